Source: an optimization exercise on an open RTL-to-GDS flow (aim: small area, a short achievable clock period and few clock cycles). Production flows keep margins and buffers that such runs may drop.
The RTL was checked by simulation tests, not by an equivalence proof against the original design.
The runs stand in the order in which they began. Some may have run side by side, so a run need not build on the results above it, and the first need not be the original design.
Not every run is shown, and edits may drop behaviour that the tests do not exercise.

==> design.v <==
`timescale 1ns/1ps
package rv32i_core_pkg;
  localparam int unsigned XLEN = 32;
  typedef enum logic [4:0] {
    ALU_OP_ADD   = 5'd0,
    ALU_OP_SUB   = 5'd1,
    ALU_OP_AND   = 5'd2,
    ALU_OP_OR    = 5'd3,
    ALU_OP_XOR   = 5'd4,
    ALU_OP_SLL   = 5'd5,
    ALU_OP_SRL   = 5'd6,
    ALU_OP_SRA   = 5'd7,
    ALU_OP_SLT   = 5'd8,
    ALU_OP_SLTU  = 5'd9,
    ALU_OP_PASS_B= 5'd10
  } alu_op_e;
  typedef enum logic [2:0] {
    IMM_NONE = 3'd0,
    IMM_I    = 3'd1,
    IMM_S    = 3'd2,
    IMM_B    = 3'd3,
    IMM_U    = 3'd4,
    IMM_J    = 3'd5
  } imm_type_e;
  typedef enum logic [1:0] {
    OP_A_RS1  = 2'b00,
    OP_A_PC   = 2'b01,
    OP_A_ZERO = 2'b10
  } op_a_sel_e;
  typedef enum logic [1:0] {
    OP_B_RS2    = 2'b00,
    OP_B_IMM    = 2'b01,
    OP_B_CONST4 = 2'b10,
    OP_B_ZERO   = 2'b11
  } op_b_sel_e;
  typedef enum logic [2:0] {
    BR_NONE = 3'd0,
    BR_EQ   = 3'd1,
    BR_NE   = 3'd2,
    BR_LT   = 3'd3,
    BR_GE   = 3'd4,
    BR_LTU  = 3'd5,
    BR_GEU  = 3'd6
  } branch_type_e;
  typedef enum logic [1:0] {
    MEM_SIZE_BYTE = 2'b00,
    MEM_SIZE_HALF = 2'b01,
    MEM_SIZE_WORD = 2'b10
  } mem_size_e;
  typedef enum logic [1:0] {
    WB_FROM_ALU = 2'b00,
    WB_FROM_MEM = 2'b01,
    WB_FROM_PC4 = 2'b10,
    WB_FROM_NONE= 2'b11
  } wb_sel_e;
  typedef struct packed {
    logic [31:0] pc;
    logic [31:0] instr;
  } if_id_payload_t;
  typedef struct packed {
    logic [31:0] pc;
    logic [31:0] pc_plus4;
    logic [31:0] instr;
    logic [31:0] imm;
    logic [31:0] rs1_data;
    logic [31:0] rs2_data;
    logic [4:0]  rs1_addr;
    logic [4:0]  rs2_addr;
    logic [4:0]  rd_addr;
    op_a_sel_e   op_a_sel;
    op_b_sel_e   op_b_sel;
    alu_op_e     alu_op;
    wb_sel_e     wb_sel;
    branch_type_e branch_type;
    logic        branch;
    logic        jump;
    logic        jalr;
    logic        mem_read;
    logic        mem_write;
    mem_size_e   mem_size;
    logic        mem_unsigned;
    logic        reg_write;
  } id_ex_payload_t;
  typedef struct packed {
    logic [31:0] pc;
    logic [31:0] pc_plus4;
    logic [31:0] alu_result;
    logic [31:0] rs2_data;
    logic [4:0]  rd_addr;
    wb_sel_e     wb_sel;
    logic        mem_read;
    logic        mem_write;
    mem_size_e   mem_size;
    logic        mem_unsigned;
    logic        reg_write;
    branch_type_e branch_type;
    logic        branch;
    logic        jump;
    logic        jalr;
  } ex_mem_payload_t;
  typedef struct packed {
    logic [31:0] pc;
    logic [31:0] pc_plus4;
    logic [31:0] alu_result;
    logic [31:0] mem_rdata;
    logic [4:0]  rd_addr;
    wb_sel_e     wb_sel;
    logic        reg_write;
  } mem_wb_payload_t;
  typedef struct packed {
    logic        valid;
    logic [4:0]  rd;
    logic [4:0]  rs1;
    logic [4:0]  rs2;
    op_a_sel_e   op_a_sel;
    op_b_sel_e   op_b_sel;
    alu_op_e     alu_op;
    imm_type_e   imm_type;
    wb_sel_e     wb_sel;
    branch_type_e branch_type;
    logic        branch;
    logic        jump;
    logic        jalr;
    logic        mem_read;
    logic        mem_write;
    mem_size_e   mem_size;
    logic        mem_unsigned;
    logic        reg_write;
  } decode_ctrl_t;
  function automatic logic [3:0] mem_size_to_be(input mem_size_e size, input logic [1:0] addr);
    logic [3:0] be;
    case (size)
      rv32i_core_pkg::MEM_SIZE_BYTE: be = 4'b0001 << addr;
      rv32i_core_pkg::MEM_SIZE_HALF: be = addr[1] ? 4'b1100 : 4'b0011;
      default:       be = 4'b1111;
    endcase
    mem_size_to_be = be;
  endfunction
endpackage
`timescale 1ns/1ps
module rv32i_alu #(
  parameter int unsigned XLEN_P = rv32i_core_pkg::XLEN
) (
  input  logic [XLEN_P-1:0] operand_a_i,
  input  logic [XLEN_P-1:0] operand_b_i,
  input  rv32i_core_pkg::alu_op_e           op_i,
  output logic [XLEN_P-1:0] result_o,
  output logic              cmp_eq_o,
  output logic              cmp_lt_o,
  output logic              cmp_ltu_o,
  output logic              result_ready_o,
  output logic              cmp_ready_o
);
  localparam int unsigned SHIFT_WIDTH_P = (XLEN_P > 1) ? $clog2(XLEN_P) : 1;
  logic [SHIFT_WIDTH_P-1:0] shamt;
  logic [XLEN_P-1:0]        add_result;
  logic [XLEN_P-1:0]        sub_result;
  logic [XLEN_P-1:0]        shift_left;
  logic [XLEN_P-1:0]        shift_right_logical;
  logic [XLEN_P-1:0]        shift_right_arith;
  logic [XLEN_P-1:0]        result;
  logic                     cmp_eq;
  logic                     cmp_lt_signed;
  logic                     cmp_lt_unsigned;
  assign shamt               = operand_b_i[SHIFT_WIDTH_P-1:0];
  assign add_result          = operand_a_i + operand_b_i;
  assign sub_result          = operand_a_i - operand_b_i;
  assign shift_left          = operand_a_i << shamt;
  assign shift_right_logical = operand_a_i >> shamt;
  assign shift_right_arith   = $signed(operand_a_i) >>> shamt;
  assign cmp_eq          = (operand_a_i == operand_b_i);
  assign cmp_lt_signed   = ($signed(operand_a_i) < $signed(operand_b_i));
  assign cmp_lt_unsigned = (operand_a_i < operand_b_i);
  always_comb begin
    result = '0;
    unique case (op_i)
      rv32i_core_pkg::ALU_OP_ADD:    result = add_result;
      rv32i_core_pkg::ALU_OP_SUB:    result = sub_result;
      rv32i_core_pkg::ALU_OP_AND:    result = operand_a_i & operand_b_i;
      rv32i_core_pkg::ALU_OP_OR:     result = operand_a_i | operand_b_i;
      rv32i_core_pkg::ALU_OP_XOR:    result = operand_a_i ^ operand_b_i;
      rv32i_core_pkg::ALU_OP_SLL:    result = shift_left;
      rv32i_core_pkg::ALU_OP_SRL:    result = shift_right_logical;
      rv32i_core_pkg::ALU_OP_SRA:    result = shift_right_arith;
      rv32i_core_pkg::ALU_OP_SLT:    result = {{(XLEN_P-1){1'b0}}, cmp_lt_signed};
      rv32i_core_pkg::ALU_OP_SLTU:   result = {{(XLEN_P-1){1'b0}}, cmp_lt_unsigned};
      rv32i_core_pkg::ALU_OP_PASS_B: result = operand_b_i;
      default:       result = '0;
    endcase
  end
  assign result_o     = result;
  assign cmp_eq_o     = cmp_eq;
  assign cmp_lt_o     = cmp_lt_signed;
  assign cmp_ltu_o    = cmp_lt_unsigned;
  assign result_ready_o = 1'b1;
  assign cmp_ready_o    = 1'b1;
endmodule
`timescale 1ns/1ps
module rv32i_imm_gen #(
  parameter int unsigned XLEN_P = rv32i_core_pkg::XLEN
) (
  input  logic [31:0] instr_i,
  input  rv32i_core_pkg::imm_type_e   imm_type_i,
  output logic [XLEN_P-1:0] imm_o
);
  logic [XLEN_P-1:0] imm_value;
  initial begin
    if (XLEN_P != 32) begin
      $fatal(1, "[rv32i_imm_gen] Only rv32i_core_pkg::XLEN=32 is supported in this implementation (got %0d)", XLEN_P);
    end
  end
  always_comb begin
    unique case (imm_type_i)
      rv32i_core_pkg::IMM_I: imm_value = {{20{instr_i[31]}}, instr_i[31:20]};
      rv32i_core_pkg::IMM_S: imm_value = {{20{instr_i[31]}}, instr_i[31:25], instr_i[11:7]};
      rv32i_core_pkg::IMM_B: imm_value = {{19{instr_i[31]}}, instr_i[31], instr_i[7],
                          instr_i[30:25], instr_i[11:8], 1'b0};
      rv32i_core_pkg::IMM_U: imm_value = {instr_i[31:12], 12'b0};
      rv32i_core_pkg::IMM_J: imm_value = {{11{instr_i[31]}}, instr_i[31], instr_i[19:12],
                          instr_i[20], instr_i[30:21], 1'b0};
      default: imm_value = '0;
    endcase
  end
  assign imm_o = imm_value;
endmodule
`timescale 1ns/1ps
module rv32i_decoder (
  input  logic [31:0]  instr_i,
  output rv32i_core_pkg::decode_ctrl_t ctrl_o,
  output logic         illegal_o
);
  logic [6:0] opcode;
  logic [2:0] funct3;
  logic [6:0] funct7;
  logic [4:0] rd;
  logic [4:0] rs1;
  logic [4:0] rs2;
  rv32i_core_pkg::decode_ctrl_t ctrl;
  logic         illegal;
  assign opcode = instr_i[6:0];
  assign funct3 = instr_i[14:12];
  assign funct7 = instr_i[31:25];
  assign rd     = instr_i[11:7];
  assign rs1    = instr_i[19:15];
  assign rs2    = instr_i[24:20];
  always_comb begin
    ctrl = '0;
    ctrl.valid = 1'b0;
    ctrl.rd = 5'd0;
    ctrl.rs1 = 5'd0;
    ctrl.rs2 = 5'd0;
    ctrl.op_a_sel = rv32i_core_pkg::OP_A_ZERO;
    ctrl.op_b_sel = rv32i_core_pkg::OP_B_ZERO;
    ctrl.alu_op = rv32i_core_pkg::ALU_OP_ADD;
    ctrl.imm_type = rv32i_core_pkg::IMM_NONE;
    ctrl.wb_sel = rv32i_core_pkg::WB_FROM_ALU;
    ctrl.branch_type = rv32i_core_pkg::BR_NONE;
    ctrl.branch = 1'b0;
    ctrl.jump = 1'b0;
    ctrl.jalr = 1'b0;
    ctrl.mem_read = 1'b0;
    ctrl.mem_write = 1'b0;
    ctrl.mem_size = rv32i_core_pkg::MEM_SIZE_WORD;
    ctrl.mem_unsigned = 1'b0;
    ctrl.reg_write = 1'b0;
    illegal = 1'b0;
    unique case (opcode)
      7'b0110111: begin  
        ctrl.valid        = 1'b1;
        ctrl.rd           = rd;
        ctrl.alu_op       = rv32i_core_pkg::ALU_OP_PASS_B;
        ctrl.op_a_sel     = rv32i_core_pkg::OP_A_ZERO;
        ctrl.op_b_sel     = rv32i_core_pkg::OP_B_IMM;
        ctrl.imm_type     = rv32i_core_pkg::IMM_U;
        ctrl.wb_sel       = rv32i_core_pkg::WB_FROM_ALU;
        ctrl.reg_write    = 1'b1;
      end
      7'b0010111: begin  
        ctrl.valid        = 1'b1;
        ctrl.rd           = rd;
        ctrl.op_a_sel     = rv32i_core_pkg::OP_A_PC;
        ctrl.op_b_sel     = rv32i_core_pkg::OP_B_IMM;
        ctrl.alu_op       = rv32i_core_pkg::ALU_OP_ADD;
        ctrl.imm_type     = rv32i_core_pkg::IMM_U;
        ctrl.wb_sel       = rv32i_core_pkg::WB_FROM_ALU;
        ctrl.reg_write    = 1'b1;
      end
      7'b1101111: begin  
        ctrl.valid        = 1'b1;
        ctrl.rd           = rd;
        ctrl.op_a_sel     = rv32i_core_pkg::OP_A_PC;
        ctrl.op_b_sel     = rv32i_core_pkg::OP_B_IMM;
        ctrl.alu_op       = rv32i_core_pkg::ALU_OP_ADD;
        ctrl.imm_type     = rv32i_core_pkg::IMM_J;
        ctrl.jump         = 1'b1;
        ctrl.wb_sel       = rv32i_core_pkg::WB_FROM_PC4;
        ctrl.reg_write    = 1'b1;
      end
      7'b1100111: begin  
        ctrl.valid        = 1'b1;
        ctrl.rd           = rd;
        ctrl.rs1          = rs1;
        ctrl.op_a_sel     = rv32i_core_pkg::OP_A_RS1;
        ctrl.op_b_sel     = rv32i_core_pkg::OP_B_IMM;
        ctrl.alu_op       = rv32i_core_pkg::ALU_OP_ADD;
        ctrl.imm_type     = rv32i_core_pkg::IMM_I;
        ctrl.jump         = 1'b1;
        ctrl.jalr         = 1'b1;
        ctrl.wb_sel       = rv32i_core_pkg::WB_FROM_PC4;
        ctrl.reg_write    = 1'b1;
      end
      7'b1100011: begin  
        ctrl.valid     = 1'b1;
        ctrl.rs1       = rs1;
        ctrl.rs2       = rs2;
        ctrl.op_a_sel  = rv32i_core_pkg::OP_A_PC;
        ctrl.op_b_sel  = rv32i_core_pkg::OP_B_IMM;
        ctrl.alu_op    = rv32i_core_pkg::ALU_OP_ADD;
        ctrl.imm_type  = rv32i_core_pkg::IMM_B;
        ctrl.branch    = 1'b1;
        unique case (funct3)
          3'b000: ctrl.branch_type = rv32i_core_pkg::BR_EQ;
          3'b001: ctrl.branch_type = rv32i_core_pkg::BR_NE;
          3'b100: ctrl.branch_type = rv32i_core_pkg::BR_LT;
          3'b101: ctrl.branch_type = rv32i_core_pkg::BR_GE;
          3'b110: ctrl.branch_type = rv32i_core_pkg::BR_LTU;
          3'b111: ctrl.branch_type = rv32i_core_pkg::BR_GEU;
          default: begin
            ctrl.valid  = 1'b0;
            illegal     = 1'b1;
          end
        endcase
      end
      7'b0000011: begin  
        ctrl.valid        = 1'b1;
        ctrl.rd           = rd;
        ctrl.rs1          = rs1;
        ctrl.op_a_sel     = rv32i_core_pkg::OP_A_RS1;
        ctrl.op_b_sel     = rv32i_core_pkg::OP_B_IMM;
        ctrl.alu_op       = rv32i_core_pkg::ALU_OP_ADD;
        ctrl.imm_type     = rv32i_core_pkg::IMM_I;
        ctrl.mem_read     = 1'b1;
        ctrl.wb_sel       = rv32i_core_pkg::WB_FROM_MEM;
        ctrl.reg_write    = 1'b1;
        unique case (funct3)
          3'b000: begin ctrl.mem_size = rv32i_core_pkg::MEM_SIZE_BYTE; ctrl.mem_unsigned = 1'b0; end  
          3'b001: begin ctrl.mem_size = rv32i_core_pkg::MEM_SIZE_HALF; ctrl.mem_unsigned = 1'b0; end  
          3'b010: begin ctrl.mem_size = rv32i_core_pkg::MEM_SIZE_WORD; ctrl.mem_unsigned = 1'b0; end  
          3'b100: begin ctrl.mem_size = rv32i_core_pkg::MEM_SIZE_BYTE; ctrl.mem_unsigned = 1'b1; end  
          3'b101: begin ctrl.mem_size = rv32i_core_pkg::MEM_SIZE_HALF; ctrl.mem_unsigned = 1'b1; end  
          default: begin
            ctrl.valid  = 1'b0;
            illegal     = 1'b1;
          end
        endcase
      end
      7'b0100011: begin  
        ctrl.valid        = 1'b1;
        ctrl.rs1          = rs1;
        ctrl.rs2          = rs2;
        ctrl.op_a_sel     = rv32i_core_pkg::OP_A_RS1;
        ctrl.op_b_sel     = rv32i_core_pkg::OP_B_IMM;
        ctrl.alu_op       = rv32i_core_pkg::ALU_OP_ADD;
        ctrl.imm_type     = rv32i_core_pkg::IMM_S;
        ctrl.mem_write    = 1'b1;
        ctrl.wb_sel       = rv32i_core_pkg::WB_FROM_NONE;
        unique case (funct3)
          3'b000: ctrl.mem_size = rv32i_core_pkg::MEM_SIZE_BYTE;  
          3'b001: ctrl.mem_size = rv32i_core_pkg::MEM_SIZE_HALF;  
          3'b010: ctrl.mem_size = rv32i_core_pkg::MEM_SIZE_WORD;  
          default: begin
            ctrl.valid  = 1'b0;
            illegal     = 1'b1;
          end
        endcase
      end
      7'b0010011: begin  
        ctrl.valid        = 1'b1;
        ctrl.rd           = rd;
        ctrl.rs1          = rs1;
        ctrl.op_a_sel     = rv32i_core_pkg::OP_A_RS1;
        ctrl.op_b_sel     = rv32i_core_pkg::OP_B_IMM;
        ctrl.imm_type     = rv32i_core_pkg::IMM_I;
        ctrl.wb_sel       = rv32i_core_pkg::WB_FROM_ALU;
        ctrl.reg_write    = 1'b1;
        unique case (funct3)
          3'b000: ctrl.alu_op = rv32i_core_pkg::ALU_OP_ADD;   
          3'b010: ctrl.alu_op = rv32i_core_pkg::ALU_OP_SLT;   
          3'b011: ctrl.alu_op = rv32i_core_pkg::ALU_OP_SLTU;  
          3'b100: ctrl.alu_op = rv32i_core_pkg::ALU_OP_XOR;   
          3'b110: ctrl.alu_op = rv32i_core_pkg::ALU_OP_OR;    
          3'b111: ctrl.alu_op = rv32i_core_pkg::ALU_OP_AND;   
          3'b001: begin  
            if (funct7 == 7'b0000000) begin
              ctrl.alu_op = rv32i_core_pkg::ALU_OP_SLL;
            end else begin
              ctrl.valid  = 1'b0;
              illegal     = 1'b1;
            end
          end
          3'b101: begin
            if (funct7 == 7'b0000000) begin
              ctrl.alu_op = rv32i_core_pkg::ALU_OP_SRL;  
            end else if (funct7 == 7'b0100000) begin
              ctrl.alu_op = rv32i_core_pkg::ALU_OP_SRA;  
            end else begin
              ctrl.valid  = 1'b0;
              illegal     = 1'b1;
            end
          end
          default: begin
            ctrl.valid  = 1'b0;
            illegal     = 1'b1;
          end
        endcase
      end
      7'b0110011: begin  
        ctrl.valid        = 1'b1;
        ctrl.rd           = rd;
        ctrl.rs1          = rs1;
        ctrl.rs2          = rs2;
        ctrl.op_a_sel     = rv32i_core_pkg::OP_A_RS1;
        ctrl.op_b_sel     = rv32i_core_pkg::OP_B_RS2;
        ctrl.imm_type     = rv32i_core_pkg::IMM_NONE;
        ctrl.wb_sel       = rv32i_core_pkg::WB_FROM_ALU;
        ctrl.reg_write    = 1'b1;
        unique case ({funct7, funct3})
          {7'b0000000,3'b000}: ctrl.alu_op = rv32i_core_pkg::ALU_OP_ADD;
          {7'b0100000,3'b000}: ctrl.alu_op = rv32i_core_pkg::ALU_OP_SUB;
          {7'b0000000,3'b001}: ctrl.alu_op = rv32i_core_pkg::ALU_OP_SLL;
          {7'b0000000,3'b010}: ctrl.alu_op = rv32i_core_pkg::ALU_OP_SLT;
          {7'b0000000,3'b011}: ctrl.alu_op = rv32i_core_pkg::ALU_OP_SLTU;
          {7'b0000000,3'b100}: ctrl.alu_op = rv32i_core_pkg::ALU_OP_XOR;
          {7'b0000000,3'b101}: ctrl.alu_op = rv32i_core_pkg::ALU_OP_SRL;
          {7'b0100000,3'b101}: ctrl.alu_op = rv32i_core_pkg::ALU_OP_SRA;
          {7'b0000000,3'b110}: ctrl.alu_op = rv32i_core_pkg::ALU_OP_OR;
          {7'b0000000,3'b111}: ctrl.alu_op = rv32i_core_pkg::ALU_OP_AND;
          default: begin
            ctrl.valid  = 1'b0;
            illegal     = 1'b1;
          end
        endcase
      end
      7'b0001111: begin  
        ctrl.valid        = 1'b1;
        ctrl.rd           = rd;
        ctrl.rs1          = rs1;
        ctrl.reg_write    = 1'b0;
      end
      default: begin
        ctrl.valid  = 1'b0;
        illegal     = 1'b1;
      end
    endcase
  end
  assign ctrl_o    = ctrl;
  assign illegal_o = illegal;
endmodule
`timescale 1ns/1ps
module rv32i_register_file #(
  parameter int unsigned XLEN_P       = rv32i_core_pkg::XLEN,
  parameter int unsigned DEPTH_P      = 32,
  parameter int unsigned ADDR_WIDTH_P = (DEPTH_P > 1) ? $clog2(DEPTH_P) : 1
) (
  input  logic                     clk_i,
  input  logic                     rst_ni,
  input  logic [ADDR_WIDTH_P-1:0]  rs1_addr_i,
  input  logic [ADDR_WIDTH_P-1:0]  rs2_addr_i,
  output logic [XLEN_P-1:0]        rs1_data_o,
  output logic [XLEN_P-1:0]        rs2_data_o,
  input  logic                     rd_we_i,
  input  logic [ADDR_WIDTH_P-1:0]  rd_addr_i,
  input  logic [XLEN_P-1:0]        rd_wdata_i
);
  localparam int unsigned ZERO_REG_INDEX = 0;
  logic [XLEN_P-1:0] regs_q [0:DEPTH_P-1];
  logic [XLEN_P-1:0] rs1_raw;
  logic [XLEN_P-1:0] rs2_raw;
  logic              rs1_addr_in_range;
  logic              rs2_addr_in_range;
  logic              rd_addr_in_range;
  integer idx;
  initial begin
    if (DEPTH_P < 1) begin
      $fatal(1, "[rv32i_register_file] DEPTH_P must be at least 1 (got %0d)", DEPTH_P);
    end
    if (ZERO_REG_INDEX >= DEPTH_P) begin
      $fatal(1, "[rv32i_register_file] ZERO register index %0d outside DEPTH %0d",
             ZERO_REG_INDEX, DEPTH_P);
    end
    if (ADDR_WIDTH_P < $clog2(DEPTH_P)) begin
      $fatal(1, "[rv32i_register_file] ADDR_WIDTH_P (%0d) insufficient for DEPTH_P (%0d)",
             ADDR_WIDTH_P, DEPTH_P);
    end
  end
  assign rs1_addr_in_range = (rs1_addr_i < DEPTH_P);
  assign rs2_addr_in_range = (rs2_addr_i < DEPTH_P);
  assign rd_addr_in_range  = (rd_addr_i  < DEPTH_P);
  always_ff @(posedge clk_i or negedge rst_ni) begin
    if (!rst_ni) begin
      for (idx = 0; idx < DEPTH_P; idx++) begin
        regs_q[idx] <= '0;
      end
    end else begin
      if (rd_we_i && (rd_addr_i != ZERO_REG_INDEX) && rd_addr_in_range) begin
        regs_q[rd_addr_i] <= rd_wdata_i;
      end
      regs_q[ZERO_REG_INDEX] <= '0;
    end
  end
  assign rs1_raw = (rs1_addr_i == ZERO_REG_INDEX) ? '0 :
                   (rs1_addr_in_range ? regs_q[rs1_addr_i] : '0);
  assign rs2_raw = (rs2_addr_i == ZERO_REG_INDEX) ? '0 :
                   (rs2_addr_in_range ? regs_q[rs2_addr_i] : '0);
  assign rs1_data_o = (rd_we_i && (rd_addr_i == rs1_addr_i) &&
                       (rd_addr_i != ZERO_REG_INDEX) && rd_addr_in_range)
                      ? rd_wdata_i : rs1_raw;
  assign rs2_data_o = (rd_we_i && (rd_addr_i == rs2_addr_i) &&
                       (rd_addr_i != ZERO_REG_INDEX) && rd_addr_in_range)
                      ? rd_wdata_i : rs2_raw;
endmodule
`timescale 1ns/1ps
module rv32i_pipeline_reg #(
  parameter int unsigned W = 1
) (
  input  logic         clk_i,
  input  logic         rst_ni,
  input  logic         hold_i,
  input  logic         flush_i,
  input  logic         valid_i,
  input  logic [W-1:0] data_i,
  output logic         valid_o,
  output logic [W-1:0] data_o
);
  always_ff @(posedge clk_i or negedge rst_ni) begin
    if (!rst_ni) begin
      valid_o <= 1'b0;
      data_o  <= '0;
    end else begin
      if (flush_i) begin
        valid_o <= 1'b0;
      end else if (!hold_i) begin
        valid_o <= valid_i;
        data_o  <= data_i;
      end
    end
  end
endmodule
`timescale 1ns/1ps
module rv32i_if_stage #(
  parameter logic [31:0] RESET_PC = 32'h0000_0000
) (
  input  logic        clk_i,
  input  logic        rst_ni,
  input  logic        stall_i,
  input  logic        flush_i,
  input  logic        redirect_i,
  input  logic [31:0] redirect_pc_i,
  output logic        instr_req_o,
  output logic [31:0] instr_addr_o,
  input  logic        instr_gnt_i,
  input  logic        instr_rvalid_i,
  input  logic [31:0] instr_rdata_i,
  output logic        fetch_valid_o,
  output logic [31:0] fetch_pc_o,
  output logic [31:0] fetch_instr_o,
  input  logic        fetch_ready_i
);
  logic [31:0] pc_q;
  logic [31:0] issue_pc_q;
  logic        outstanding_q;
  logic        buffer_valid_q;
  logic [31:0] buffer_pc_q;
  logic [31:0] buffer_instr_q;
  logic        drop_response_q;
  logic        request_ok;
  logic        advance_pc;
  assign instr_addr_o = pc_q;
  assign request_ok = !stall_i && !redirect_i && !buffer_valid_q && !outstanding_q;
  assign instr_req_o = request_ok;
  assign fetch_valid_o = buffer_valid_q;
  assign fetch_pc_o    = buffer_pc_q;
  assign fetch_instr_o = buffer_instr_q;
  assign advance_pc = (buffer_valid_q && fetch_ready_i && !stall_i && !redirect_i);
  always_ff @(posedge clk_i or negedge rst_ni) begin
    if (!rst_ni) begin
      pc_q           <= RESET_PC;
      outstanding_q  <= 1'b0;
      issue_pc_q     <= RESET_PC;
      buffer_valid_q <= 1'b0;
      buffer_pc_q    <= RESET_PC;
      buffer_instr_q <= 32'h00000013;  
      drop_response_q<= 1'b0;
    end else begin
      if (redirect_i) begin
        pc_q <= redirect_pc_i;
      end else if (advance_pc) begin
        pc_q <= pc_q + 32'd4;
      end
      if (request_ok && instr_gnt_i) begin
        outstanding_q <= 1'b1;
        issue_pc_q    <= pc_q;
      end
      if (instr_rvalid_i) begin
        outstanding_q <= 1'b0;
        if (drop_response_q) begin
          drop_response_q <= 1'b0;
        end else begin
          buffer_valid_q <= 1'b1;
          buffer_pc_q    <= issue_pc_q;
          buffer_instr_q <= instr_rdata_i;
        end
      end
      if (flush_i) begin
        buffer_valid_q <= 1'b0;
        if (outstanding_q) begin
          drop_response_q <= 1'b1;
        end
      end
      if (redirect_i) begin
        buffer_valid_q <= 1'b0;
        if (outstanding_q) begin
          drop_response_q <= 1'b1;
        end
      end
      if (buffer_valid_q && fetch_ready_i) begin
        buffer_valid_q <= 1'b0;
      end
      if (!outstanding_q && !drop_response_q && !buffer_valid_q && redirect_i) begin
        drop_response_q <= 1'b0;
      end
    end
  end
endmodule
`timescale 1ns/1ps
module rv32i_id_stage (
  input  logic            if_valid_i,
  input  rv32i_core_pkg::if_id_payload_t  if_payload_i,
  output logic            id_valid_o,
  output rv32i_core_pkg::id_ex_payload_t  id_payload_o,
  output logic [4:0]      rf_rs1_addr_o,
  output logic [4:0]      rf_rs2_addr_o,
  input  logic [31:0]     rf_rs1_data_i,
  input  logic [31:0]     rf_rs2_data_i
);
  rv32i_core_pkg::decode_ctrl_t decode_ctrl;
  logic         illegal_instr;
  logic [31:0]  imm_value;
  rv32i_decoder decoder_i (
    .instr_i   (if_payload_i.instr),
    .ctrl_o    (decode_ctrl),
    .illegal_o (illegal_instr)
  );
  rv32i_imm_gen imm_gen_i (
    .instr_i    (if_payload_i.instr),
    .imm_type_i (decode_ctrl.imm_type),
    .imm_o      (imm_value)
  );
  assign rf_rs1_addr_o = decode_ctrl.rs1;
  assign rf_rs2_addr_o = decode_ctrl.rs2;
  always_comb begin
    id_payload_o = '0;
    id_valid_o   = if_valid_i && decode_ctrl.valid && !illegal_instr;
    if (id_valid_o) begin
      id_payload_o.pc          = if_payload_i.pc;
      id_payload_o.pc_plus4    = if_payload_i.pc + 32'd4;
      id_payload_o.instr       = if_payload_i.instr;
      id_payload_o.imm         = imm_value;
      id_payload_o.rs1_data    = rf_rs1_data_i;
      id_payload_o.rs2_data    = rf_rs2_data_i;
      id_payload_o.rs1_addr    = decode_ctrl.rs1;
      id_payload_o.rs2_addr    = decode_ctrl.rs2;
      id_payload_o.rd_addr     = decode_ctrl.rd;
      id_payload_o.op_a_sel    = decode_ctrl.op_a_sel;
      id_payload_o.op_b_sel    = decode_ctrl.op_b_sel;
      id_payload_o.alu_op      = decode_ctrl.alu_op;
      id_payload_o.wb_sel      = decode_ctrl.wb_sel;
      id_payload_o.branch_type = decode_ctrl.branch_type;
      id_payload_o.branch      = decode_ctrl.branch;
      id_payload_o.jump        = decode_ctrl.jump;
      id_payload_o.jalr        = decode_ctrl.jalr;
      id_payload_o.mem_read    = decode_ctrl.mem_read;
      id_payload_o.mem_write   = decode_ctrl.mem_write;
      id_payload_o.mem_size    = decode_ctrl.mem_size;
      id_payload_o.mem_unsigned= decode_ctrl.mem_unsigned;
      id_payload_o.reg_write   = decode_ctrl.reg_write;
    end
  end
endmodule
`timescale 1ns/1ps
module rv32i_ex_stage (
  input  logic            id_valid_i,
  input  rv32i_core_pkg::id_ex_payload_t  id_payload_i,
  output logic            ex_valid_o,
  output rv32i_core_pkg::ex_mem_payload_t ex_payload_o,
  output logic            branch_taken_o,
  output logic [31:0]     branch_target_o
);
  logic [31:0] operand_a;
  logic [31:0] operand_b;
  logic [31:0] alu_result;
  logic        cmp_eq;
  logic        cmp_lt;
  logic        cmp_ltu;
  logic        alu_result_ready;
  logic        alu_cmp_ready;
  logic [31:0] pc_plus_imm;
  logic [31:0] jalr_target;
  logic        branch_condition_met;
  logic        branch_taken;
  logic        br_eq;
  logic        br_lt;
  logic        br_ltu;
  always_comb begin
    unique case (id_payload_i.op_a_sel)
      rv32i_core_pkg::OP_A_RS1:  operand_a = id_payload_i.rs1_data;
      rv32i_core_pkg::OP_A_PC:   operand_a = id_payload_i.pc;
      default:   operand_a = 32'd0;
    endcase
    unique case (id_payload_i.op_b_sel)
      rv32i_core_pkg::OP_B_RS2:    operand_b = id_payload_i.rs2_data;
      rv32i_core_pkg::OP_B_IMM:    operand_b = id_payload_i.imm;
      rv32i_core_pkg::OP_B_CONST4: operand_b = 32'd4;
      default:     operand_b = 32'd0;
    endcase
  end
  rv32i_alu alu_i (
    .operand_a_i     (operand_a),
    .operand_b_i     (operand_b),
    .op_i            (id_payload_i.alu_op),
    .result_o        (alu_result),
    .cmp_eq_o        (cmp_eq),
    .cmp_lt_o        (cmp_lt),
    .cmp_ltu_o       (cmp_ltu),
    .result_ready_o  (alu_result_ready),
    .cmp_ready_o     (alu_cmp_ready)
  );
  assign pc_plus_imm = id_payload_i.pc + id_payload_i.imm;
  assign br_eq  = (id_payload_i.rs1_data == id_payload_i.rs2_data);
  assign br_lt  = ($signed(id_payload_i.rs1_data) < $signed(id_payload_i.rs2_data));
  assign br_ltu = (id_payload_i.rs1_data < id_payload_i.rs2_data);
  assign jalr_target = {alu_result[31:1], 1'b0};
  always_comb begin
    branch_condition_met = 1'b0;
    if (alu_cmp_ready) begin
      unique case (id_payload_i.branch_type)
        rv32i_core_pkg::BR_EQ:  branch_condition_met = br_eq;
        rv32i_core_pkg::BR_NE:  branch_condition_met = !br_eq;
        rv32i_core_pkg::BR_LT:  branch_condition_met = br_lt;
        rv32i_core_pkg::BR_GE:  branch_condition_met = !br_lt;
        rv32i_core_pkg::BR_LTU: branch_condition_met = br_ltu;
        rv32i_core_pkg::BR_GEU: branch_condition_met = !br_ltu;
        default: branch_condition_met = 1'b0;
      endcase
    end
  end
  assign branch_taken   = id_valid_i && ((id_payload_i.branch && branch_condition_met) || id_payload_i.jump);
  assign branch_target_o= id_payload_i.jalr ? jalr_target : pc_plus_imm;
  assign branch_taken_o = branch_taken;
  always_comb begin
    ex_payload_o = '0;
    ex_payload_o.pc           = id_payload_i.pc;
    ex_payload_o.pc_plus4     = id_payload_i.pc_plus4;
    ex_payload_o.alu_result   = alu_result;
    ex_payload_o.rs2_data     = id_payload_i.rs2_data;
    ex_payload_o.rd_addr      = id_payload_i.rd_addr;
    ex_payload_o.wb_sel       = id_payload_i.wb_sel;
    ex_payload_o.mem_read     = id_payload_i.mem_read;
    ex_payload_o.mem_write    = id_payload_i.mem_write;
    ex_payload_o.mem_size     = id_payload_i.mem_size;
    ex_payload_o.mem_unsigned = id_payload_i.mem_unsigned;
    ex_payload_o.reg_write    = id_payload_i.reg_write;
    ex_payload_o.branch_type  = id_payload_i.branch_type;
    ex_payload_o.branch       = id_payload_i.branch;
    ex_payload_o.jump         = id_payload_i.jump;
    ex_payload_o.jalr         = id_payload_i.jalr;
  end
  assign ex_valid_o = id_valid_i && alu_result_ready;
endmodule
`timescale 1ns/1ps
module rv32i_mem_stage (
  input  logic            clk_i,
  input  logic            rst_ni,
  input  logic            ex_valid_i,
  input  rv32i_core_pkg::ex_mem_payload_t ex_payload_i,
  output logic            ex_hold_o,
  output logic            data_req_o,
  output logic            data_we_o,
  output logic [3:0]      data_be_o,
  output logic [31:0]     data_addr_o,
  output logic [31:0]     data_wdata_o,
  input  logic            data_rvalid_i,
  input  logic [31:0]     data_rdata_i,
  output logic            mem_valid_o,
  output rv32i_core_pkg::mem_wb_payload_t mem_payload_o
);
  logic                    load_pending_q;
  rv32i_core_pkg::ex_mem_payload_t          pending_payload_q;
  logic [1:0]               pending_addr_offset_q;
  rv32i_core_pkg::mem_wb_payload_t          mem_payload_q;
  logic                     mem_valid_q;
  logic                     start_load;
  logic                     start_store;
  logic [1:0]               curr_addr_offset;
  logic [3:0]               curr_store_be;
  logic [31:0]              curr_store_data;
  assign start_load  = ex_valid_i && ex_payload_i.mem_read  && !load_pending_q;
  assign start_store = ex_valid_i && ex_payload_i.mem_write && !load_pending_q;
  assign curr_addr_offset = ex_payload_i.alu_result[1:0];
  always_comb begin
    curr_store_data = 32'h0000_0000;
    if (ex_payload_i.mem_write) begin
      unique case (ex_payload_i.mem_size)
        rv32i_core_pkg::MEM_SIZE_BYTE: curr_store_data = {{24{1'b0}}, ex_payload_i.rs2_data[7:0]} << {curr_addr_offset, 3'b000};
        rv32i_core_pkg::MEM_SIZE_HALF: curr_store_data = {{16{1'b0}}, ex_payload_i.rs2_data[15:0]} << {curr_addr_offset, 3'b000};
        default:       curr_store_data = ex_payload_i.rs2_data;
      endcase
    end
  end
  assign curr_store_be = start_store
      ? rv32i_core_pkg::mem_size_to_be(ex_payload_i.mem_size, curr_addr_offset)
      : 4'b0000;
  function automatic logic [31:0] extend_load_data(
    input rv32i_core_pkg::mem_size_e size,
    input logic      is_unsigned,
    input logic [31:0] data,
    input logic [1:0] offset
  );
    logic [31:0] shifted;
    logic [7:0]  byte_val;
    logic [15:0] half_val;
    logic [31:0] result;
    shifted  = data >> {offset, 3'b000};
    byte_val = shifted[7:0];
    half_val = shifted[15:0];
    unique case (size)
      rv32i_core_pkg::MEM_SIZE_BYTE: result = is_unsigned ? {24'h0, byte_val} : {{24{byte_val[7]}}, byte_val};
      rv32i_core_pkg::MEM_SIZE_HALF: result = is_unsigned ? {16'h0, half_val} : {{16{half_val[15]}}, half_val};
      default:       result = shifted;
    endcase
    extend_load_data = result;
  endfunction
  assign data_req_o   = start_load || start_store;
  assign data_we_o    = start_store;
  assign data_addr_o  = ex_payload_i.alu_result;
  assign data_be_o    = curr_store_be;
  assign data_wdata_o = curr_store_data;
  always_ff @(posedge clk_i or negedge rst_ni) begin
    if (!rst_ni) begin
      load_pending_q          <= 1'b0;
      pending_payload_q       <= '0;
      pending_addr_offset_q   <= 2'b00;
      mem_payload_q           <= '0;
      mem_valid_q             <= 1'b0;
    end else begin
      mem_valid_q <= 1'b0;
      if (load_pending_q) begin
        if (data_rvalid_i) begin
          load_pending_q        <= 1'b0;
          mem_valid_q           <= 1'b1;
          mem_payload_q.pc          <= pending_payload_q.pc;
          mem_payload_q.pc_plus4    <= pending_payload_q.pc_plus4;
          mem_payload_q.alu_result  <= pending_payload_q.alu_result;
          mem_payload_q.mem_rdata   <= extend_load_data(
                                         pending_payload_q.mem_size,
                                         pending_payload_q.mem_unsigned,
                                         data_rdata_i,
                                         pending_addr_offset_q
                                       );
          mem_payload_q.rd_addr     <= pending_payload_q.rd_addr;
          mem_payload_q.wb_sel      <= pending_payload_q.wb_sel;
          mem_payload_q.reg_write   <= pending_payload_q.reg_write;
        end
      end else if (ex_valid_i) begin
        if (ex_payload_i.mem_read) begin
          load_pending_q        <= 1'b1;
          pending_payload_q     <= ex_payload_i;
          pending_addr_offset_q <= curr_addr_offset;
        end else begin
          mem_valid_q           <= 1'b1;
          mem_payload_q.pc         <= ex_payload_i.pc;
          mem_payload_q.pc_plus4   <= ex_payload_i.pc_plus4;
          mem_payload_q.alu_result <= ex_payload_i.alu_result;
          mem_payload_q.mem_rdata  <= '0;
          mem_payload_q.rd_addr    <= ex_payload_i.rd_addr;
          mem_payload_q.wb_sel     <= ex_payload_i.wb_sel;
          mem_payload_q.reg_write  <= ex_payload_i.reg_write;
        end
      end
    end
  end
  assign ex_hold_o    = start_load || (load_pending_q && !data_rvalid_i);
  assign mem_valid_o  = mem_valid_q;
  assign mem_payload_o= mem_payload_q;
endmodule
`timescale 1ns/1ps
module rv32i_wb_stage (
  input  logic            mem_valid_i,
  input  rv32i_core_pkg::mem_wb_payload_t mem_payload_i,
  output logic            rd_we_o,
  output logic [4:0]      rd_addr_o,
  output logic [31:0]     rd_wdata_o
);
  logic [31:0] wb_data;
  always_comb begin
    unique case (mem_payload_i.wb_sel)
      rv32i_core_pkg::WB_FROM_MEM: wb_data = mem_payload_i.mem_rdata;
      rv32i_core_pkg::WB_FROM_PC4: wb_data = mem_payload_i.pc_plus4;
      default:     wb_data = mem_payload_i.alu_result;
    endcase
  end
  assign rd_we_o    = mem_valid_i && mem_payload_i.reg_write && (mem_payload_i.rd_addr != 5'd0);
  assign rd_addr_o  = mem_payload_i.rd_addr;
  assign rd_wdata_o = wb_data;
endmodule
`timescale 1ns/1ps
module rv32i_core #(
  parameter logic [31:0] RESET_VECTOR = 32'h0000_0000
) (
  input  logic        clk_i,
  input  logic        rst_ni,
  output logic        instr_req_o,
  input  logic        instr_gnt_i,
  input  logic        instr_rvalid_i,
  output logic [31:0] instr_addr_o,
  input  logic [31:0] instr_rdata_i,
  output logic        data_req_o,
  output logic        data_we_o,
  output logic [3:0]  data_be_o,
  output logic [31:0] data_addr_o,
  output logic [31:0] data_wdata_o,
  input  logic        data_rvalid_i,
  input  logic [31:0] data_rdata_i,
  input  logic        irq_timer_i,
  input  logic        irq_external_i,
  input  logic        irq_soft_i,
  input  logic        dbg_req_i,
  output logic        dbg_halted_o
);
  logic             if_fetch_valid;
  logic [31:0]      if_fetch_pc;
  logic [31:0]      if_fetch_instr;
  logic             instr_req;
  logic [31:0]      instr_addr;
  logic             if_id_valid;
  rv32i_core_pkg::if_id_payload_t   if_id_payload;
  logic             id_stage_valid;
  rv32i_core_pkg::id_ex_payload_t   id_stage_payload;
  logic [4:0]       id_rs1_addr;
  logic [4:0]       id_rs2_addr;
  logic [31:0]      rf_rs1_data;
  logic [31:0]      rf_rs2_data;
  logic             id_ex_valid;
  rv32i_core_pkg::id_ex_payload_t   id_ex_payload;
  logic             ex_stage_valid;
  rv32i_core_pkg::ex_mem_payload_t  ex_stage_payload;
  logic             branch_taken;
  logic [31:0]      branch_target;
  logic             ex_mem_valid;
  rv32i_core_pkg::ex_mem_payload_t  ex_mem_payload;
  logic             mem_stage_valid;
  rv32i_core_pkg::mem_wb_payload_t  mem_stage_payload;
  logic             ex_stage_hold;
  logic             data_req;
  logic             data_we;
  logic [3:0]       data_be;
  logic [31:0]      data_addr;
  logic [31:0]      data_wdata;
  logic             mem_wb_valid;
  rv32i_core_pkg::mem_wb_payload_t  mem_wb_payload;
  logic             wb_rd_we;
  logic [4:0]       wb_rd_addr;
  logic [31:0]      wb_rd_wdata;
  logic             pipeline_hold;
  logic             pipeline_flush_if;
  logic             pipeline_flush_id;
  logic             redirect;
  logic             id_hazard;
  logic             front_hold;
  rv32i_if_stage #(
    .RESET_PC (RESET_VECTOR)
  ) if_stage_i (
    .clk_i          (clk_i),
    .rst_ni         (rst_ni),
    .stall_i        (front_hold),
    .flush_i        (pipeline_flush_if),
    .redirect_i     (redirect),
    .redirect_pc_i  (branch_target),
    .instr_req_o    (instr_req),
    .instr_addr_o   (instr_addr),
    .instr_gnt_i    (instr_gnt_i),
    .instr_rvalid_i (instr_rvalid_i),
    .instr_rdata_i  (instr_rdata_i),
    .fetch_valid_o  (if_fetch_valid),
    .fetch_pc_o     (if_fetch_pc),
    .fetch_instr_o  (if_fetch_instr),
    .fetch_ready_i  (!front_hold)
  );
  rv32i_pipeline_reg #(
    .W(64)
  ) if_id_reg_i (
    .clk_i    (clk_i),
    .rst_ni   (rst_ni),
    .hold_i   (front_hold),
    .flush_i  (pipeline_flush_if),
    .valid_i  (if_fetch_valid),
    .data_i   ({if_fetch_pc, if_fetch_instr}),
    .valid_o  (if_id_valid),
    .data_o   (if_id_payload)
  );
  rv32i_id_stage id_stage_i (
    .if_valid_i    (if_id_valid),
    .if_payload_i  (if_id_payload),
    .id_valid_o    (id_stage_valid),
    .id_payload_o  (id_stage_payload),
    .rf_rs1_addr_o (id_rs1_addr),
    .rf_rs2_addr_o (id_rs2_addr),
    .rf_rs1_data_i (rf_rs1_data),
    .rf_rs2_data_i (rf_rs2_data)
  );
  rv32i_pipeline_reg #(
    .W(230)
  ) id_ex_reg_i (
    .clk_i    (clk_i),
    .rst_ni   (rst_ni),
    .hold_i   (pipeline_hold),
    .flush_i  (pipeline_flush_id),
    .valid_i  (id_stage_valid && !id_hazard),
    .data_i   (id_stage_payload),
    .valid_o  (id_ex_valid),
    .data_o   (id_ex_payload)
  );
  rv32i_ex_stage ex_stage_i (
    .id_valid_i      (id_ex_valid),
    .id_payload_i    (id_ex_payload),
    .ex_valid_o      (ex_stage_valid),
    .ex_payload_o    (ex_stage_payload),
    .branch_taken_o  (branch_taken),
    .branch_target_o (branch_target)
  );
  rv32i_pipeline_reg #(
    .W(147)
  ) ex_mem_reg_i (
    .clk_i    (clk_i),
    .rst_ni   (rst_ni),
    .hold_i   (ex_stage_hold),
    .flush_i  (1'b0),
    .valid_i  (ex_stage_valid),
    .data_i   (ex_stage_payload),
    .valid_o  (ex_mem_valid),
    .data_o   (ex_mem_payload)
  );
  rv32i_mem_stage mem_stage_i (
    .clk_i         (clk_i),
    .rst_ni        (rst_ni),
    .ex_valid_i    (ex_mem_valid),
    .ex_payload_i  (ex_mem_payload),
    .ex_hold_o     (ex_stage_hold),
    .data_req_o    (data_req),
    .data_we_o     (data_we),
    .data_be_o     (data_be),
    .data_addr_o   (data_addr),
    .data_wdata_o  (data_wdata),
    .data_rvalid_i (data_rvalid_i),
    .data_rdata_i  (data_rdata_i),
    .mem_valid_o   (mem_stage_valid),
    .mem_payload_o (mem_stage_payload)
  );
  rv32i_pipeline_reg #(
    .W(136)
  ) mem_wb_reg_i (
    .clk_i    (clk_i),
    .rst_ni   (rst_ni),
    .hold_i   (1'b0),
    .flush_i  (1'b0),
    .valid_i  (mem_stage_valid),
    .data_i   (mem_stage_payload),
    .valid_o  (mem_wb_valid),
    .data_o   (mem_wb_payload)
  );
  rv32i_wb_stage wb_stage_i (
    .mem_valid_i  (mem_wb_valid),
    .mem_payload_i(mem_wb_payload),
    .rd_we_o      (wb_rd_we),
    .rd_addr_o    (wb_rd_addr),
    .rd_wdata_o   (wb_rd_wdata)
  );
  rv32i_register_file rf_i (
    .clk_i       (clk_i),
    .rst_ni      (rst_ni),
    .rs1_addr_i  (id_rs1_addr),
    .rs2_addr_i  (id_rs2_addr),
    .rs1_data_o  (rf_rs1_data),
    .rs2_data_o  (rf_rs2_data),
    .rd_we_i     (wb_rd_we),
    .rd_addr_i   (wb_rd_addr),
    .rd_wdata_i  (wb_rd_wdata)
  );
  assign pipeline_hold     = ex_stage_hold;
  assign redirect          = branch_taken && !pipeline_hold;
  assign pipeline_flush_if = redirect;
  assign pipeline_flush_id = redirect;
  function automatic logic rd_match(input logic v, input logic we, input logic [4:0] rd,
                                    input logic [4:0] rs);
    rd_match = v && we && (rd != 5'd0) && (rd == rs);
  endfunction
  assign id_hazard = if_id_valid && (
      rd_match(id_ex_valid, id_ex_payload.reg_write, id_ex_payload.rd_addr, id_rs1_addr) ||
      rd_match(id_ex_valid, id_ex_payload.reg_write, id_ex_payload.rd_addr, id_rs2_addr) ||
      rd_match(ex_mem_valid, ex_mem_payload.reg_write, ex_mem_payload.rd_addr, id_rs1_addr) ||
      rd_match(ex_mem_valid, ex_mem_payload.reg_write, ex_mem_payload.rd_addr, id_rs2_addr) ||
      rd_match(mem_stage_valid, mem_stage_payload.reg_write, mem_stage_payload.rd_addr, id_rs1_addr) ||
      rd_match(mem_stage_valid, mem_stage_payload.reg_write, mem_stage_payload.rd_addr, id_rs2_addr));
  assign front_hold = pipeline_hold || id_hazard;
  assign instr_req_o   = instr_req;
  assign instr_addr_o  = instr_addr;
  assign data_req_o    = data_req;
  assign data_we_o     = data_we;
  assign data_be_o     = data_be;
  assign data_addr_o   = data_addr;
  assign data_wdata_o  = data_wdata;
  assign dbg_halted_o  = 1'b0;
endmodule
==> run.sh <==
#!/bin/bash
# synth_recipe.tcl (not shown) runs the flow's synth.tcl, then flattens the netlist and writes it again
# the make line also repeats each setting of config.mk as NAME=value (left out here)
make -C /OpenROAD-flow-scripts/flow DESIGN_CONFIG=/design/flow/config.mk WORK_HOME=/design/flow/orfs CLKGATE_MAP_FILE= SYNTH_SCRIPT=/design/flow/synth_recipe.tcl finish
==> config.mk <==
export PLATFORM = sky130hd
export DESIGN_NAME = rv32i_core
export DESIGN_NICKNAME = rv32i_core
export VERILOG_FILES = /design/flow/design.v
export SDC_FILE = /design/flow/constraint.sdc
export NUM_CORES = 4
export LEC_CHECK = 0
export CAP_MARGIN = 20
export CORE_MARGIN = 2
export CORE_UTILIZATION = 45
export PLACE_DENSITY = 0.6
export SLEW_MARGIN = 20
==> constraint.sdc <==
create_clock -name core_clock -period 8.0 [get_ports {clk_i}]
set_input_delay 1.6000 -clock core_clock [delete_from_list [all_inputs] [get_ports {clk_i}]]
set_output_delay 1.6000 -clock core_clock [all_outputs]
set_load 0.01 [all_outputs]
==> results.txt, run 1 <==
EDFF count, synth=0; number of CTS-inserted buffers=191; area share of the largest cell type after synthesis=0.472; Worst EP arrival=5.42 ns; post-CTS resize count=0; worst-path fanout max=15; Clock Skew=0.0523 ns; Root Driver=clkbuf_16; Chip Width=460 um; DR vias/cell=6.88; Synth area leader=dfrtp_1; Clock Latency Late Sink=0.89 ns; fin crit share=0.877; Slew Viols, Final=0; class of the worst hold path=reg2reg; Nets=10318; Worst setup SP type=flip-flop; drt pass-1 iters=11; Mapped Cells=10276; first-pass GRT wire length=660000 um; Worst-path clk slew=0.06 ns; top_reg_cell synth=dfrtp_1; Final HPWL DP=317000 um; residual DRC count=0; vias in the first global route=84856; wirelength, routed=475000 um; CP required=6.40 ns; post-synthesis cell area=0.0937 mm^2; max_cap viols=0; Worst Tran Pin Value=1.32 ns; Core ar.=0.207 mm^2; CP Capture Type=output pin; Num Clock Sinks=1770; initial DRC count=14499; CTS H-tree depth=4; post-cts hold buffer count=0; outcome=no timing/DRC/antenna violations; starting density of the core=0.453; Hold Violations, Final=0; Final ANT Viol Nets=0; top sig layer=met5; Routed met1 length=171000 um; P&R area growth vs syn=12.4%; Slew HR=0.117; path type of the worst setup path=reg2out; Synth area leaders=dfrtp_1 47%, nand2_1 7.6%, o21ai_0 7.6%, a22oi_1 4.9%, mux2i_1 2.8%; antenna violations before repair=25; ys async rst share=1.00; RePlAce Congestion=1.03; Setup TNS=0 ns; min cycle time layout=7.02 ns; YS warnings=15; achievable frequency=0.142 GHz; vias=89772; post-synthesis sequential area ratio=0.473; num rows=167; final setup fails=0; Filler cells=19351; port bufs=171; number of synthesized register bits=1770; Routed WL per cell=36.4 um; # Post-CTS Setup Buffers=0; clock buffer depth=3; total grt overflow=0; die area=0.212 mm^2; met3 wire length=56900 um; I/O pin count=177; Syn Area/Cell=9.12 um^2; metal2 WL=199000 um; CTS tree=yes; Synth cell types=109; largest net degree at the start of global routing=212; unrepaired setup endpoints after global routing=false; most common cell after layout, fill and taps aside=nand2_1; share of layout cells above drive strength 1=0.109; gr usage total=0.440; chip height=460 um; highest-count cells in the layout ignoring fill and taps=1872 x nand2_1, 1761 x dfrtp_1, 1421 x o21ai_0
[metrics by stage]
stage | worst slack (ns) | cells | instance area [um^2] | utilization | hold WS, ns
6_report | 0.981 | 13049 | 105000 | 0.509 | 0.363
2_1_floorplan | 3.51 | 10276 | 93700 | - | 0.352
3_5_place_dp | 1.95 | 12669 | 98700 | 0.477 | 0.359
3_3_place_gp | 1.98 | 12669 | 98700 | 0.477 | 0.357
5_1_grt | 0.794 | 13026 | 105000 | 0.509 | 0.364
4_1_cts | 1.02 | 13015 | 105000 | 0.508 | 0.351
[kinds of logic (layout without fill, tap and decap cells)]
family	count (synthesis)	in the layout	share of synthesized area
AOI/OAI and AO/OA	3487	3487	0.240
xor gates and xnor gates	100	100	0.00934
adders and majority gates	167	167	0.0225
buffers and inverters	1086	1041	0.0484
DFF	1770	1770	0.473
muxes	525	525	0.0611
other	1	31	0.0000400
and+or+nand+nor	3140	3140	0.146
[per-layer routing]
layer  GRT usage  vias up
met2       0.641     6718
li1            -    37008
met3       0.151     2260
met5     0.00344        -
met4       0.350       16
met1       0.530    43770
[cell type report]
class	instances	area, um^2	area share
multi-input combinational	7420	45800	0.434
sequential	1770	44300	0.420
clock buffer	285	5670	0.0538
timing repair buffer	522	4610	0.0437
tap	2788	3490	0.0331
clock inverter	61	836	0.00793
inverter	173	652	0.00619
antenna	30	75.1	0.000712
[cells in the mapped netlist, types with 107 or more instances]
library cell and count:
nand3_1 169, a221oi_1 159, clkbuf_1 665, o31ai_1 107, a21oi_1 388, mux2i_1 258
nand4_1 124, nor3_1 164, a22oi_1 611, nor2_1 437, nand2_1 1898, o21ai_0 1422
mux2_2 223, a22o_1 125, ha_1 164, inv_1 165, dfrtp_1 1767
[registers in the layout, indices dropped and copies added, names as in the netlist, 32 cells and up]
register	count
if_id_reg_i.data_o	64
mem_stage_i.mem_payload_q	104
if_stage_i.buffer_pc_q	32
if_stage_i.issue_pc_q	32
if_stage_i.pc_q	32
id_ex_reg_i.data_o	185
mem_stage_i.pending_payload_q	74
if_stage_i.buffer_instr_q	32
rf_i.regs_q	992
mem_wb_reg_i.data_o	104
ex_mem_reg_i.data_o	109
[critical path, cell delays in order (launching register included)]
cell and delay [ns]:
dfrtp_1 0.54, nand4bb_1 0.62, nor2_1 0.90, buf_4 0.36
nand2_1 0.27, xor2_1 0.25, a41o_1 0.26, nor2_1 0.24
a31oi_4 0.26, nor4_4 0.26, clkdlybuf4s50_1 0.59
[final timing paths]
kind,from,slack [ns],cells past startpoint,endpoint
min,mem_stage_i.mem_payload_q[96],0.36,0,mem_wb_reg_i.data_o[96]
min reg2reg,mem_stage_i.mem_payload_q[96],0.36,0,mem_wb_reg_i.data_o[96]
max reg2reg,if_id_reg_i.data_o[5],1.57,11,id_ex_reg_i.data_o[72]
max in group asynchronous,rst_ni,5.37,3,rf_i.regs_q[27][0]
min in group asynchronous,rst_ni,0.66,1,mem_stage_i.pending_addr_offset_q[0]
max,if_id_reg_i.data_o[3],0.98,10,instr_req_o
Testbench counts, summed over its fixed seeds: cycles 57,901.
Power of run 1 is not shown: the default activity estimate is doubtful for this run.
==> run 2, diff against run 1 <==
==> design.v (replaced) <==
module rv32i_ks_add #(
  parameter int W = 32
) (
  input  logic [W-1:0] a,
  input  logic [W-1:0] b,
  input  logic         cin,
  output logic [W-1:0] sum,
  output logic         cout
);
  localparam int L = $clog2(W);
  logic [W-1:0] g [0:L];
  logic [W-1:0] p [0:L];
  logic [W-1:0] p0;
  logic [W:0]   c;
  assign p0 = a ^ b;
  always_comb begin
    g[0] = a & b;
    p[0] = p0;
    g[0][0] = (a[0] & b[0]) | (p0[0] & cin);
    for (int l = 1; l <= L; l++) begin
      for (int i = 0; i < W; i++) begin
        if (i >= (1 << (l - 1))) begin
          g[l][i] = g[l-1][i] | (p[l-1][i] & g[l-1][i - (1 << (l - 1))]);
          p[l][i] = p[l-1][i] & p[l-1][i - (1 << (l - 1))];
        end else begin
          g[l][i] = g[l-1][i];
          p[l][i] = p[l-1][i];
        end
      end
    end
  end
  assign c   = {g[L], cin};
  assign sum = p0 ^ c[W-1:0];
  assign cout = c[W];
endmodule
`timescale 1ns/1ps
module rv32i_core #(
  parameter logic [31:0] RESET_VECTOR = 32'h0000_0000
) (
  input  logic        clk_i,
  input  logic        rst_ni,
  output logic        instr_req_o,
  input  logic        instr_gnt_i,
  input  logic        instr_rvalid_i,
  output logic [31:0] instr_addr_o,
  input  logic [31:0] instr_rdata_i,
  output logic        data_req_o,
  output logic        data_we_o,
  output logic [3:0]  data_be_o,
  output logic [31:0] data_addr_o,
  output logic [31:0] data_wdata_o,
  input  logic        data_rvalid_i,
  input  logic [31:0] data_rdata_i,
  input  logic        irq_timer_i,
  input  logic        irq_external_i,
  input  logic        irq_soft_i,
  input  logic        dbg_req_i,
  output logic        dbg_halted_o
);
  logic [31:2] pc_q;         
  logic [1:0]  ocnt_q;       
  logic [1:0]  dcnt_q;       
  logic [1:0]  qcnt_q;       
  logic [31:0] buf0_q, buf1_q;
  logic [31:2] dpc_q;        
  logic        x_redirect_q;  
  logic        xd_redirect_q;  
  logic        e_valid_q;
  logic [31:0] e_a_q, e_b_q;
  logic [11:0] e_simm_q;
  logic [31:2] e_alt_q;
  logic [31:2] e_tgt_q;      
  logic [2:0]  e_asel_q;     
  logic [3:0]  e_bsel_q;     
  logic [2:0]  e_dsel_q;     
  logic        e_sub_q;
  logic        e_r_add_q, e_r_slt_q, e_r_sltu_q, e_r_xor_q, e_r_or_q, e_r_and_q,
               e_r_sh_q, e_r_link_q;
  logic        e_sh_left_q, e_sh_arith_q;
  logic        e_branch_q, e_jalr_q, e_pred_q;
  logic [2:0]  e_f3_q;
  logic        e_load_q, e_store_q, e_we_q;
  logic [4:0]  e_rd_q;
  logic        m_valid_q;
  logic [31:0] m_res_q;
  logic [31:0] m_wdata_q;
  logic        m_load_q, m_store_q, m_we_q, m_issued_q;
  logic [2:0]  m_f3_q;
  logic [4:0]  m_rd_q;
  logic        w_valid_q;
  logic [31:0] w_res_q;
  logic        w_load_q, w_we_q;
  logic [2:0]  w_f3_q;
  logic [4:0]  w_rd_q;
  logic [31:0] rf_q [1:31];
  logic w_wait;
  logic hold;
  assign w_wait = w_valid_q && w_load_q && !data_rvalid_i;
  assign hold   = w_wait;
  logic [31:0] ld_shift;
  logic [31:0] ld_data;
  logic [31:0] w_data;
  logic        w_write;
  always_comb begin
    ld_shift = data_rdata_i >> {w_res_q[1:0], 3'b000};
    case (w_f3_q[1:0])
      2'b00:   ld_data = {{24{ld_shift[7]  & ~w_f3_q[2]}}, ld_shift[7:0]};
      2'b01:   ld_data = {{16{ld_shift[15] & ~w_f3_q[2]}}, ld_shift[15:0]};
      default: ld_data = data_rdata_i;
    endcase
  end
  assign w_data  = w_load_q ? ld_data : w_res_q;
  assign w_write = w_valid_q && w_we_q && !w_wait;
  always_ff @(posedge clk_i) begin
    if (w_write) rf_q[w_rd_q] <= w_data;
  end
  logic        resp;          
  logic        d_valid;
  logic [31:0] d_ins;
  logic        d_adv;         
  logic        d_stall;
  logic        fetch;         
  logic        e_redirect;
  logic [31:2] e_target;
  logic        d_redirect;
  logic [31:2] d_target;
  assign instr_req_o  = ({1'b0, ocnt_q} + {1'b0, qcnt_q}) < 3'd2;
  logic [31:2] fa;
  assign fa           = x_redirect_q ? e_tgt_q : pc_q;
  assign instr_addr_o = {fa, 2'b00};
  assign fetch        = instr_req_o && instr_gnt_i;
  assign resp    = instr_rvalid_i && (dcnt_q == 2'd0);
  assign d_valid = (qcnt_q != 2'd0) || resp;
  assign d_ins   = (qcnt_q != 2'd0) ? buf0_q : instr_rdata_i;
  logic [4:0] opc;
  logic [2:0] f3;
  logic [4:0] rs1, rs2, rd;
  logic op_load, op_imm, op_auipc, op_store, op_op, op_lui, op_branch, op_jalr, op_jal;
  logic use_rs1, use_rs2, writes_rd;
  assign opc = d_ins[6:2];
  assign f3  = d_ins[14:12];
  assign rs1 = d_ins[19:15];
  assign rs2 = d_ins[24:20];
  assign rd  = d_ins[11:7];
  assign op_load   = (opc == 5'b00000);
  assign op_imm    = (opc == 5'b00100);
  assign op_auipc  = (opc == 5'b00101);
  assign op_store  = (opc == 5'b01000);
  assign op_op     = (opc == 5'b01100);
  assign op_lui    = (opc == 5'b01101);
  assign op_branch = (opc == 5'b11000);
  assign op_jalr   = (opc == 5'b11001);
  assign op_jal    = (opc == 5'b11011);
  assign use_rs1   = op_load | op_imm | op_store | op_op | op_branch | op_jalr;
  assign use_rs2   = op_store | op_op | op_branch;
  assign writes_rd = (op_load | op_imm | op_auipc | op_op | op_lui | op_jalr | op_jal)
                     && (rd != 5'd0);
  logic [31:0] imm_i, imm_u, imm_b, imm_j;
  assign imm_i = {{20{d_ins[31]}}, d_ins[31:20]};
  assign imm_u = {d_ins[31:12], 12'd0};
  assign imm_b = {{20{d_ins[31]}}, d_ins[7], d_ins[30:25], d_ins[11:8], 1'b0};
  assign imm_j = {{12{d_ins[31]}}, d_ins[19:12], d_ins[20], d_ins[30:21], 1'b0};
  logic [31:0] rf_rs1, rf_rs2, rd1, rd2;
  always_comb begin
    rf_rs1 = 32'd0;
    rf_rs2 = 32'd0;
    for (int i = 1; i < 32; i++) begin
      rf_rs1 = rf_rs1 | ({32{rs1 == 5'(i)}} & rf_q[i]);
      rf_rs2 = rf_rs2 | ({32{rs2 == 5'(i)}} & rf_q[i]);
    end
  end
  assign rd1 = (w_valid_q && w_we_q && (w_rd_q == rs1)) ? w_data : rf_rs1;
  assign rd2 = (w_valid_q && w_we_q && (w_rd_q == rs2)) ? w_data : rf_rs2;
  logic e_hit1, e_hit2, m_hit1, m_hit2;
  assign e_hit1 = e_valid_q && e_we_q && (e_rd_q == rs1);
  assign e_hit2 = e_valid_q && e_we_q && (e_rd_q == rs2);
  assign m_hit1 = m_valid_q && m_we_q && (m_rd_q == rs1);
  assign m_hit2 = m_valid_q && m_we_q && (m_rd_q == rs2);
  assign d_stall = (use_rs1 && ((e_hit1 && e_load_q) || (m_hit1 && m_load_q))) ||
                   (use_rs2 && ((e_hit2 && e_load_q) || (m_hit2 && m_load_q)));
  assign d_adv = d_valid && !d_stall && !hold && !x_redirect_q && !xd_redirect_q;
  logic        pred_taken;
  logic [31:2] d_pc4, d_tgt;
  assign pred_taken = d_ins[6] && (d_ins[3] || (!d_ins[2] && d_ins[31]));
  assign d_pc4      = dpc_q + 30'd1;
  logic d_tgt_co;
  rv32i_ks_add #(.W(30)) tgt_add_i (
    .a(dpc_q), .b(d_ins[3] ? imm_j[31:2] : imm_b[31:2]), .cin(1'b0),
    .sum(d_tgt), .cout(d_tgt_co)
  );
  assign d_redirect = d_adv && pred_taken;
  assign d_target   = d_tgt;
  logic [31:0] alu_a, alu_b, st_data;
  logic [31:0] b_x, sum;
  logic        cout;
  logic        lt_u, lt_s, eq;
  logic [31:0] sh_in, sh_out;
  logic [32:0] sh_r;
  logic [31:0] e_res;
  logic        br_cond;
  assign alu_a = ({32{e_asel_q[0]}} & e_a_q) |
                 ({32{e_asel_q[1]}} & m_res_q) |
                 ({32{e_asel_q[2]}} & w_res_q);
  assign alu_b = ({32{e_bsel_q[0]}} & e_b_q) |
                 ({32{e_bsel_q[1]}} & m_res_q) |
                 ({32{e_bsel_q[2]}} & w_res_q) |
                 ({32{e_bsel_q[3]}} & {{20{e_simm_q[11]}}, e_simm_q});
  assign st_data = ({32{e_dsel_q[0]}} & e_b_q) |
                   ({32{e_dsel_q[1]}} & m_res_q) |
                   ({32{e_dsel_q[2]}} & w_res_q);
  assign b_x = alu_b ^ {32{e_sub_q}};
  rv32i_ks_add #(.W(32)) alu_add_i (
    .a(alu_a), .b(b_x), .cin(e_sub_q), .sum(sum), .cout(cout)
  );
  assign lt_u = !cout;
  assign lt_s = (alu_a[31] ^ alu_b[31]) ? alu_a[31] : sum[31];
  assign eq   = (alu_a == alu_b);
  function automatic logic [31:0] rev32(input logic [31:0] x);
    for (int i = 0; i < 32; i++) rev32[i] = x[31-i];
  endfunction
  assign sh_in  = e_sh_left_q ? rev32(alu_a) : alu_a;
  assign sh_r   = $signed({e_sh_arith_q & alu_a[31], sh_in}) >>> alu_b[4:0];
  assign sh_out = e_sh_left_q ? rev32(sh_r[31:0]) : sh_r[31:0];
  assign e_res = ({32{e_r_add_q}}  & sum) |
                 ({32{e_r_slt_q}}  & {31'd0, lt_s}) |
                 ({32{e_r_sltu_q}} & {31'd0, lt_u}) |
                 ({32{e_r_xor_q}}  & (alu_a ^ alu_b)) |
                 ({32{e_r_or_q}}   & (alu_a | alu_b)) |
                 ({32{e_r_and_q}}  & (alu_a & alu_b)) |
                 ({32{e_r_sh_q}}   & sh_out) |
                 ({32{e_r_link_q}} & {e_alt_q, 2'b00});
  always_comb begin
    case (e_f3_q)
      3'b000:  br_cond = eq;
      3'b001:  br_cond = !eq;
      3'b100:  br_cond = lt_s;
      3'b101:  br_cond = !lt_s;
      3'b110:  br_cond = lt_u;
      default: br_cond = !lt_u;
    endcase
  end
  logic e_live;
  assign e_live     = e_valid_q && !x_redirect_q;
  assign e_redirect = e_live && !hold &&
                      ((e_branch_q && (br_cond != e_pred_q)) || e_jalr_q);
  assign e_target   = e_jalr_q ? sum[31:2] : e_alt_q;
  assign data_req_o   = m_valid_q && (m_load_q || m_store_q) && !m_issued_q;
  assign data_we_o    = m_store_q;
  assign data_addr_o  = m_res_q;
  assign data_wdata_o = m_wdata_q;
  always_comb begin
    case (m_f3_q[1:0])
      2'b00:   data_be_o = 4'b0001 << m_res_q[1:0];
      2'b01:   data_be_o = m_res_q[1] ? 4'b1100 : 4'b0011;
      default: data_be_o = 4'b1111;
    endcase
  end
  assign dbg_halted_o = 1'b0;
  logic [1:0] ocnt_n;
  assign ocnt_n = ocnt_q + {1'b0, fetch} - {1'b0, instr_rvalid_i};
  always_ff @(posedge clk_i or negedge rst_ni) begin
    if (!rst_ni) begin
      pc_q   <= RESET_VECTOR[31:2];
      dpc_q  <= RESET_VECTOR[31:2];
      ocnt_q <= 2'd0;
      dcnt_q <= 2'd0;
      qcnt_q <= 2'd0;
      x_redirect_q <= 1'b0;
      xd_redirect_q <= 1'b0;
    end else begin
      ocnt_q       <= ocnt_n;
      x_redirect_q  <= e_redirect;
      xd_redirect_q <= d_redirect;
      if (d_redirect)      pc_q <= d_target;
      else if (fetch)      pc_q <= fa + 30'd1;
      else                 pc_q <= fa;
      if (x_redirect_q || xd_redirect_q) begin
        dpc_q  <= fa;
        dcnt_q <= ocnt_q - {1'b0, instr_rvalid_i};
        qcnt_q <= 2'd0;
      end else begin
        if (d_adv) dpc_q <= d_pc4;
        if (instr_rvalid_i && dcnt_q != 2'd0) dcnt_q <= dcnt_q - 2'd1;
        qcnt_q <= qcnt_q + {1'b0, resp} - {1'b0, d_adv};
      end
    end
  end
  always_ff @(posedge clk_i) begin
    e_tgt_q <= e_target;
  end
  always_ff @(posedge clk_i) begin
    case (qcnt_q)
      2'd0: if (resp && !d_adv) buf0_q <= instr_rdata_i;
      2'd1: begin
        if (d_adv) buf0_q <= instr_rdata_i;
        else       buf1_q <= instr_rdata_i;
      end
      default: if (d_adv) buf0_q <= buf1_q;
    endcase
  end
  always_ff @(posedge clk_i or negedge rst_ni) begin
    if (!rst_ni) begin
      e_valid_q <= 1'b0;
    end else if (!hold) begin
      e_valid_q <= d_adv;
    end else if (x_redirect_q) begin
      e_valid_q <= 1'b0;
    end
  end
  always_ff @(posedge clk_i) begin
    if (!hold) begin
      e_a_q    <= op_lui ? 32'd0 : (op_auipc ? {dpc_q, 2'b00} : rd1);
      e_b_q    <= (op_op | op_branch | op_store) ? rd2 :
                  ((op_lui | op_auipc) ? imm_u : imm_i);
      e_simm_q <= {d_ins[31:25], d_ins[11:7]};
      e_alt_q  <= (op_branch && !d_ins[31]) ? d_tgt : d_pc4;
      e_asel_q[1] <= use_rs1 && e_hit1 && !op_auipc && !op_lui;
      e_asel_q[2] <= use_rs1 && !e_hit1 && m_hit1;
      e_asel_q[0] <= !(use_rs1 && (e_hit1 || m_hit1));
      e_bsel_q[3] <= op_store;
      e_bsel_q[1] <= (op_op | op_branch) && e_hit2;
      e_bsel_q[2] <= (op_op | op_branch) && !e_hit2 && m_hit2;
      e_bsel_q[0] <= !op_store && !((op_op | op_branch) && (e_hit2 || m_hit2));
      e_dsel_q[1] <= e_hit2;
      e_dsel_q[2] <= !e_hit2 && m_hit2;
      e_dsel_q[0] <= !(e_hit2 || m_hit2);
      e_sub_q      <= op_branch || (op_op && d_ins[30] && f3 == 3'b000) ||
                      ((op_op || op_imm) && (f3 == 3'b010 || f3 == 3'b011));
      e_r_add_q    <= op_load || op_store || op_lui || op_auipc ||
                      ((op_op || op_imm) && f3 == 3'b000);
      e_r_slt_q    <= (op_op || op_imm) && f3 == 3'b010;
      e_r_sltu_q   <= (op_op || op_imm) && f3 == 3'b011;
      e_r_xor_q    <= (op_op || op_imm) && f3 == 3'b100;
      e_r_or_q     <= (op_op || op_imm) && f3 == 3'b110;
      e_r_and_q    <= (op_op || op_imm) && f3 == 3'b111;
      e_r_sh_q     <= (op_op || op_imm) && f3[1:0] == 2'b01;
      e_r_link_q   <= op_jal || op_jalr;
      e_sh_left_q  <= !f3[2];
      e_sh_arith_q <= d_ins[30];
      e_branch_q   <= op_branch;
      e_jalr_q     <= op_jalr;
      e_pred_q     <= d_ins[31];
      e_f3_q       <= f3;
      e_load_q     <= op_load;
      e_store_q    <= op_store;
      e_we_q       <= writes_rd;
      e_rd_q       <= rd;
    end
  end
  always_ff @(posedge clk_i or negedge rst_ni) begin
    if (!rst_ni) begin
      m_valid_q  <= 1'b0;
      m_issued_q <= 1'b0;
      w_valid_q  <= 1'b0;
    end else begin
      if (!hold) begin
        m_valid_q  <= e_live;
        m_issued_q <= 1'b0;
        w_valid_q  <= m_valid_q;
      end else if (data_req_o) begin
        m_issued_q <= 1'b1;
      end
    end
  end
  always_ff @(posedge clk_i) begin
    if (!hold) begin
      m_res_q   <= e_res;
      case (e_f3_q[1:0])
        2'b00:   m_wdata_q <= {4{st_data[7:0]}};
        2'b01:   m_wdata_q <= {2{st_data[15:0]}};
        default: m_wdata_q <= st_data;
      endcase
      m_load_q  <= e_load_q;
      m_store_q <= e_store_q;
      m_we_q    <= e_we_q;
      m_f3_q    <= e_f3_q;
      m_rd_q    <= e_rd_q;
      w_res_q   <= m_res_q;
      w_load_q  <= m_load_q;
      w_we_q    <= m_we_q;
      w_f3_q    <= m_f3_q;
      w_rd_q    <= m_rd_q;
    end
  end
endmodule
--- a/config.mk
+++ b/config.mk
@@ -8,5 +8,7 @@
 export CAP_MARGIN = 20
 export CORE_MARGIN = 2
-export CORE_UTILIZATION = 45
+export CORE_UTILIZATION = 40
 export PLACE_DENSITY = 0.6
+export SETUP_SLACK_MARGIN = 4.0
 export SLEW_MARGIN = 20
+export TNS_END_PERCENT = 100
==> run 2 against run 1 <==
  * Global-route usage decreased by 5.8 points
  * Area after synthesis down 26%
  * Maximum frequency rose by 62%
  * First-iteration DRC count up 1.3%
  * Setup slack improved by 2.7 ns
  * Cell count fell by 33%
  * Synthesized cell count down 45%
  * Sequential cell count shrank 366
  * Utilization shrank 0.10 points
  * Die area decreased by 16%
  * Clock skew grew 0.045 ns
  * Sequential share of layout area rose by 5.1 points
==> results.txt, run 2 <==
fin crit share=0.543 (-0.335); Nets=6448 (-38%); CTS tree=yes; gr usage total=0.382 (-0.0584); Clock Skew=0.0970 ns (+0.0447 ns); Mapped Cells=5613 (-45%); Slew Viols, Final=0 (unchanged); initial DRC count=14687 (+1.3%); starting density of the core=0.402 (-0.0510); vias=64239 (-28%); vias in the first global route=58166 (-31%); YS warnings=7 (-8); post-synthesis cell area=0.0697 mm^2 (-26%); share of layout cells above drive strength 1=0.249 (+0.140); Clock Latency Late Sink=0.87 ns (-0.02 ns); CP Cell Sequence=buf_6 -> buf_12 -> a22oi_2 -> nand2_2 -> xor2_4 -> fa_2 -> a21o_1 -> a221o_1 -> o211ai_1 -> o211ai_1 -> a211o_1 -> a211oi_4 -> mux2i_1 -> a21oi_2 -> o311ai_4 -> mux2i_1 -> nand3_1; number of CTS-inserted buffers=151 (-21%); Worst Tran Pin Value=1.18 ns (-0.145 ns); DP Area=0.0757 mm^2 (-23%); Root Driver=clkbuf_16; drt pass-1 iters=17 (+6); top_reg_cell synth=edfxtp_1; Synth area leader=edfxtp_1; Setup crit start=e_bsel_q[0]; Top Family by Delay on Critical Path=compound AO/OA/AOI/OAI gates; first-pass GRT wire length=474000 um (-28%); CTS H-tree depth=4 (unchanged); ys async rst share=0.0513 (-0.949); Final HPWL DP=209000 um (-34%); outcome=no timing/DRC/antenna violations; Routed WL per cell=41.1 um (+13%); antenna violations before repair=25 (unchanged); Slowest-stage cell, CP=edfxtp_1; residual DRC count=0 (unchanged); worst r2r src=e_bsel_q[0]; class of the worst hold path=reg2reg; EDFF count, synth=1302 (+1302); largest net degree at the start of global routing=160 (-25%); number of flip-flops in the largest register=992 (unchanged); CP Capture Type=flip-flop; count leader, synth=edfxtp_1; reg-to-reg endpoint=x_redirect_q; stages on the worst setup path=17 (+7); min cycle time layout=4.34 ns (-2.68 ns); Chip Width=421 um (-8.5%); highest-count cells in the layout ignoring fill and taps=1302 x edfxtp_1, 546 x a22oi_1, 493 x buf_4; Final ANT Viol Nets=0 (unchanged); Slew HR=0.213 (+0.0959); Fin Hold WS=0.454 ns (+0.0909 ns); number of synthesized register bits=1404 (-21%); CP required=8.70 ns (+2.30 ns); post-synthesis sequential area ratio=0.596 (+0.123); R2R Setup Slk=3.66 ns (+2.09 ns); Syn Area/Cell=12.4 um^2 (+36%); clock buffer depth=3 (unchanged); total grt overflow=0 (unchanged); Synth area leaders=edfxtp_1 56%, a22oi_1 6.0%, a221oi_1 2.6%, dfrtp_1 2.6%, a22o_1 2.5%; worst-path fanout max=6 (-9); final setup fails=0 (unchanged); die area=0.178 mm^2 (-16%); Worst-path clk slew=0.06 ns (about the same); most instantiated cells after synthesis=1302 x edfxtp_1, 554 x a22oi_1, 335 x nand2_1, 335 x nor2_1, 245 x o21ai_0; Core ar.=0.173 mm^2 (-16%); Largest Register=rf_q; R2R depth=17 (+6); num rows=153 (-8.4%); wirelength, routed=358000 um (-25%); path type of the worst setup path=reg2reg; RePlAce Congestion=1.02 (-0.43%); Worst setup endpoint=x_redirect_q; area share of the largest cell type after synthesis=0.561 (+0.0895); I/O pin count=177 (unchanged); DR vias/cell=7.37 (+7.2%); unrepaired setup endpoints after global routing=true; Worst EP arrival=5.04 ns (-0.38 ns); most common cell after layout, fill and taps aside=edfxtp_1; max_cap viols=0 (unchanged); Num Clock Sinks=1404 (-21%); CP Buf/Inv Count=2 (unchanged); Worst setup SP type=flip-flop; Synth cell types=92 (-16%); port bufs=167 (-2.3%); worst stage delay on the critical path=0.45 ns (-0.45 ns); achievable frequency=0.230 GHz (+62%); Hold Violations, Final=0 (unchanged); chip height=421 um (-8.5%); Setup TNS=0 ns (unchanged); P&R area growth vs syn=26.5%; design area=0.0881 mm^2 (-16%)
## run 2: final cells by class
class                           instances  area (um^2)
Inverter                              146          594
Antenna cell                           23         57.6
Timing Repair Buffer                  857         8480
Timing Repair inverter                  3         18.8
Fill cell                           14795        85300
Clock inverter                         99         1110
Sequential cell                      1404        41500
Multi-Input combinational cell       3676        29500
Tap cell                             2325         2910
Clock buffer                          178         3920
## run 2: metal layers
layer | up-vias | global-route usage | share of wire
li1 | 24025 | - | -
met1 | 30866 | 0.460 | 0.32
met2 | 7147 | 0.538 | 0.40
met3 | 2178 | 0.174 | 0.18
met4 | 23 | 0.273 | 0.10
met5 | - | 0.00860 | 0.00086
## run 2: metrics by stage
step / util / cells / worst slack, ns
after global routing: 0.508 / 8691 / 3.54
after CTS: 0.492 / 8553 / 3.57
after detailed placement: 0.437 / 7988 / 1.36
after global placement: 0.436 / 7985 / 1.42
final: 0.508 / 8711 / 3.66
after floorplan: - / 5615 / 1.60
## run 2: repair_timing
action	4_1_cts	5_1_grt
setup endpoints to repair	1322	725
buffers inserted	275	124
pin swaps	164	147
cloned	13	11
hold buffers	0	0
resized for setup	520	355
## run 2: kinds of logic after synthesis
family | Yosys count | share of synthesized area
DFF | 1404 | 0.596
muxes | 251 | 0.0412
xor gates and xnor gates | 177 | 0.0223
adders and majority gates | 136 | 0.0248
AOI/OAI and AO/OA | 1829 | 0.196
and+or+nand+nor | 1275 | 0.0874
other | 1 | 0.0000538
buffers and inverters | 540 | 0.0321
## run 2: worst min-delay path by stage
| stage | startpoint | end | slack, ns | cells after the start |
|---|---|---|---|---|
| after floorplan | m_f3_q[2] | w_f3_q[2] | 0.40 | 0 |
| after global placement | m_f3_q[2] | w_f3_q[2] | 0.42 | 0 |
| after detailed placement | m_f3_q[2] | w_f3_q[2] | 0.43 | 0 |
| after CTS | e_load_q | m_load_q | 0.45 | 0 |
| after global routing | e_load_q | m_load_q | 0.47 | 0 |
| final | e_load_q | m_load_q | 0.45 | 0 |
Testbench counts for the RTL of run 2, summed over its fixed seeds: cycles 18,927.
Power of run 2 is not shown: the default activity estimate is doubtful for this run.
==> run 3, diff against run 2 <==
--- a/design.v
+++ b/design.v
@@ -61,6 +61,6 @@
   logic [1:0]  ocnt_q;       
   logic [1:0]  dcnt_q;       
-  logic [1:0]  qcnt_q;       
-  logic [31:0] buf0_q, buf1_q;
+  logic        bvalid_q;     
+  logic [31:0] buf_q;
   logic [31:2] dpc_q;        
   logic        x_redirect_q;  
@@ -125,5 +125,5 @@
   logic        d_redirect;
   logic [31:2] d_target;
-  assign instr_req_o  = ({1'b0, ocnt_q} + {1'b0, qcnt_q}) < 3'd2;
+  assign instr_req_o  = ({1'b0, ocnt_q} + {2'b00, bvalid_q}) < 3'd2;
   logic [31:2] fa;
   assign fa           = x_redirect_q ? e_tgt_q : pc_q;
@@ -131,6 +131,6 @@
   assign fetch        = instr_req_o && instr_gnt_i;
   assign resp    = instr_rvalid_i && (dcnt_q == 2'd0);
-  assign d_valid = (qcnt_q != 2'd0) || resp;
-  assign d_ins   = (qcnt_q != 2'd0) ? buf0_q : instr_rdata_i;
+  assign d_valid = bvalid_q || resp;
+  assign d_ins   = bvalid_q ? buf_q : instr_rdata_i;
   logic [4:0] opc;
   logic [2:0] f3;
@@ -259,43 +259,43 @@
   logic [1:0] ocnt_n;
   assign ocnt_n = ocnt_q + {1'b0, fetch} - {1'b0, instr_rvalid_i};
+  logic cleanup, overflow;
+  assign cleanup  = x_redirect_q || xd_redirect_q;
+  assign overflow = bvalid_q && resp && !d_adv && !cleanup;
   always_ff @(posedge clk_i or negedge rst_ni) begin
     if (!rst_ni) begin
-      pc_q   <= RESET_VECTOR[31:2];
-      dpc_q  <= RESET_VECTOR[31:2];
-      ocnt_q <= 2'd0;
-      dcnt_q <= 2'd0;
-      qcnt_q <= 2'd0;
-      x_redirect_q <= 1'b0;
-      xd_redirect_q <= 1'b0;
+      pc_q          <= RESET_VECTOR[31:2];
+      ocnt_q        <= 2'd0;
+      dcnt_q        <= 2'd0;
+      bvalid_q      <= 1'b0;
+      x_redirect_q  <= 1'b0;
+      xd_redirect_q <= 1'b1;
     end else begin
-      ocnt_q       <= ocnt_n;
+      ocnt_q        <= ocnt_n;
       x_redirect_q  <= e_redirect;
       xd_redirect_q <= d_redirect;
       if (d_redirect)      pc_q <= d_target;
+      else if (overflow)   pc_q <= d_pc4;
       else if (fetch)      pc_q <= fa + 30'd1;
       else                 pc_q <= fa;
-      if (x_redirect_q || xd_redirect_q) begin
-        dpc_q  <= fa;
-        dcnt_q <= ocnt_q - {1'b0, instr_rvalid_i};
-        qcnt_q <= 2'd0;
+      if (cleanup) begin
+        dcnt_q   <= ocnt_q - {1'b0, instr_rvalid_i};
+        bvalid_q <= 1'b0;
+      end else if (overflow) begin
+        dcnt_q   <= ocnt_n;
       end else begin
-        if (d_adv) dpc_q <= d_pc4;
         if (instr_rvalid_i && dcnt_q != 2'd0) dcnt_q <= dcnt_q - 2'd1;
-        qcnt_q <= qcnt_q + {1'b0, resp} - {1'b0, d_adv};
+        bvalid_q <= bvalid_q ? (!d_adv || resp) : (resp && !d_adv);
       end
     end
   end
   always_ff @(posedge clk_i) begin
+    if (cleanup)    dpc_q <= fa;
+    else if (d_adv) dpc_q <= d_pc4;
+  end
+  always_ff @(posedge clk_i) begin
     e_tgt_q <= e_target;
   end
   always_ff @(posedge clk_i) begin
-    case (qcnt_q)
-      2'd0: if (resp && !d_adv) buf0_q <= instr_rdata_i;
-      2'd1: begin
-        if (d_adv) buf0_q <= instr_rdata_i;
-        else       buf1_q <= instr_rdata_i;
-      end
-      default: if (d_adv) buf0_q <= buf1_q;
-    endcase
+    if (resp && (bvalid_q ? d_adv : !d_adv)) buf_q <= instr_rdata_i;
   end
   always_ff @(posedge clk_i or negedge rst_ni) begin
@@ -314,5 +314,5 @@
                   ((op_lui | op_auipc) ? imm_u : imm_i);
       e_simm_q <= {d_ins[31:25], d_ins[11:7]};
-      e_alt_q  <= (op_branch && !d_ins[31]) ? d_tgt : d_pc4;
+      e_alt_q  <= (!d_ins[31] && !d_ins[2]) ? d_tgt : d_pc4;
       e_asel_q[1] <= use_rs1 && e_hit1 && !op_auipc && !op_lui;
       e_asel_q[2] <= use_rs1 && !e_hit1 && m_hit1;
==> run 3 against run 2 <==
  * Still clean on timing, DRC and antenna
  * Critical path depth shrank 1
  * Setup slack gained 0.039 ns
  * Maximum frequency grew 0.90%
  * Synthesized cell count shrank 2.9%
  * Via count shrank 2.0%
  * Clock skew shrank 0.036 ns
  * Register-to-register slack gained 0.04 ns
  * Critical path type unchanged
  * Critical endpoint is now m_res_q[19]
  * Highest routed layer unchanged
==> results.txt, run 3 <==
number of CTS-inserted buffers=148 (-2.0%); class of the worst hold path=reg2reg; design area=0.0859 mm^2 (-2.5%); Worst setup SP type=flip-flop; Slowest-stage cell, CP=edfxtp_1; num rows=151 (-1.3%); CP Capture Type=flip-flop; starting density of the core=0.403 (+0.00100); Worst-path clk slew=0.06 ns (about the same); placed insts=7745 (-3.0%); stages on the worst setup path=16 (-1); share of layout cells above drive strength 1=0.242 (-0.00739); R2R Setup Slk=3.70 ns (+0.04 ns); achievable frequency=0.232 GHz (+0.90%); Clock Latency Late Sink=0.83 ns (-0.04 ns); Synth area leader=edfxtp_1; Final ANT Viol Nets=0 (unchanged); CTS tree=yes; Chip Width=417 um (-1.0%); top_reg_cell synth=edfxtp_1; highest-count cells in the layout ignoring fill and taps=1302 x edfxtp_1, 512 x a22oi_1, 478 x buf_4; area share of the largest cell type after synthesis=0.573 (+0.0117); Setup TNS=0 ns (unchanged); worst-path fanout max=32 (+26); post-synthesis sequential area ratio=0.597 (+0.00108); Mapped Cells=5451 (-2.9%); Worst setup endpoint=m_res_q[19]; clock buffer depth=3 (unchanged); Num Clock Sinks=1373 (-2.2%); EDFF count, synth=1302 (unchanged); CP Buf/Inv Count=4 (+2); Syn Area/Cell=12.5 um^2 (+0.87%); number of flip-flops in the largest register=992 (unchanged); Worst Tran Pin Value=1.31 ns (+0.130 ns); number of synthesized register bits=1373 (-2.2%); fin crit share=0.538 (-0.00482); P&R area growth vs syn=25.9%; wirelength, routed=367000 um (+2.6%); DP Area=0.0743 mm^2 (-1.9%); Place WS=1.68 ns (+0.315 ns); Slew HR=0.129 (-0.0838); Synth cell types=95 (+3.3%); Final HPWL DP=223000 um (+6.6%); Nets=6239 (-3.2%); DR vias/cell=7.50 (+1.6%); gr usage total=0.407 (+0.0253); Root Driver=clkbuf_16; I/O pin count=177 (unchanged); largest net degree at the start of global routing=76 (-53%); final std cells w/o fill=8396 (-3.6%); RePlAce Congestion=1.05 (+3.0%); post-synthesis cell area=0.0682 mm^2 (-2.0%); drt pass-1 iters=16 (-1); vias in the first global route=57927 (-0.41%); total grt overflow=0 (unchanged); most common cell after layout, fill and taps aside=edfxtp_1; CP required=8.42 ns (-0.28 ns); vias=62934 (-2.0%); R2R depth=16 (-1); count leader, synth=edfxtp_1; Worst EP arrival=4.72 ns (-0.32 ns); Core ar.=0.169 mm^2 (-2.3%); unrepaired setup endpoints after global routing=true; Setup crit start=e_asel_q[2]; chip height=417 um (-1.0%); final worst slack=3.70 ns (+0.0385 ns); Largest Register=rf_q; worst r2r src=e_asel_q[2]; Routed WL per cell=43.8 um (+6.5%); most instantiated cells after synthesis=1302 x edfxtp_1, 529 x a22oi_1, 297 x nor2_1; YS warnings=7 (unchanged); initial DRC count=15085 (+2.7%); first-pass GRT wire length=486000 um (+2.5%); port bufs=167 (unchanged); outcome=no timing/DRC/antenna violations; reg-to-reg endpoint=m_res_q[19]; Hold Violations, Final=0 (unchanged); Clock Skew=0.0612 ns (-0.0359 ns); Slew Viols, Final=0 (unchanged); CP Cell Sequence=buf_12 -> a222oi_1 -> buf_4 -> clkinvlp_4 -> ha_4 -> or3_4 -> nand4_1 -> buf_4 -> a21oi_4 -> nor4_4 -> a211oi_2 -> o31ai_2 -> nand2_1 -> xor2_2 -> nand2_1 -> nand4_1; min cycle time layout=4.30 ns (-0.0385 ns); Synth area leaders=edfxtp_1 57%, a22oi_1 5.8%, a221oi_1 2.9%, a22o_1 2.8%, ha_1 2.4%; final setup fails=0 (unchanged); post-cts hold buffer count=0 (unchanged); worst stage delay on the critical path=0.43 ns (-0.02 ns); Top Family by Delay on Critical Path=simple AND/OR/NAND/NOR gates; ys async rst share=0.0299 (-0.0214); residual DRC count=0 (unchanged); antenna violations before repair=28 (+12%); CTS H-tree depth=4 (unchanged); max_cap viols=0 (unchanged); path type of the worst setup path=reg2reg; die area=0.174 mm^2 (-2.0%)
## run 3: metrics by stage
step	hold slack [ns]	util
2_1_floorplan	0.400	-
3_3_place_gp	0.410	0.438
3_5_place_dp	0.416	0.438
4_1_cts	0.423	0.495
5_1_grt	0.445	0.507
6_report	0.420	0.507
## run 3: area by class of cell
cell class	instances	area (um^2)
diodes	26	65.1
repair buffers	813	7910
clock buffers	185	3890
fillers	14383	83600
clock inverters	83	1050
well taps	2218	2780
inverters	128	528
multi-input cells	3570	29000
flip-flops and latches	1373	40700
## run 3: what timing repair did
| action | in CTS | in global routing |
|---|---|---|
| hold endpoints to repair | 0 | 0 |
| setup endpoints to repair | 1031 | 279 |
| setup buffers | 250 | 93 |
| gates cloned | 9 | 4 |
| pin swaps | 136 | 138 |
| resized for setup | 492 | 267 |
## run 3: cells by family after synthesis
group                      Yosys count  synth area share
DFF                               1373             0.597
muxes                              265            0.0439
and+or+nand+nor                   1142            0.0803
adders and majority gates          133            0.0246
buffers and inverters              514            0.0303
AOI/OAI and AO/OA                 1845             0.201
xor gates and xnor gates           178            0.0228
other                                1         0.0000550
## run 3: how the worst min path moves through the flow
stage          startpoint        end  slack, ns  depth (start not counted)
2_1_floorplan   m_f3_q[2]  w_f3_q[2]       0.40                          0
3_5_place_dp    m_f3_q[2]  w_f3_q[2]       0.42                          0
6_report        m_f3_q[2]  w_f3_q[2]       0.42                          0
4_1_cts         m_f3_q[2]  w_f3_q[2]       0.42                          0
3_3_place_gp    m_f3_q[2]  w_f3_q[2]       0.41                          0
5_1_grt         m_f3_q[2]  w_f3_q[2]       0.45                          0
## run 3: metal layers
metal / vias to the layer above / wire (um) / GRT usage
li1: 23437 / - / -
met1: 30330 / 115000 / 0.459
met2: 6923 / 150000 / 0.579
met3: 2226 / 60900 / 0.189
met4: 18 / 41800 / 0.351
met5: - / 292 / 0.0183
Testbench counts for the RTL of run 3, summed over its fixed seeds: cycles 18,927.
Power of run 3 is not shown: the default activity estimate is doubtful for this run.
==> run 4, diff against run 3 <==
--- a/design.v
+++ b/design.v
@@ -71,4 +71,5 @@
   logic [31:2] e_alt_q;
   logic [31:2] e_tgt_q;      
+  logic [4:0]  e_sh_q;       
   logic [2:0]  e_asel_q;     
   logic [3:0]  e_bsel_q;     
@@ -78,5 +79,6 @@
                e_r_sh_q, e_r_link_q;
   logic        e_sh_left_q, e_sh_arith_q;
-  logic        e_branch_q, e_jalr_q, e_pred_q;
+  logic        e_jalr_q;
+  logic        e_br_eq_q, e_br_lts_q, e_br_ltu_q, e_br_inv_q;
   logic [2:0]  e_f3_q;
   logic        e_load_q, e_store_q, e_we_q;
@@ -220,5 +222,9 @@
   endfunction
   assign sh_in  = e_sh_left_q ? rev32(alu_a) : alu_a;
-  assign sh_r   = $signed({e_sh_arith_q & alu_a[31], sh_in}) >>> alu_b[4:0];
+  logic [4:0] shamt;
+  assign shamt  = ({5{e_bsel_q[0]}} & e_sh_q) |
+                  ({5{e_bsel_q[1]}} & m_res_q[4:0]) |
+                  ({5{e_bsel_q[2]}} & w_res_q[4:0]);
+  assign sh_r   = $signed({e_sh_arith_q & alu_a[31], sh_in}) >>> shamt;
   assign sh_out = e_sh_left_q ? rev32(sh_r[31:0]) : sh_r[31:0];
   assign e_res = ({32{e_r_add_q}}  & sum) |
@@ -230,18 +236,9 @@
                  ({32{e_r_sh_q}}   & sh_out) |
                  ({32{e_r_link_q}} & {e_alt_q, 2'b00});
-  always_comb begin
-    case (e_f3_q)
-      3'b000:  br_cond = eq;
-      3'b001:  br_cond = !eq;
-      3'b100:  br_cond = lt_s;
-      3'b101:  br_cond = !lt_s;
-      3'b110:  br_cond = lt_u;
-      default: br_cond = !lt_u;
-    endcase
-  end
+  assign br_cond = ((e_br_eq_q & eq) | (e_br_lts_q & lt_s) | (e_br_ltu_q & lt_u)) ^ e_br_inv_q;
   logic e_live;
   assign e_live     = e_valid_q && !x_redirect_q;
   assign e_redirect = e_live && !hold &&
-                      ((e_branch_q && (br_cond != e_pred_q)) || e_jalr_q);
+                      (br_cond || e_jalr_q);
   assign e_target   = e_jalr_q ? sum[31:2] : e_alt_q;
   assign data_req_o   = m_valid_q && (m_load_q || m_store_q) && !m_issued_q;
@@ -311,4 +308,5 @@
     if (!hold) begin
       e_a_q    <= op_lui ? 32'd0 : (op_auipc ? {dpc_q, 2'b00} : rd1);
+      e_sh_q   <= op_op ? rd2[4:0] : d_ins[24:20];
       e_b_q    <= (op_op | op_branch | op_store) ? rd2 :
                   ((op_lui | op_auipc) ? imm_u : imm_i);
@@ -338,7 +336,9 @@
       e_sh_left_q  <= !f3[2];
       e_sh_arith_q <= d_ins[30];
-      e_branch_q   <= op_branch;
+      e_br_eq_q    <= op_branch && !f3[2];
+      e_br_lts_q   <= op_branch && f3[2:1] == 2'b10;
+      e_br_ltu_q   <= op_branch && f3[2:1] == 2'b11;
+      e_br_inv_q   <= op_branch && (f3[0] ^ d_ins[31]);
       e_jalr_q     <= op_jalr;
-      e_pred_q     <= d_ins[31];
       e_f3_q       <= f3;
       e_load_q     <= op_load;
==> run 4 against run 3 <==
  * Clock skew up 0.012 ns
  * Wire length down 3.2%
  * Area after synthesis is 0.27% higher
  * Highest routed layer unchanged
  * Critical endpoint is now m_res_q[0]
  * Global-route usage down 1.8 points
  * Sequential share of layout area rose by 0.87 points
  * Clock-buffer cell count is 13 lower
  * First-iteration DRC count shrank 8.8%
==> results.txt, run 4 <==
outcome=no timing/DRC/antenna violations; Final ANT Viol Nets=0 (unchanged); met2 usage=0.560 (-0.0191); initial DRC count=13751 (-8.8%); Hold Violations, Final=0 (unchanged); I/O pin count=177 (unchanged); Clock Skew=0.0728 ns (+0.0116 ns); Chip Width=418 um (+0.13%); wirelength, routed=356000 um (-3.2%); final std cells w/o fill=8322 (-0.88%); Synth area leaders=edfxtp_1 57%, a22oi_1 4.7%, a22o_1 3.4%, a221oi_1 3.4%, ha_1 2.4%; post-synthesis sequential area ratio=0.599 (+0.00190); max_cap viols=0 (unchanged); Routed WL per cell=42.7 um (-2.3%); RePlAce Congestion=1.01 (-3.8%); unrepaired setup endpoints after global routing=true; Syn Area/Cell=12.6 um^2 (+0.64%); worst-path fanout max=17 (-47%); antenna violations before repair=33 (+18%); Finished Core Util=0.500 (-0.00679); Nets=6180 (-0.95%); num rows=151 (unchanged); DR vias/cell=7.48 (-0.22%); total grt overflow=0 (unchanged); EDFF count, synth=1310 (+0.61%); Worst Tran Pin Value=1.19 ns (-0.119 ns); number of CTS-inserted buffers=148 (unchanged); number of synthesized register bits=1381 (+0.58%); CP Capture Type=flip-flop; CP required=8.55 ns (+0.13 ns); CTS tree=yes; Synth area leader=edfxtp_1; GR Layer Usage met3=0.169 (-0.0204); YS warnings=7 (unchanged); placed insts=7689 (-0.72%); final setup fails=0 (unchanged); achievable frequency=0.234 GHz (+0.73%); Num Clock Sinks=1381 (+0.58%); Synth cell types=94 (-1.1%); clock buffer depth=3 (unchanged); Slowest-stage cell, CP=a221o_1; P&R area growth vs syn=24.0%; Core ar.=0.170 mm^2 (+0.11%); fin crit share=0.534 (-0.00392); min cycle time layout=4.27 ns (-0.0313 ns); most common cell after layout, fill and taps aside=edfxtp_1; chip height=418 um (+0.13%); Clock Latency Late Sink=0.86 ns (+0.03 ns); gr usage total=0.389 (-0.0184); Slew HR=0.208 (+0.0791); Worst-path clk slew=0.06 ns (about the same); first-pass GRT wire length=469000 um (-3.5%); top_reg_cell synth=edfxtp_1; post-synthesis cell area=0.0684 mm^2 (+0.27%); count leader, synth=edfxtp_1; share of layout cells above drive strength 1=0.229 (-0.0126); Root Driver=clkbuf_16; CTS H-tree depth=4 (unchanged); largest net degree at the start of global routing=139 (+83%); Worst setup SP type=flip-flop; worst stage delay on the critical path=0.45 ns (+0.02 ns); Final HPWL DP=211000 um (-5.6%); path type of the worst setup path=reg2reg; ys async rst share=0.0297 (-0.000173); Mapped Cells=5431 (-0.37%); starting density of the core=0.403 (+0.000643); Worst EP arrival=4.82 ns (+0.10 ns); GR Layer Usage met1=0.448 (-0.0104); die area=0.174 mm^2 (+0.27%); drt pass-1 iters=15 (-1); area share of the largest cell type after synthesis=0.575 (+0.00196); Slew Viols, Final=0 (unchanged); vias in the first global route=57281 (-1.1%); number of flip-flops in the largest register=992 (unchanged); most instantiated cells after synthesis=1310 x edfxtp_1, 427 x a22oi_1, 358 x nor2_1; residual DRC count=0 (unchanged); Fin Hold WS=0.421 ns (+0.000724 ns); class of the worst hold path=reg2reg; GRT Max-Usage Layer=met2; CP Cell Sequence=buf_4 -> bufbuf_16 -> a22oi_1 -> nand3_2 -> xnor2_1 -> ha_1 -> a211o_1 -> a221o_1 -> or3_1 -> mux2i_4 -> buf_6 -> nor2_4 -> a311o_1; port bufs=167 (unchanged); Largest Register=rf_q; highest-count cells in the layout ignoring fill and taps=1310 x edfxtp_1, 477 x buf_4, 423 x a22oi_1; vias=62244 (-1.1%)
run 4: cell types whose count changed in the layout (fill, tap and decap cells not counted), moves of 37 or more:
cell	before	now
a21oi_1	168	217
a221oi_1	224	261
a22o_1	215	265
a22oi_1	512	423
mux2i_1	125	75
nor2_1	222	262
o21ai_0	184	129
run 4: worst paths after layout:
path	startpoint	endpoint	slack (ns)	cells after the start
max	e_bsel_q[2]	m_res_q[0]	3.73	13
min	e_f3_q[2]	m_f3_q[2]	0.42	0
max reg2reg	e_bsel_q[2]	m_res_q[0]	3.73	13
min reg2reg	e_f3_q[2]	m_f3_q[2]	0.42	0
max in group asynchronous	rst_ni	bvalid_q	6.56	2
min in group asynchronous	rst_ni	pc_q[18]	0.89	2
run 4: metal layers:
layer	share of wire	wire length, um
met5	0.0013	448
met4	0.11	39100
met3	0.16	57800
met1	0.32	113000
met2	0.41	145000
run 4: logic make-up after synthesis:
kind of cell / count (synthesis) / share of synthesized area
other cells: 1 / 0.0000548
simple gates: 1162 / 0.0808
fa+ha+maj: 132 / 0.0244
compound gates: 1857 / 0.204
xor+xnor: 176 / 0.0225
mux: 213 / 0.0390
flops: 1381 / 0.599
buf+inv: 509 / 0.0305
run 4: worst max-delay path, delay by kind of cell (launching register included):
family                     cells  cell delay (ns)
and+or+nand+nor                3             0.72
DFF                            1             0.43
muxes                          1             0.22
xor gates and xnor gates       1             0.22
buffers and inverters          3             0.66
adders and majority gates      1             0.40
AOI/OAI and AO/OA              4             1.33
run 4: metrics by stage:
| stage | setup WS, ns | TNS [ns] | area [um^2] |
|---|---|---|---|
| after floorplan | -2.46 | -3020.33 | 68700 |
| after global placement | 2.00 | 0 | 74200 |
| after detailed placement | 2.01 | 0 | 74300 |
| after CTS | 3.74 | 0 | 82700 |
| after global routing | 3.67 | 0 | 84800 |
| final | 3.73 | 0 | 84800 |
run 4: repair_timing:
action,in CTS,in global routing
setup endpoints to repair,834,385
cloned,13,10
hold buffers,0,0
pin swaps,131,145
gates resized for setup,368,262
buffers inserted,213,116
run 4: layout make-up:
cell class	instances	area, um^2
flip-flops and latches	1381	41000
clock buffers	172	3820
well taps	2218	2780
diodes	10	25.0
repair inverters	1	5.00
clock inverters	97	1010
multi-input cells	3552	28500
inverters	122	472
fillers	14543	84800
repair buffers	769	7280
Testbench counts for the RTL of run 4, summed over its fixed seeds: cycles 18,927.
Power of run 4 is not shown: the default activity estimate is doubtful for this run.
==> run 5, diff against run 4 <==
--- a/config.mk
+++ b/config.mk
@@ -9,4 +9,5 @@
 export CORE_MARGIN = 2
 export CORE_UTILIZATION = 40
+export CTS_BUF_LIST = sky130_fd_sc_hd__clkbuf_8
 export PLACE_DENSITY = 0.6
 export SETUP_SLACK_MARGIN = 4.0
==> run 5 against run 4 <==
  * Highest routed layer unchanged
  * First-iteration DRC count decreased by 1.5%
  * Global-route usage increased by 0.15 points
  * Sequential share of layout area increased by 0.66 points
  * Hold slack got worse by 0.0010 ns
  * Wire length decreased by 0.75%
  * Critical endpoint is now x_redirect_q
  * Die area unchanged
  * Non-clock buffer count decreased by 46
  * Clock-buffer cell count increased by 61
  * Setup slack got worse by 0.012 ns
  * Sequential cell count unchanged
  * Register-to-register slack about the same
==> results.txt, run 5 <==
outcome=no timing/DRC/antenna violations; chip height=418 um (unchanged); starting density of the core=0.403 (unchanged); path type of the worst setup path=reg2reg; initial DRC count=13547 (-1.5%); final setup fails=0 (unchanged); vias in the first global route=57657 (+0.66%); Clock Skew=0.108 ns (+0.0356 ns); Top Family by Delay on Critical Path=simple AND/OR/NAND/NOR gates; share of layout cells above drive strength 1=0.228 (-0.000541); mux contribution to synthesized area=0.0390 (unchanged); Core ar.=0.170 mm^2 (unchanged); largest family of logic cells by synthesized area=compound AO/OA/AOI/OAI gates; achievable frequency=0.233 GHz (-0.28%); drt pass-1 iters=13 (-2); post-synthesis cell area=0.0684 mm^2 (unchanged); Num Clock Sinks=1381 (unchanged); most used cell, CP=nand3_2; Finished Core Util=0.493 (-0.00674); post-synthesis sequential area ratio=0.599 (unchanged); Compound-Gate Fraction of Synth Area=0.204 (unchanged); CP Buf/Inv Count=2 (-1); num rows=151 (unchanged); Slowest-stage cell, CP=a2111o_1; Worst EP arrival=5.15 ns (+0.33 ns); P&R area growth vs syn=22.3%; CP required=8.87 ns (+0.32 ns); highest-count cells in the layout ignoring fill and taps=1310 x edfxtp_1, 446 x buf_4, 424 x a22oi_1; Filler cells=14801 (+1.8%); most instantiated cells after synthesis=1310 x edfxtp_1, 427 x a22oi_1, 358 x nor2_1; Worst Tran Pin Value=1.27 ns (+0.0861 ns); largest net degree at the start of global routing=139 (unchanged); die area=0.174 mm^2 (unchanged); CTS H-tree depth=4 (unchanged); post-synthesis simple-gate area fraction=0.0808 (unchanged); Synth area leaders=edfxtp_1 57%, a22oi_1 4.7%, a22o_1 3.4%, a221oi_1 3.4%, ha_1 2.4%; total grt overflow=0 (unchanged); Root Driver=clkbuf_8; Synth area leader=edfxtp_1; Chip Width=418 um (unchanged); clock buffer depth=3 (unchanged); max_cap viols=0 (unchanged); min cycle time layout=4.28 ns (+0.0121 ns); adder-cell area share of the yosys netlist=0.0244 (unchanged); Nets=6208 (+0.45%); ys async rst share=0.0297 (unchanged); EDFF count, synth=1310 (unchanged); most common cell after layout, fill and taps aside=edfxtp_1; RePlAce Congestion=1.01 (unchanged); DR vias/cell=7.35 (-1.7%); placed insts=7689 (unchanged); Syn Area/Cell=12.6 um^2 (unchanged); CP Cell Sequence=buf_12 -> buf_4 -> a22oi_1 -> nand3_2 -> xnor2_1 -> ha_1 -> and4_1 -> and4_4 -> nand2_2 -> o211ai_1 -> o2111ai_4 -> nand3_2 -> a41oi_4 -> a2111o_1 -> nor4_4 -> nor3b_2; Hold Violations, Final=0 (unchanged); vias=61990 (-0.41%); worst-path fanout max=8 (-9); CTS tree=yes; area share of the largest cell type after synthesis=0.575 (unchanged); worst stage delay on the critical path=0.56 ns (+0.11 ns); Clock Latency Late Sink=1.05 ns (+0.19 ns); Slew HR=0.149 (-0.0594); Largest Register=rf_q; YS warnings=7 (unchanged); port bufs=167 (unchanged); first-pass GRT wire length=471000 um (+0.34%); final std cells w/o fill=8431 (+1.3%); CP Capture Type=flip-flop; residual DRC count=0 (unchanged); Worst-path clk slew=0.06 ns (about the same); Slew Viols, Final=0 (unchanged); count leader, synth=edfxtp_1; Final HPWL DP=211000 um (unchanged); Routed WL per cell=41.9 um (-2.0%); class of the worst hold path=reg2reg; Final ANT Viol Nets=0 (unchanged); number of CTS-inserted buffers=224 (+51%); post-cts hold buffer count=0 (unchanged); antenna violations before repair=22 (-33%); I/O pin count=177 (unchanged); unrepaired setup endpoints after global routing=true; Synth cell types=94 (unchanged); number of flip-flops in the largest register=992 (unchanged); number of synthesized register bits=1381 (unchanged); fin crit share=0.535 (+0.00151); top_reg_cell synth=edfxtp_1; wirelength, routed=353000 um (-0.75%); Worst setup SP type=flip-flop; gr usage total=0.390 (+0.00145); Synth Area in XOR/XNOR=0.0225 (unchanged); Mapped Cells=5431 (unchanged)
-- run 5: changes by cell type in the layout (fill, tap and decap cells not counted), sizes merged, moves of 4 or more --
cell,delta
dlymetal6s2s,+5
clkinv,+20
diode,+7
inv,+70
clkinvlp,-4
buf,-35
clkbuf,+68
dlygate4sd2,-27
-- run 5: cell families (layout without fill, tap and decap cells) --
family,after synthesis,count (layout)
AO/OA/AOI/OAI,1857,1857
XOR/XNOR,176,176
adder cells (fa/ha/maj),132,132
buffers and inverters,509,1265
flip-flops,1381,1381
multiplexers,213,215
other,1,20
AND/OR/NAND/NOR,1162,1167
-- run 5: final cells by class --
type / count / area, um^2 / share of cell area
sequential: 1381 / 41000 / 0.489
clock inverter: 186 / 1250 / 0.0150
tap: 2218 / 2780 / 0.0332
inverter: 122 / 469 / 0.00561
antenna: 17 / 42.5 / 0.000508
timing repair buffer: 723 / 6770 / 0.0808
timing repair inverter: 1 / 5.00 / 0.0000598
clock buffer: 233 / 3210 / 0.0383
multi-input combinational: 3550 / 28200 / 0.337
-- run 5: worst paths after layout --
path	from	to	slack, ns	depth (start not counted)
min reg2reg	e_f3_q[2]	m_f3_q[2]	0.42	0
min in group asynchronous	rst_ni	pc_q[20]	0.75	2
max reg2reg	e_bsel_q[2]	x_redirect_q	3.72	16
max	e_bsel_q[2]	x_redirect_q	3.72	16
max in group asynchronous	rst_ni	bvalid_q	6.69	2
min	e_f3_q[2]	m_f3_q[2]	0.42	0
-- run 5: repair_timing --
item | in CTS | in global routing
setup endpoints to repair | 488 | 255
resized for setup | 356 | 276
gates cloned | 13 | 4
pin swaps | 116 | 119
setup buffers | 189 | 97
-- run 5: stage by stage --
step	worst slack [ns]	area (um^2)	setup TNS, ns	hold WS [ns]
global placement	2.00	74200	0	0.403
finish	3.72	83700	0	0.420
CTS	3.71	81900	0	0.420
global route	3.61	83700	0	0.426
detailed placement	2.01	74300	0	0.406
floorplan	-2.46	68700	-3020.33	0.400
-- run 5: routing by layer --
layer / vias up / track usage / part of all wire
met2: 6529 / 0.562 / 0.41
li1: 23453 / - / -
met5: - / 0.00861 / 0.0012
met1: 29932 / 0.452 / 0.32
met3: 2060 / 0.169 / 0.16
met4: 16 / 0.313 / 0.11
Power of run 5 is not shown: the default activity estimate is doubtful for this run.
==> run 6, diff against run 5 <==
==> design.v: back to that of run 3 <==
==> run 6 against run 5 <==
  * Global-route usage rose by 1.2 points
  * Clock skew fell by 0.032 ns
  * Design area rose by 1.1%
  * Via count rose by 1.1%
  * Synthesized cell count rose by 0.37%
  * Maximum frequency fell by 0.13%
  * First-iteration DRC count rose by 6.1%
  * Clock-buffer cell count fell by 1
  * Setup slack got worse by 0.0054 ns
  * Sequential cell count fell by 8
  * Cell count rose by 0.53%
  * Sequential share of layout area fell by 0.83 points
  * Critical path type unchanged
  * Highest routed layer unchanged
==> results.txt, run 6 <==
outcome=no timing/DRC/antenna violations; die area=0.174 mm^2 (-0.27%); R2R depth=17 (+1); initial DRC count=14369 (+6.1%); number of flip-flops in the largest register=992 (unchanged); clock buffer depth=3 (unchanged); Worst setup SP type=flip-flop; Synth cell types=95 (+1.1%); antenna violations before repair=32 (+45%); vias=62700 (+1.1%); class of the worst hold path=reg2reg; R2R Setup Slk=3.71 ns (about the same); most common cell after layout, fill and taps aside=edfxtp_1; top_reg_cell synth=edfxtp_1; Nets=6263 (+0.89%); Synth area leaders=edfxtp_1 57%, a22oi_1 5.8%, a221oi_1 2.9%, a22o_1 2.8%, ha_1 2.4%; Setup crit start=e_asel_q[0]; Root Driver=clkbuf_8; CTS H-tree depth=4 (unchanged); worst r2r src=e_asel_q[0]; Largest Register=rf_q; drt pass-1 iters=15 (+2); unrepaired setup endpoints after global routing=true; first-pass GRT wire length=481000 um (+2.3%); CP Capture Type=flip-flop; Final HPWL DP=223000 um (+6.0%); gr usage total=0.403 (+0.0121); I/O pin count=177 (unchanged); Clock Latency Late Sink=1.03 ns (-0.02 ns); post-synthesis sequential area ratio=0.597 (-0.00190); Filler cells=14690 (-0.75%); Setup TNS=0 ns (unchanged); number of synthesized register bits=1373 (-0.58%); min cycle time layout=4.29 ns (+0.00540 ns); wirelength, routed=364000 um (+3.0%); ys async rst share=0.0299 (+0.000173); Slew Viols, Final=0 (unchanged); starting density of the core=0.403 (-0.000643); CTS tree=yes; Hold Violations, Final=0 (unchanged); achievable frequency=0.233 GHz (-0.13%); Mapped Cells=5451 (+0.37%); YS warnings=7 (unchanged); share of layout cells above drive strength 1=0.241 (+0.0123); Final ANT Viol Nets=0 (unchanged); EDFF count, synth=1302 (-0.61%); most instantiated cells after synthesis=1302 x edfxtp_1, 529 x a22oi_1, 297 x nor2_1; Slew HR=0.141 (-0.00805); worst-path fanout max=5 (-3); Chip Width=417 um (-0.13%); Worst-path clk slew=0.07 ns (about the same); Worst EP arrival=4.85 ns (-0.30 ns); Routed WL per cell=42.9 um (+2.5%); total grt overflow=0 (unchanged); final setup fails=0 (unchanged); path type of the worst setup path=reg2reg; DR vias/cell=7.40 (+0.61%); vias in the first global route=57795 (+0.24%); number of CTS-inserted buffers=225 (+0.45%); Clock Skew=0.0765 ns (-0.0318 ns); largest net degree at the start of global routing=76 (-45%); count leader, synth=edfxtp_1; port bufs=167 (unchanged); post-synthesis cell area=0.0682 mm^2 (-0.27%); P&R area growth vs syn=24.0%; Worst setup endpoint=m_res_q[19]; CP required=8.57 ns (-0.30 ns); highest-count cells in the layout ignoring fill and taps=1302 x edfxtp_1, 517 x a22oi_1, 460 x buf_4; Num Clock Sinks=1373 (-0.58%); fin crit share=0.536 (+0.000675); area share of the largest cell type after synthesis=0.573 (-0.00196); reg-to-reg endpoint=m_res_q[19]; Syn Area/Cell=12.5 um^2 (-0.64%); Worst Tran Pin Value=1.29 ns (+0.0151 ns); chip height=417 um (-0.13%); Synth area leader=edfxtp_1; num rows=151 (unchanged); max_cap viols=0 (unchanged); RePlAce Congestion=1.05 (+3.9%); Core ar.=0.169 mm^2 (-0.11%); residual DRC count=0 (unchanged)
-- run 6: cell types whose count changed after synthesis, moves of 15 or more --
cell / change
mux2_2: +21
a22oi_1: +102
a21oi_1: -51
xor2_1: +33
nor2_1: -61
mux2i_1: +48
nand3_1: +42
a221oi_1: -41
a22o_1: -52
clkbuf_1: -24
mux4_2: -15
o21ai_0: +47
buf_2: +25
xnor2_1: -31
-- run 6: routing by layer --
| metal | part of all wire | global-route usage | wire [um] | vias up |
|---|---|---|---|---|
| met3 | 0.16 | 0.188 | 59500 | 2182 |
| met4 | 0.11 | 0.340 | 41000 | 33 |
| met5 | 0.0012 | 0.00250 | 441 | - |
| met2 | 0.41 | 0.573 | 148000 | 6700 |
| li1 | - | - | - | 23526 |
| met1 | 0.32 | 0.456 | 115000 | 30259 |
-- run 6: cell type report --
type	instances	area (um^2)	area share
timing repair buffer	761	7350	0.0868
antenna	14	35.0	0.000414
multi-input combinational	3569	28500	0.337
sequential	1373	40700	0.481
clock buffer	232	3190	0.0377
tap	2218	2780	0.0328
inverter	128	528	0.00624
clock inverter	181	1500	0.0178
-- run 6: repair_timing --
action	CTS	global route
pin swaps	94	130
endpoints found under the setup margin	711	392
hold buffers	0	0
gates cloned	7	4
gates resized for setup	372	283
setup buffers	182	110
-- run 6: worst min-delay path by stage --
stage / startpoint / to / depth (start not counted)
floorplan: m_f3_q[2] / w_f3_q[2] / 0
global route: m_f3_q[2] / w_f3_q[2] / 0
CTS: m_f3_q[2] / w_f3_q[2] / 0
global placement: m_f3_q[2] / w_f3_q[2] / 0
detailed placement: m_f3_q[2] / w_f3_q[2] / 0
finish: m_we_q / w_we_q / 0
-- run 6: worst max-delay path, cell delays in order, from the launching register on --
cell and delay, ns:
edfxtp_1 0.38, buf_6 0.18, buf_12 0.15, buf_8 0.12, a222oi_1 0.32, buf_4 0.21
clkinvlp_4 0.16, ha_4 0.21, or3_4 0.41, nand4_1 0.20, a21oi_4 0.07, nor4_4 0.20
a211oi_2 0.13, o31ai_2 0.26, nand2_1 0.14, xor2_2 0.20, nand2_1 0.08, nand4_1 0.38
-- run 6: cell families after synthesis --
family / after synthesis / share of synthesized area
AND/OR/NAND/NOR: 1142 / 0.0803
flip-flops: 1373 / 0.597
buffers and inverters: 514 / 0.0303
multiplexers: 265 / 0.0439
other: 1 / 0.0000550
AO/OA/AOI/OAI: 1845 / 0.201
adder cells (fa/ha/maj): 133 / 0.0246
XOR/XNOR: 178 / 0.0228
-- run 6: stage by stage --
step / instances / util / hold slack (ns) / instance area (um^2) / setup slack, ns
after CTS: 8347 / 0.486 / 0.430 / 82400 / 3.69
after detailed placement: 7745 / 0.438 / 0.416 / 74300 / 1.68
final: 8476 / 0.499 / 0.422 / 84600 / 3.71
after global routing: 8465 / 0.499 / 0.451 / 84600 / 3.69
after floorplan: 5453 / - / 0.400 / 68300 / 1.27
after global placement: 7738 / 0.438 / 0.410 / 74200 / 1.59
Testbench counts for the RTL of run 6, summed over its fixed seeds: cycles 18,927.
Power of run 6 is not shown: the default activity estimate is doubtful for this run.

-- static timing again, ports no longer ideal --
In the flow no input, the clock included, has a driving cell. The finished layouts below were timed again as built, in two steps. Step 1, drivers: a clkbuf_16 drives clk_i and a buf_2 each remaining input, both assumed. Step 2 times the ports against the registers' clock, not the clock port: input delays grow and output delays shrink by t, the midpoint of the rising clock arrivals with the driver on. Slacks: ideal / step 1 / step 2; pairs: ideal / step 1.
run	t, ns	setup WS [ns]	hold WS [ns]	clock arrival spread, ns	worst register clock-pin slew, ns
run 1	0.973	0.981 / 0.880 / 1.575	0.363 / 0.363 / 0.363	0.064 / 0.064	0.07 / 0.07
run 2	0.907	3.659 / 3.659 / 2.808	0.454 / 0.454 / 0.454	0.099 / 0.099	0.07 / 0.07
run 3	0.892	3.697 / 3.697 / 2.983	0.420 / 0.420 / 0.420	0.084 / 0.084	0.08 / 0.08
run 4	0.902	3.729 / 3.729 / 3.005	0.421 / 0.421 / 0.421	0.078 / 0.078	0.07 / 0.07
run 5	1.090	3.717 / 3.717 / 2.865	0.420 / 0.420 / 0.420	0.110 / 0.110	0.08 / 0.08
run 6	1.083	3.711 / 3.654 / 2.874	0.422 / 0.422 / 0.422	0.080 / 0.079	0.08 / 0.08
After both steps setup and hold are still met in every run listed. The setup slack of run 5, which loses most, moves by 0.000 ns with the drivers and by -0.852 ns with both steps.
